Source: an optimization exercise on an open RTL-to-GDS flow (aim: small area, a short achievable clock period and few clock cycles per item). Production flows keep margins and buffers that such runs may drop.
Where RTL was checked, it was by simulation tests only, not by an equivalence proof against the original.
Order is by start time. A run may have started before the one above it ended, and the first run may already hold edits.
The series may have gaps, and a smaller design here may also do less where the tests do not look.
Only the layout flow was run in run 1; the RTL was not checked for function there.
Power and IR drop assume default switching activity.

==> flow/design.v <==
`timescale 1ns / 1ps
module cnn_top(
    input wire clk,
    input wire rst,
    input wire start,
    output reg  [9:0]  img_addr,
    input  wire [7:0]  img_data,
    output reg  [14:0] w_addr,
    input  wire [7:0]  w_data,
    output wire [10:0] s_raddr,
    input  wire [7:0]  s_rdata,
    output wire [10:0] s_waddr,
    output reg  [7:0]  s_wdata,
    output reg         s_we,
    output reg  [3:0]  result,
    output wire [79:0] scores,
    output reg         done
);
    localparam B1_BASE = 21672;
    localparam W2_BASE = 21704;
    localparam B2_BASE = 22024;
    localparam H_BASE  = 676;
    localparam LK_NONE = 3'd0, LK_CQ0 = 3'd1, LK_CQM = 3'd2, LK_CQ3 = 3'd3,
               LK_FC1 = 3'd4, LK_FC2 = 3'd5;
    localparam S_IDLE = 3'd0, S_CONV = 3'd1, S_FC1 = 3'd2, S_FC2 = 3'd3,
               S_WAIT = 3'd4, S_FIN = 3'd5;
    reg [2:0] st;
    reg [1:0] f;           
    reg [3:0] pr, pc;      
    reg [1:0] q;           
    reg [1:0] kr, kc;      
    reg [9:0] pb;          
    reg [2:0] gap;         
    reg       bphase;      
    reg [4:0] o;           
    reg [9:0] i;           
    reg [14:0] wp;         
    reg [9:0] rp;          
    reg [9:0] wcnt;        
    assign s_raddr = {1'b0, rp};
    assign s_waddr = {1'b0, wcnt};
    reg       i_asel, i_bias, i_cb, i_first;    
    reg [2:0] i_lk;
    reg       m_asel, m_bias, m_cb, m_first;    
    reg [2:0] m_lk;
    reg       d_first, p_first;
    reg [2:0] d_lk, p_lk, a_lk;
    reg       o_cout, o_sc;
    wire [1:0] rowo = q[1] + kr;
    wire [9:0] conv_addr = pb + rowo * 5'd28 + q[0] + kc;
    wire [5:0] conv_w = {f, 3'b000} + f + {kr, 1'b0} + kr + kc;
    wire       tap_last = (kr == 2'd2) && (kc == 2'd2);
    always @(posedge clk) begin
        if (rst) begin
            st <= S_IDLE;
            done <= 1'b0;
            i_asel <= 1'b0; i_bias <= 1'b0; i_cb <= 1'b0; i_first <= 1'b0; i_lk <= LK_NONE;
        end else begin
            i_asel <= 1'b0; i_bias <= 1'b0; i_cb <= 1'b0; i_first <= 1'b0; i_lk <= LK_NONE;
            case (st)
                S_IDLE: begin
                    if (start) begin
                        st <= S_CONV;
                        f <= 2'd0; pr <= 4'd0; pc <= 4'd0; q <= 2'd0; kr <= 2'd0; kc <= 2'd0;
                        pb <= 10'd0; gap <= 3'd0; bphase <= 1'b1;
                    end
                end
                S_CONV: begin
                    if (gap != 3'd0) begin
                        gap <= gap - 3'd1;
                    end else if (bphase) begin
                        w_addr <= 15'd36 + f;
                        i_cb <= 1'b1;
                        bphase <= 1'b0;
                    end else begin
                        img_addr <= conv_addr;
                        w_addr <= {9'd0, conv_w};
                        i_first <= (kr == 2'd0) && (kc == 2'd0);
                        i_lk <= !tap_last ? LK_NONE :
                                (q == 2'd0) ? LK_CQ0 :
                                (q == 2'd3) ? LK_CQ3 : LK_CQM;
                        if (kc == 2'd2) begin
                            kc <= 2'd0;
                            if (kr == 2'd2) begin
                                kr <= 2'd0;
                                q <= q + 2'd1;
                                if (q == 2'd3) begin
                                    if (pc == 4'd12) begin
                                        pc <= 4'd0;
                                        if (pr == 4'd12) begin
                                            pr <= 4'd0;
                                            pb <= 10'd0;
                                            f <= f + 2'd1;
                                            gap <= 3'd4;
                                            bphase <= 1'b1;
                                            if (f == 2'd3) begin
                                                st <= S_FC1;
                                                o <= 5'd0; i <= 10'd0;
                                                wp <= 15'd40;
                                                gap <= 3'd0;
                                            end
                                        end else begin
                                            pr <= pr + 4'd1;
                                            pb <= pb + 10'd32;
                                        end
                                    end else begin
                                        pc <= pc + 4'd1;
                                        pb <= pb + 10'd2;
                                    end
                                end
                            end else begin
                                kr <= kr + 2'd1;
                            end
                        end else begin
                            kc <= kc + 2'd1;
                        end
                    end
                end
                S_FC1, S_FC2: begin
                    if (bphase) begin
                        w_addr <= (st == S_FC1 ? 15'd21672 : 15'd22024) + o;
                        i_bias <= 1'b1;
                        i_first <= 1'b1;
                        bphase <= 1'b0;
                        i <= 10'd0;
                        rp <= (st == S_FC1) ? 10'h3ff : H_BASE - 10'd1;
                    end else begin
                        w_addr <= wp;
                        wp <= wp + 15'd1;
                        rp <= rp + 10'd1;
                        i <= i + 10'd1;
                        i_asel <= 1'b1;
                        if (st == S_FC1 ? (i == 10'd675) : (i == 10'd31)) begin
                            i_lk <= (st == S_FC1) ? LK_FC1 : LK_FC2;
                            bphase <= 1'b1;
                            o <= o + 5'd1;
                            if (st == S_FC1 && o == 5'd31) begin
                                st <= S_FC2;
                                o <= 5'd0;
                                wp <= W2_BASE;
                            end else if (st == S_FC2 && o == 5'd9) begin
                                st <= S_WAIT;
                            end
                        end
                    end
                end
                S_WAIT: begin
                    if (o_sc && k == 4'd9) begin
                        done <= 1'b1;
                        st <= S_FIN;
                    end
                end
                S_FIN: begin
                    if (!start) begin
                        done <= 1'b0;
                        st <= S_IDLE;
                    end
                end
                default: st <= S_IDLE;
            endcase
        end
    end
    reg [7:0] a_r;
    reg signed [7:0] w_r;
    reg signed [16:0] p;
    reg signed [25:0] acc;
    reg signed [19:0] mx;
    reg signed [7:0] bc;
    reg [79:0] sc;
    reg [7:0] bestv;
    reg [3:0] k;
    assign scores = sc;
    always @(posedge clk) begin
        if (rst) begin
            m_asel <= 1'b0; m_bias <= 1'b0; m_cb <= 1'b0; m_first <= 1'b0; m_lk <= LK_NONE;
            d_first <= 1'b0; d_lk <= LK_NONE;
            p_first <= 1'b0; p_lk <= LK_NONE;
            a_lk <= LK_NONE;
            o_cout <= 1'b0; o_sc <= 1'b0;
            s_we <= 1'b0;
        end else begin
            m_asel <= i_asel; m_bias <= i_bias; m_cb <= i_cb; m_first <= i_first; m_lk <= i_lk;
            d_first <= m_first; d_lk <= m_lk;
            p_first <= d_first; p_lk <= d_lk;
            a_lk <= p_lk;
            o_cout <= (a_lk == LK_CQ3);
            o_sc <= (a_lk == LK_FC2);
            s_we <= (a_lk == LK_FC1) || o_cout;
        end
    end
    wire [7:0] fc_clip = acc[25] ? 8'd0 : (|acc[24:15]) ? 8'd255 : acc[14:7];
    wire signed [12:0] cv_t = $signed(mx[19:8]) + bc;
    wire [7:0] cv_clip = cv_t[12] ? 8'd0 : (|cv_t[11:8]) ? 8'd255 : cv_t[7:0];
    always @(posedge clk) begin
        a_r <= m_bias ? 8'd128 : m_asel ? s_rdata : img_data;
        w_r <= w_data;
        if (m_cb) bc <= w_data;
        p <= $signed({1'b0, a_r}) * w_r;
        acc <= (p_first ? 26'sd0 : acc) + p;
        if (a_lk == LK_CQ0) mx <= acc[19:0];
        else if ((a_lk == LK_CQM || a_lk == LK_CQ3) && $signed(acc[19:0]) > mx) mx <= acc[19:0];
        if (a_lk == LK_FC2) sc <= {fc_clip, sc[79:8]};
        if (a_lk == LK_FC1) s_wdata <= fc_clip;
        else if (o_cout) s_wdata <= cv_clip;
        if (st == S_IDLE) k <= 4'd0;
        else if (o_sc) begin
            if (k == 4'd0 || sc[79:72] > bestv) begin
                bestv <= sc[79:72];
                result <= k;
            end
            k <= k + 4'd1;
        end
        if (st == S_IDLE) wcnt <= 10'd0;
        else if (s_we) wcnt <= wcnt + 10'd1;
    end
endmodule
==> flow/run.sh <==
#!/bin/bash
# synth_recipe.tcl (not shown) runs the flow's synth.tcl, then flattens the netlist and writes it again
# the make line also repeats each setting of config.mk as NAME=value (left out here)
make -C /OpenROAD-flow-scripts/flow DESIGN_CONFIG=/design/flow/config.mk WORK_HOME=/design/flow/orfs CLKGATE_MAP_FILE= SYNTH_SCRIPT=/design/flow/synth_recipe.tcl finish
==> flow/config.mk <==
export PLATFORM = sky130hd
export DESIGN_NAME = cnn_top
export DESIGN_NICKNAME = cnn_top
export VERILOG_FILES = /design/flow/design.v
export SDC_FILE = /design/flow/constraint.sdc
export NUM_CORES = 4
export LEC_CHECK = 0
export CAP_MARGIN = 20
export CORE_MARGIN = 2
export CORE_UTILIZATION = 40
export SLEW_MARGIN = 20
==> flow/constraint.sdc <==
create_clock -name core_clock -period 9.0 [get_ports {clk}]
set_input_delay 1.8000 -clock core_clock [delete_from_list [all_inputs] [get_ports {clk}]]
set_output_delay 1.8000 -clock core_clock [all_outputs]
set_load 0.01 [all_outputs]
==> summary.txt, run 1 <==
- The run finished with no timing, DRC or antenna violations.
- The slowest stage of the critical path is the sky130_fd_sc_hd__fa_1 cell.
- The area of the die is 44500 sq um.
- The floorplan row count is 75.
- The deepest level of the CTS H-tree is 2.
- The net count of the finished layout is 1921.
- At the later pin of the worst-skew pair, clock insertion delay measures 550 ps.
- Yosys instantiated no cell more often than sky130_fd_sc_hd__edfxtp_1.
- The count of endpoints failing setup in the final report is 0.
- The number of slew-limit violations in the final report is 0.
- The worst path meets setup with 4290 ps of slack.
- The class of the tightest hold or removal check is reg -> reg.
- The most used flip-flop cell after synthesis is sky130_fd_sc_hd__edfxtp_1.
- The number of global-route vias before repair came to 11400.
- The total power draw is 5760 uW.
- The async set-or-reset flop fraction in the synthesized netlist is 0%.
- Hold repair after CTS inserted 0 buffers.
- The starting utilization of the core area is 40.7%.
- The required time at the endpoint of the critical path is 9480 ps.
- The detail route stage leaves a number of antenna-violating nets equal to 0.
- The number of vias per cell is 5.01.
- The area growth from synthesis to layout is 20.7%.
- The post-placement worst setup slack is 4290 ps.
- Buffers inserted during clock tree synthesis total 39.
- The number of buffers added on ports is 165.
- The pre-antenna-repair detailed-routing pass consisted of 4 iterations.
- Summed over all layers, the routed wires come to 36000 um.
- The routed wire length per instance is 15.8 um.
- At the end of routability-driven placement, the weighted congestion stood at 0.816.
- By area the synthesized netlist is led by sky130_fd_sc_hd__edfxtp_1 39%, sky130_fd_sc_hd__dfxtp_1 12%, sky130_fd_sc_hd__ha_1 11%.
- The TritonCTS sink count is 328.
- Dividing total power by cell area gives a power density of 278 nW/um^2.
- Adding up every negative setup slack in the final design gives 0 ps.
- Setup repair after global routing left no endpoint under its margin.
- The number of distinct standard cells referenced by the synthesized netlist is 65.
- The startpoint identified for the worst register-to-register timing path is w_r[7].
- The source of the worst hold timing path is acc[0].
- The share of synthesized area in the top cell type comes to 39.1%.
- The total overflow left after global routing is 0.
- The remaining design rule violation count is 0.
- The number of gates resized after CTS is 0.
- The root buffer cell is sky130_fd_sc_hd__clkbuf_16.
- The first global-routing pass estimated 58600 um of wire.
- The data arrival time of the critical path is 5190 ps.
- The count of state elements after synthesis is 328.
- The hold violation count in the final report is 0.
- The achievable frequency is 212 MHz.
- The pin count of the biggest net entering global routing is 81.
- The layout cell share with drive strength beyond 1 is 5.77%.
- After legalization and detailed placement, the total HPWL measured 26500 um.
- The boundary pin count is 168.
- The slew at the pin closest to its max-slew limit is 999 ps.
- The relative max-transition margin is 33.4%.
- In this run the static leakage power is 0.00828 uW.
- The synthesized design contains 223 enable-type register cells.
- The total core area is 42100 sq um.
- The most area-hungry cell type in the Yosys netlist is sky130_fd_sc_hd__edfxtp_1.
- The largest driver fanout on the critical path is 6.
- The floorplan step set the die width to 211 um.
- The critical path starts at w_r[7].
- The final worst hold slack is 411 ps.
- The worst setup path is captured at a flop.
- Counting stages on the worst path, the most repeated cell is sky130_fd_sc_hd__fa_1.
- By count the netlist is led by 223 x sky130_fd_sc_hd__edfxtp_1, 146 x sky130_fd_sc_hd__ha_1, 139 x sky130_fd_sc_hd__inv_1, 137 x sky130_fd_sc_hd__nor2_1, 105 x sky130_fd_sc_hd__dfxtp_1.
- The startpoint class of the critical path is a flop.
- After clock tree synthesis, the clock-pin slew on the worst setup and hold paths is 60 ps.
- The share of the cycle needed by the critical path after routing is 52.3%.
- For this block, the initial DRC count from the detailed router was 436.
- The number of setup buffers added after CTS is 0.
- The TritonCTS clock tree is done.
- The global routing usage summed across all routing layers is 16.4%.
- The count of mapped cells out of synthesis is 1518.
- For this run, the slowest stage of the critical path takes 550 ps.
- Measured along the y axis, the die boundary spans 211 um.
- The initial antenna violation count is 4.
- The warning count from the yosys run is 1.
- The kind of cell adding the most delay to the critical path is adder cells.
- Across the routed clock network, the largest skew measured is 21.8 ps.
- The worst vdd rail ir drop is 0.156 mV.
- The signal on the critical path passes through inv_1 > nor2_1 > fa_1 > fa_1 > fa_1 > inv_1 > fa_1 > inv_1 > ha_1 > or3_1 > a41oi_1 > nor2b_1 > o21a_1 > o41ai_1 > xnor2_1.
- The per-instance average area after synthesis is 11.3 sq um.
- The clock period minus worst slack is 4710 ps.
- The netlist area before placement is 17100 sq um.
- The total vias in the final route is 11400.
- Counting both buffers and inverters, the worst setup path holds a total of 3.
- The tool flagged a number of max-cap violations equal to 0.
- The critical path is of the reg -> reg type.
- The share of the Yosys chip area taken by registers is 51.3%.
- The number of buffers on the longest clock path is 3.
## area by class of cell
cell class                      count  area (sq um)
Fill cell                        3769         21400
Sequential cell                   328          8800
Multi-Input combinational cell   1019          7730
Timing Repair Buffer              177          1740
Clock buffer                       42           997
Tap cell                          539           674
Inverter                          139           522
Clock inverter                     28           241
Antenna cell                        1          2.50
## logic make-up (layout without fill, tap and decap cells)
group / after synthesis / after routing / share of synthesized area (%)
compound gates: 228 / 228 / 8.68
xor+xnor: 99 / 99 / 5.06
fa+ha+maj: 190 / 190 / 15.8
buf+inv: 172 / 386 / 3.82
flops: 328 / 328 / 51.3
mux: 15 / 15 / 1.03
other cells: 1 / 3 / 0.0219
simple gates: 485 / 485 / 14.3
## power by group
part | switching [uW] | internal (uW) | total, uW
Sequential | 190 | 1900 | 2090
Combinational | 1160 | 969 | 2130
Clock | 637 | 894 | 1530
Total | 1990 | 3770 | 5760
## cells in the final DEF, fill, tap and decap left out, drive strengths merged, types with 4 or more instances in the layout
| master | count |
|---|---|
| o21ai | 48 |
| clkbuf | 42 |
| o22ai | 5 |
| nor3 | 27 |
| clkinv | 19 |
| a21o | 22 |
| clkdlybuf4s50 | 164 |
| nand2b | 27 |
| nand2 | 79 |
| dfxtp | 105 |
| or2 | 4 |
| mux2i | 12 |
| a21oi | 74 |
| o21a | 10 |
| ha | 146 |
| inv | 142 |
| buf | 13 |
| nor4 | 5 |
| nand4 | 15 |
| o21bai | 9 |
| xnor2 | 52 |
| edfxtp | 223 |
| and3 | 19 |
| o211ai | 6 |
| and2 | 52 |
| or3 | 7 |
| a211o | 5 |
| nor3b | 4 |
| nand3 | 40 |
| a211oi | 12 |
| xor2 | 47 |
| a31oi | 7 |
| o311ai | 9 |
| nor2 | 137 |
| nor2b | 59 |
| fa | 44 |
## sequential cells by signal, indices dropped and copies added (netlist names), 10 cells and up
| name | flops |
|---|---|
| mx | 20 |
| i | 10 |
| wp | 15 |
| pb | 10 |
| acc | 26 |
| rp | 10 |
| sc | 80 |
| img_addr | 10 |
| p | 17 |
| wcnt | 10 |
| w_addr | 15 |
## worst paths after layout
check / endpoint / depth (start not counted) / slack (ps)
worst min register to register: mx[0] / 0 / 410
worst max register to register: p[15] / 15 / 4290
worst max-delay path: p[15] / 15 / 4290
worst min-delay path: mx[0] / 0 / 410
## routing by layer
layer	up-vias	global-route usage, %	wire (um)
met2	243	27.3	16800
met4	0	5.03	818
met5	-	0	0
met1	5418	21.2	16500
met3	51	3.87	1850
li1	5671	-	-
## per-stage QoR
step / utilization [%] / std cells / instance area [sq um]
after floorplan: - / 1519 / 17100
final: 49.1 / 2273 / 20700
after global placement: 46.2 / 2202 / 19500
after detailed placement: 46.2 / 2202 / 19500
after global routing: 49.1 / 2272 / 20700
after CTS: 49.1 / 2272 / 20700
==> inputs of run 2 (changes only) <==
--- a/flow/design.v
+++ b/flow/design.v
@@ -33,7 +33,6 @@
     reg [2:0] gap;         
     reg       bphase;      
     reg [4:0] o;           
-    reg [9:0] i;           
     reg [14:0] wp;         
     reg [9:0] rp;          
     reg [9:0] wcnt;        
@@ -43,8 +42,8 @@
     reg [2:0] i_lk;
     reg       m_asel, m_bias, m_cb, m_first;    
     reg [2:0] m_lk;
-    reg       d_first, p_first;
-    reg [2:0] d_lk, p_lk, a_lk;
+    reg       d_first, p1_first, p_first;
+    reg [2:0] d_lk, p1_lk, p_lk, a_lk;
     reg       o_cout, o_sc;
     wire [1:0] rowo = q[1] + kr;
     wire [9:0] conv_addr = pb + rowo * 5'd28 + q[0] + kc;
@@ -56,6 +55,8 @@
             done <= 1'b0;
             i_asel <= 1'b0; i_bias <= 1'b0; i_cb <= 1'b0; i_first <= 1'b0; i_lk <= LK_NONE;
         end else begin
+            img_addr <= conv_addr;
+            w_addr <= {9'd0, conv_w};
             i_asel <= 1'b0; i_bias <= 1'b0; i_cb <= 1'b0; i_first <= 1'b0; i_lk <= LK_NONE;
             case (st)
                 S_IDLE: begin
@@ -73,8 +74,6 @@
                         i_cb <= 1'b1;
                         bphase <= 1'b0;
                     end else begin
-                        img_addr <= conv_addr;
-                        w_addr <= {9'd0, conv_w};
                         i_first <= (kr == 2'd0) && (kc == 2'd0);
                         i_lk <= !tap_last ? LK_NONE :
                                 (q == 2'd0) ? LK_CQ0 :
@@ -91,11 +90,11 @@
                                             pr <= 4'd0;
                                             pb <= 10'd0;
                                             f <= f + 2'd1;
-                                            gap <= 3'd4;
+                                            gap <= 3'd5;
                                             bphase <= 1'b1;
                                             if (f == 2'd3) begin
                                                 st <= S_FC1;
-                                                o <= 5'd0; i <= 10'd0;
+                                                o <= 5'd0;
                                                 wp <= 15'd40;
                                                 gap <= 3'd0;
                                             end
@@ -122,15 +121,13 @@
                         i_bias <= 1'b1;
                         i_first <= 1'b1;
                         bphase <= 1'b0;
-                        i <= 10'd0;
                         rp <= (st == S_FC1) ? 10'h3ff : H_BASE - 10'd1;
                     end else begin
                         w_addr <= wp;
                         wp <= wp + 15'd1;
                         rp <= rp + 10'd1;
-                        i <= i + 10'd1;
                         i_asel <= 1'b1;
-                        if (st == S_FC1 ? (i == 10'd675) : (i == 10'd31)) begin
+                        if (rp == 10'd674 || rp == 10'd706) begin
                             i_lk <= (st == S_FC1) ? LK_FC1 : LK_FC2;
                             bphase <= 1'b1;
                             o <= o + 5'd1;
@@ -162,9 +159,11 @@
     end
     reg [7:0] a_r;
     reg signed [7:0] w_r;
+    reg [11:0] pl;
+    reg signed [11:0] ph;
     reg signed [16:0] p;
     reg signed [25:0] acc;
-    reg signed [19:0] mx;
+    reg signed [11:0] mx;
     reg signed [7:0] bc;
     reg [79:0] sc;
     reg [7:0] bestv;
@@ -174,6 +173,7 @@
         if (rst) begin
             m_asel <= 1'b0; m_bias <= 1'b0; m_cb <= 1'b0; m_first <= 1'b0; m_lk <= LK_NONE;
             d_first <= 1'b0; d_lk <= LK_NONE;
+            p1_first <= 1'b0; p1_lk <= LK_NONE;
             p_first <= 1'b0; p_lk <= LK_NONE;
             a_lk <= LK_NONE;
             o_cout <= 1'b0; o_sc <= 1'b0;
@@ -181,7 +181,8 @@
         end else begin
             m_asel <= i_asel; m_bias <= i_bias; m_cb <= i_cb; m_first <= i_first; m_lk <= i_lk;
             d_first <= m_first; d_lk <= m_lk;
-            p_first <= d_first; p_lk <= d_lk;
+            p1_first <= d_first; p1_lk <= d_lk;
+            p_first <= p1_first; p_lk <= p1_lk;
             a_lk <= p_lk;
             o_cout <= (a_lk == LK_CQ3);
             o_sc <= (a_lk == LK_FC2);
@@ -189,19 +190,20 @@
         end
     end
     wire [7:0] fc_clip = acc[25] ? 8'd0 : (|acc[24:15]) ? 8'd255 : acc[14:7];
-    wire signed [12:0] cv_t = $signed(mx[19:8]) + bc;
+    wire signed [12:0] cv_t = mx + bc;
     wire [7:0] cv_clip = cv_t[12] ? 8'd0 : (|cv_t[11:8]) ? 8'd255 : cv_t[7:0];
     always @(posedge clk) begin
         a_r <= m_bias ? 8'd128 : m_asel ? s_rdata : img_data;
         w_r <= w_data;
         if (m_cb) bc <= w_data;
-        p <= $signed({1'b0, a_r}) * w_r;
+        pl <= a_r * w_r[3:0];
+        ph <= $signed({1'b0, a_r}) * $signed(w_r[7:4]);
+        p <= $signed({ph, 4'b0000}) + $signed({5'b00000, pl});
         acc <= (p_first ? 26'sd0 : acc) + p;
-        if (a_lk == LK_CQ0) mx <= acc[19:0];
-        else if ((a_lk == LK_CQM || a_lk == LK_CQ3) && $signed(acc[19:0]) > mx) mx <= acc[19:0];
+        if (a_lk == LK_CQ0) mx <= acc[19:8];
+        else if ((a_lk == LK_CQM || a_lk == LK_CQ3) && $signed(acc[19:8]) > mx) mx <= acc[19:8];
         if (a_lk == LK_FC2) sc <= {fc_clip, sc[79:8]};
-        if (a_lk == LK_FC1) s_wdata <= fc_clip;
-        else if (o_cout) s_wdata <= cv_clip;
+        s_wdata <= (a_lk == LK_FC1) ? fc_clip : cv_clip;
         if (st == S_IDLE) k <= 4'd0;
         else if (o_sc) begin
             if (k == 4'd0 || sc[79:72] > bestv) begin
--- a/flow/config.mk
+++ b/flow/config.mk
@@ -7,5 +7,5 @@
 export LEC_CHECK = 0
 export CAP_MARGIN = 20
 export CORE_MARGIN = 2
-export CORE_UTILIZATION = 40
+export CORE_UTILIZATION = 60
 export SLEW_MARGIN = 20
==> summary.txt, run 2 <==
- The pin count of the biggest net entering global routing is 82 (+1.2%).
- The total core area is 27700 sq um (-34%).
- The most used flip-flop cell after synthesis is sky130_fd_sc_hd__edfxtp_1.
- The count of routing violations after the opening detailed-route iteration came to 621 (+42%).
- The total length of routed wires is 33200 um (-7.6%).
- The number of gates resized after CTS is 0 (unchanged).
- The worst setup path is of the reg -> reg kind.
- The required time at the endpoint of the critical path is 9400 ps (-80 ps).
- The achievable frequency came to 257 MHz (+21%).
- The width of the chip came to 171 um (-19%).
- Leaving out fill and tap cells, the most frequent cells in the layout are 197 x sky130_fd_sc_hd__edfxtp_1, 165 x sky130_fd_sc_hd__clkdlybuf4s50_1, 146 x sky130_fd_sc_hd__nor2_1.
- The global route total overflow is 0 (unchanged).
- The layout cell share with drive strength beyond 1 is 5.67% (-0.096 points).
- The number of buffers added by the clock tree synthesis step came to 38 (-2.6%).
- The power per cell area came to 284 nW/um^2 (+2.0%).
- The number of vias per cell is 5.46 (+8.9%).
- The number of global-route vias before repair is 11300 (-0.81%).
- The number of buffer and inverter instances along the worst setup path is 1 (-2).
- The wire length of the first global-routing pass is 54200 um (-7.5%).
- The count of mapped cells out of synthesis is 1514 (-0.26%).
- The number of buffers on the longest clock path is 3 (unchanged).
- The area of the die is 29400 sq um (-34%).
- The number of stages on the worst setup path was 15 (unchanged).
- The number of max-capacitance violations reported is 0 (unchanged).
- The delay of the slowest critical-path stage is 520 ps (-30 ps).
- The final worst hold slack is 325 ps (-85.5 ps).
- The depth of the worst hold-timing path is 0 (unchanged).
- The number of enable-type register cells in the synthesized netlist was 197 (-12%).
- The async set-or-reset flop fraction in the synthesized netlist is 0% (unchanged).
- The floorplan row count was 61 (-19%).
- The die height is 171 um (-19%).
- The post-detailed-route count of antenna-violating nets came to 0 (unchanged).
- The number of buffers added on ports is 165 (unchanged).
- The TritonCTS sink count is 338 (+3.0%).
- The count of state elements after synthesis is 338 (+3.0%).
- The number of distinct standard cells referenced by the synthesized netlist is 70 (+7.7%).
- The remaining design rule violation count is 0 (unchanged).
- The register name with the most flops is sc.
- The largest individual stage delay along the critical path comes from the cell sky130_fd_sc_hd__fa_1.
- The number of slew-limit violations in the final report came to 0 (unchanged).
- The sequential-to-total area share from yosys stat came to 52.0% (+0.63 points).
- The number of cells on the worst reg-to-reg path is 15 (unchanged).
- The half-perimeter wire length after placement was 23900 um (-9.7%).
- The warning count from the yosys run was 1 (unchanged).
- The register clock-pin slew on the reported worst setup and hold paths is 60 ps (about the same).
- Sorting the synthesized cells by how often they occur yields 197 x sky130_fd_sc_hd__edfxtp_1, 146 x sky130_fd_sc_hd__nor2_1, 142 x sky130_fd_sc_hd__ha_1, 141 x sky130_fd_sc_hd__dfxtp_1, 127 x sky130_fd_sc_hd__inv_1.
- The per-instance average area after synthesis came to 11.1 sq um (-1.6%).
- The clock period minus worst slack is 3900 ps (-811 ps).
- The number of search-and-repair iterations in the first detailed-routing pass came to 5 (+1).
- The total power draw came to 5750 uW (-0.15%).
- Leaving out fill and tap cells, the most frequent cell in the layout is sky130_fd_sc_hd__edfxtp_1.
- The sum of negative setup slack is 0 ps (unchanged).
- The startpoint class of the critical path is a flop.
- The total vias in the final route came to 11500 (+0.90%).
- By instance count, the leading cell after synthesis is sky130_fd_sc_hd__edfxtp_1.
- On the critical path the largest part of the delay comes from adder cells.
- CTS placed an instance of sky130_fd_sc_hd__clkbuf_16 at the clock tree root.
- The routed wire length per instance was 15.8 um (-0.20%).
- The most area-hungry cell type in the Yosys netlist is sky130_fd_sc_hd__edfxtp_1.
- The static leakage power was 0.00824 uW (-0.49%).
- The relative max-transition margin is 32.3% (-1.1 points).
- The fill cell instance count of the final layout is 2027 (-46%).
- The netlist area before placement was 16800 sq um (-1.9%).
- The post-cts hold buffer count is 0 (unchanged).
- The count of endpoints failing setup in the final report is 0 (unchanged).
- The buffer count from post-CTS setup fixing is 0 (unchanged).
- The share of the cycle needed by the critical path after routing is 43.3% (-9.0 points).
- The largest driver fanout on the critical path was 8 (+2).
- The slew at the pin closest to its max-slew limit came to 1020 ps (+16.5 ps).
- The path class of the tightest hold or removal check is reg -> reg.
- The global routing usage summed across all routing layers is 22.8% (+6.4 points).
- The flow ran to the end and the layout has no timing, DRC or antenna violations.
- Traced cell by cell, the critical path runs through nand2b_1 > fa_1 > fa_1 > fa_1 > inv_1 > ha_1 > fa_1 > a21oi_1 > nor2_1 > nor2_1 > o21bai_1 > a21oi_1 > o21bai_1 > a21oi_1 > xnor2_1.
- The endpoint kind of the worst setup timing path is a flop.
- The antenna diode count was 0 (-1).
- The initial antenna violation count is 0 (-4).
- The worst vdd rail ir drop is 0.165 mV (+5.7%).
- The number of flip-flops in the largest register is 80 (unchanged).
- The hold violation count in the final report is 0 (unchanged).
- The final net count is 1900 (-1.1%).
- The weighted congestion reported at the end of routability-driven placement is 0.863 (+5.8%).
- TritonCTS built the clock tree.
- The data arrival time of the critical path was 4290 ps (-900 ps).
- The insertion delay to the later sink of the worst-skew pair is 510 ps (-40 ps).
- The boundary pin count is 168 (unchanged).
- The area growth from synthesis to layout is 20.5%.
- The starting utilization of the core area is 60.7% (+20 points).
- The deepest level of the CTS H-tree is 2 (unchanged).
- Ranked by total cell area, the synthesized netlist is headed by sky130_fd_sc_hd__edfxtp_1 35%, sky130_fd_sc_hd__dfxtp_1 17%, sky130_fd_sc_hd__ha_1 11%.
- Setup repair after global routing left no endpoint under its margin.
- The worst clock skew is 12.9 ps (-8.86 ps).
- The share of Yosys cell area claimed by the top area cell type is 35.2% (-3.9 points).
- The most prevalent standard cell on the critical path is sky130_fd_sc_hd__fa_1.
run 2: cell types whose count changed in the layout (fill, tap and decap cells not counted), sizes merged, moves of 9 or more:
cell / change
nand2b: -14
clkinv: -11
inv: -14
a21oi: +9
edfxtp: -26
clkbuf: +14
dfxtp: +36
o22ai: +9
xnor2: +12
fa: -11
nor2: +9
nand2: +12
run 2: cell type report:
class                   instances  area [sq um]  area share, %
clock inverters                13           171          0.846
multi-input cells            1018          7500           37.0
repair buffers                175          1730           8.52
clock buffers                  56          1180           5.84
inverters                     127           477           2.35
flip-flops and latches        338          8740           43.1
well taps                     378           473           2.33
run 2: power by group:
part / leakage [uW] / total, uW / internal (uW) / switching, uW
sequential: 0.00298 / 2130 / 1950 / 176
clock: 0.000672 / 1630 / 1030 / 598
combinational: 0.00459 / 1990 / 891 / 1100
total: 0.00824 / 5750 / 3870 / 1880
run 2: routing by layer:
| layer | GRT usage (%) | up-vias | share of wire (%) |
|---|---|---|---|
| met4 | 5.23 | 0 | 1.4 |
| li1 | - | 5639 | - |
| met2 | 38.6 | 340 | 47 |
| met1 | 31.3 | 5468 | 46 |
| met3 | 3.08 | 38 | 5.4 |
| met5 | 0 | - | 0 |
run 2: cells by family (layout without fill, tap and decap cells):
group	Yosys count	count (layout)	share of synthesized area [%]
simple gates	479	479	14.2
xor+xnor	108	108	5.62
fa+ha+maj	175	175	14.5
buf+inv	159	371	3.64
other cells	1	2	0.0223
compound gates	239	239	9.14
flops	338	338	52.0
mux	15	15	0.893
run 2: path summary, 6_finish.rpt:
check	from	to	slack (ps)
worst max-delay path	a_r[0]	ph[11]	5100
worst max register to register	a_r[0]	ph[11]	5100
worst min-delay path	pl[3]	p[3]	330
worst min register to register	pl[3]	p[3]	330
run 2: per-stage QoR:
stage / utilization, % / std cells / worst slack (ps) / area (sq um)
global route: 73.2 / 2105 / 4860 / 20300
floorplan: - / 1515 / 4810 / 16800
detailed placement: 68.2 / 2036 / 4850 / 18900
CTS: 73.1 / 2105 / 5060 / 20300
global placement: 68.2 / 2036 / 4940 / 18900
finish: 73.2 / 2105 / 5100 / 20300
Testbench counts for the RTL of run 2, summed over its fixed seeds: cycles 741,720, images 16.
==> inputs of run 3 (changes only) <==
==> flow/design.v (replaced) <==
module mul8us_cs(input wire [7:0] a, input wire [7:0] w, output wire [15:0] vs, output wire [15:0] vc);
    wire [7:0] pp0, pp1, pp2, pp3, pp4, pp5, pp6, nx;
    assign pp0 = a & {8{w[0]}};
    assign pp1 = a & {8{w[1]}};
    assign pp2 = a & {8{w[2]}};
    assign pp3 = a & {8{w[3]}};
    assign pp4 = a & {8{w[4]}};
    assign pp5 = a & {8{w[5]}};
    assign pp6 = a & {8{w[6]}};
    assign nx = ~(a & {8{w[7]}});
    wire s0 = pp0[6] ^ pp1[5];
    wire c0 = pp0[6] & pp1[5];
    wire s1 = pp0[7] ^ pp1[6] ^ pp2[5];
    wire c1 = (pp0[7] & pp1[6]) | (pp0[7] & pp2[5]) | (pp1[6] & pp2[5]);
    wire s2 = pp3[4] ^ pp4[3] ^ pp5[2];
    wire c2 = (pp3[4] & pp4[3]) | (pp3[4] & pp5[2]) | (pp4[3] & pp5[2]);
    wire s3 = pp1[7] ^ pp2[6] ^ pp3[5];
    wire c3 = (pp1[7] & pp2[6]) | (pp1[7] & pp3[5]) | (pp2[6] & pp3[5]);
    wire s4 = pp4[4] ^ pp5[3];
    wire c4 = pp4[4] & pp5[3];
    wire s5 = pp2[7] ^ pp3[6] ^ pp4[5];
    wire c5 = (pp2[7] & pp3[6]) | (pp2[7] & pp4[5]) | (pp3[6] & pp4[5]);
    wire s6 = pp0[4] ^ pp1[3];
    wire c6 = pp0[4] & pp1[3];
    wire s7 = pp0[5] ^ pp1[4] ^ pp2[3];
    wire c7 = (pp0[5] & pp1[4]) | (pp0[5] & pp2[3]) | (pp1[4] & pp2[3]);
    wire s8 = pp3[2] ^ pp4[1];
    wire c8 = pp3[2] & pp4[1];
    wire s9 = s0 ^ pp2[4] ^ pp3[3];
    wire c9 = (s0 & pp2[4]) | (s0 & pp3[3]) | (pp2[4] & pp3[3]);
    wire s10 = pp4[2] ^ pp5[1] ^ pp6[0];
    wire c10 = (pp4[2] & pp5[1]) | (pp4[2] & pp6[0]) | (pp5[1] & pp6[0]);
    wire s11 = c0 ^ s1 ^ s2;
    wire c11 = (c0 & s1) | (c0 & s2) | (s1 & s2);
    wire s12 = pp6[1] ^ nx[0] ^ 1'b1;
    wire c12 = (pp6[1] & nx[0]) | (pp6[1] & 1'b1) | (nx[0] & 1'b1);
    wire s13 = c1 ^ c2 ^ s3;
    wire c13 = (c1 & c2) | (c1 & s3) | (c2 & s3);
    wire s14 = s4 ^ pp6[2] ^ nx[1];
    wire c14 = (s4 & pp6[2]) | (s4 & nx[1]) | (pp6[2] & nx[1]);
    wire s15 = c3 ^ c4 ^ s5;
    wire c15 = (c3 & c4) | (c3 & s5) | (c4 & s5);
    wire s16 = pp5[4] ^ pp6[3] ^ nx[2];
    wire c16 = (pp5[4] & pp6[3]) | (pp5[4] & nx[2]) | (pp6[3] & nx[2]);
    wire s17 = c5 ^ pp3[7] ^ pp4[6];
    wire c17 = (c5 & pp3[7]) | (c5 & pp4[6]) | (pp3[7] & pp4[6]);
    wire s18 = pp5[5] ^ pp6[4] ^ nx[3];
    wire c18 = (pp5[5] & pp6[4]) | (pp5[5] & nx[3]) | (pp6[4] & nx[3]);
    wire s19 = pp4[7] ^ pp5[6] ^ pp6[5];
    wire c19 = (pp4[7] & pp5[6]) | (pp4[7] & pp6[5]) | (pp5[6] & pp6[5]);
    wire s20 = pp0[3] ^ pp1[2];
    wire c20 = pp0[3] & pp1[2];
    wire s21 = s6 ^ pp2[2] ^ pp3[1];
    wire c21 = (s6 & pp2[2]) | (s6 & pp3[1]) | (pp2[2] & pp3[1]);
    wire s22 = c6 ^ s7 ^ s8;
    wire c22 = (c6 & s7) | (c6 & s8) | (s7 & s8);
    wire s23 = c7 ^ c8 ^ s9;
    wire c23 = (c7 & c8) | (c7 & s9) | (c8 & s9);
    wire s24 = c9 ^ c10 ^ s11;
    wire c24 = (c9 & c10) | (c9 & s11) | (c10 & s11);
    wire s25 = c11 ^ c12 ^ s13;
    wire c25 = (c11 & c12) | (c11 & s13) | (c12 & s13);
    wire s26 = c13 ^ c14 ^ s15;
    wire c26 = (c13 & c14) | (c13 & s15) | (c14 & s15);
    wire s27 = c15 ^ c16 ^ s17;
    wire c27 = (c15 & c16) | (c15 & s17) | (c16 & s17);
    wire s28 = c17 ^ c18 ^ s19;
    wire c28 = (c17 & c18) | (c17 & s19) | (c18 & s19);
    wire s29 = c19 ^ pp5[7] ^ pp6[6];
    wire c29 = (c19 & pp5[7]) | (c19 & pp6[6]) | (pp5[7] & pp6[6]);
    wire s30 = pp0[2] ^ pp1[1];
    wire c30 = pp0[2] & pp1[1];
    wire s31 = s20 ^ pp2[1] ^ pp3[0];
    wire c31 = (s20 & pp2[1]) | (s20 & pp3[0]) | (pp2[1] & pp3[0]);
    wire s32 = c20 ^ s21 ^ pp4[0];
    wire c32 = (c20 & s21) | (c20 & pp4[0]) | (s21 & pp4[0]);
    wire s33 = c21 ^ s22 ^ pp5[0];
    wire c33 = (c21 & s22) | (c21 & pp5[0]) | (s22 & pp5[0]);
    wire s34 = c22 ^ s23 ^ s10;
    wire c34 = (c22 & s23) | (c22 & s10) | (s23 & s10);
    wire s35 = c23 ^ s24 ^ s12;
    wire c35 = (c23 & s24) | (c23 & s12) | (s24 & s12);
    wire s36 = c24 ^ s25 ^ s14;
    wire c36 = (c24 & s25) | (c24 & s14) | (s25 & s14);
    wire s37 = c25 ^ s26 ^ s16;
    wire c37 = (c25 & s26) | (c25 & s16) | (s26 & s16);
    wire s38 = c26 ^ s27 ^ s18;
    wire c38 = (c26 & s27) | (c26 & s18) | (s27 & s18);
    wire s39 = c27 ^ s28 ^ nx[4];
    wire c39 = (c27 & s28) | (c27 & nx[4]) | (s28 & nx[4]);
    wire s40 = c28 ^ s29 ^ nx[5];
    wire c40 = (c28 & s29) | (c28 & nx[5]) | (s29 & nx[5]);
    wire s41 = c29 ^ pp6[7] ^ nx[6];
    wire c41 = (c29 & pp6[7]) | (c29 & nx[6]) | (pp6[7] & nx[6]);
    assign vs = {1'b0, c41, c40, c39, c38, c37, c36, c35, c34, c33, c32, c31, c30, s30, pp0[1], pp0[0]};
    assign vc = {1'b0, nx[7], s41, s40, s39, s38, s37, s36, s35, s34, s33, s32, s31, pp2[0], pp1[0], 1'b0};
endmodule
`timescale 1ns / 1ps
module cnn_top(
    input wire clk,
    input wire rst,
    input wire start,
    output reg  [9:0]  img_addr,
    input  wire [7:0]  img_data,
    output reg  [14:0] w_addr,
    input  wire [7:0]  w_data,
    output reg  [10:0] s_raddr,
    input  wire [7:0]  s_rdata,
    output reg  [10:0] s_waddr,
    output reg  [7:0]  s_wdata,
    output reg         s_we,
    output reg  [3:0]  result,
    output wire [79:0] scores,
    output reg         done
);
    localparam W2_BASE = 15'd21704;
    localparam PB2_0   = 11'd1614;     
    localparam LK_NONE = 3'd0, LK_CQ0 = 3'd1, LK_CQM = 3'd2, LK_CQ3 = 3'd3,
               LK_FC1 = 3'd4, LK_FC2 = 3'd5;
    localparam S_IDLE = 3'd0, S_COPY = 3'd1, S_CONV = 3'd2, S_FC1 = 3'd3,
               S_FC2 = 3'd4, S_WAIT = 3'd5, S_FIN = 3'd6;
    reg [2:0] st;
    reg [1:0] f;           
    reg [3:0] pr, pc;      
    reg [1:0] q;           
    reg [1:0] kr, kc;      
    reg [9:0] pb;          
    reg [10:0] pb2;        
    reg [2:0] gap;         
    reg       bphase;      
    reg [4:0] o;           
    reg [14:0] wp;         
    reg       i_cp, i_asel, i_bias, i_cb, i_first, i_lw;    
    reg [2:0] i_lk;
    reg       m_cp, m_asel, m_bias, m_cb, m_first, m_lw;    
    reg [2:0] m_lk;
    reg       d_first, d_lw, c_first, c_lw, a_lw;
    reg [2:0] d_lk, c_lk, a_lk;
    reg       o_cout, o_lw, o_sc, o_cout2;
    wire [1:0] rowo = q[1] + kr;
    wire [6:0] toff = rowo * 5'd28 + q[0] + kc;
    wire [9:0] conv_addr  = pb + toff;
    wire [10:0] conv_addr2 = pb2 + toff;
    wire [5:0] conv_w = {f, 3'b000} + f + {kr, 1'b0} + kr + kc;
    wire       tap_last = (kr == 2'd2) && (kc == 2'd2);
    wire       win_last = (pr == 4'd6) && (pc == 4'd6);
    always @(posedge clk) begin
        img_addr <= conv_addr;
        w_addr <= {9'd0, conv_w};
        s_raddr <= conv_addr2;
        if (rst) begin
            st <= S_IDLE;
            done <= 1'b0;
            i_cp <= 1'b0; i_asel <= 1'b0; i_bias <= 1'b0; i_cb <= 1'b0; i_first <= 1'b0;
            i_lw <= 1'b0; i_lk <= LK_NONE;
        end else begin
            i_cp <= 1'b0; i_asel <= 1'b0; i_bias <= 1'b0; i_cb <= 1'b0; i_first <= 1'b0;
            i_lw <= 1'b0; i_lk <= LK_NONE;
            case (st)
                S_IDLE: begin
                    pb <= 10'd336;
                    if (start) st <= S_COPY;
                end
                S_COPY: begin
                    img_addr <= pb;
                    i_cp <= 1'b1;
                    pb <= pb + 10'd1;
                    w_addr <= 15'd36;
                    i_cb <= (pb == 10'd336);
                    if (pb == 10'd783) begin
                        st <= S_CONV;
                        f <= 2'd0; pr <= 4'd0; pc <= 4'd0; q <= 2'd0; kr <= 2'd0; kc <= 2'd0;
                        pb <= 10'd0; pb2 <= PB2_0; gap <= 3'd0; bphase <= 1'b0;
                    end
                end
                S_CONV: begin
                    if (gap != 3'd0) begin
                        gap <= gap - 3'd1;
                    end else if (bphase) begin
                        w_addr <= 15'd36 + f;
                        i_cb <= 1'b1;
                        bphase <= 1'b0;
                    end else begin
                        i_first <= (kr == 2'd0) && (kc == 2'd0);
                        i_lw <= win_last;
                        i_lk <= !tap_last ? LK_NONE :
                                (q == 2'd0) ? LK_CQ0 :
                                (q == 2'd3) ? LK_CQ3 : LK_CQM;
                        if (kc == 2'd2) begin
                            kc <= 2'd0;
                            if (kr == 2'd2) begin
                                kr <= 2'd0;
                                q <= q + 2'd1;
                                if (q == 2'd3) begin
                                    pb2 <= pb2 + ((pc == 4'd5) ? 11'd32 : 11'd2);
                                    if (win_last) begin
                                        pr <= 4'd0; pc <= 4'd0;
                                        pb <= 10'd0; pb2 <= PB2_0;
                                        f <= f + 2'd1;
                                        gap <= 3'd4;
                                        bphase <= 1'b1;
                                        if (f == 2'd3) begin
                                            st <= S_FC1;
                                            o <= 5'd0;
                                            wp <= 15'd40;
                                            gap <= 3'd0;
                                        end
                                    end else if (pc == 4'd12) begin
                                        pc <= 4'd0;
                                        pr <= pr + 4'd1;
                                        pb <= pb + 10'd32;
                                    end else begin
                                        pc <= pc + 4'd1;
                                        pb <= pb + 10'd2;
                                    end
                                end
                            end else begin
                                kr <= kr + 2'd1;
                            end
                        end else begin
                            kc <= kc + 2'd1;
                        end
                    end
                end
                S_FC1, S_FC2: begin
                    if (bphase) begin
                        w_addr <= (st == S_FC1 ? 15'd21672 : 15'd22024) + o;
                        i_bias <= 1'b1;
                        i_first <= 1'b1;
                        bphase <= 1'b0;
                        s_raddr <= (st == S_FC1) ? 11'h7ff : 11'd675;
                    end else begin
                        w_addr <= wp;
                        wp <= wp + 15'd1;
                        s_raddr <= s_raddr + 11'd1;
                        i_asel <= 1'b1;
                        if (s_raddr == 11'd674 || s_raddr == 11'd706) begin
                            i_lk <= (st == S_FC1) ? LK_FC1 : LK_FC2;
                            bphase <= 1'b1;
                            o <= o + 5'd1;
                            if (st == S_FC1 && o == 5'd31) begin
                                st <= S_FC2;
                                o <= 5'd0;
                                wp <= W2_BASE;
                            end else if (st == S_FC2 && o == 5'd9) begin
                                st <= S_WAIT;
                            end
                        end
                    end
                end
                S_WAIT: begin
                    if (o_sc && k == 4'd9) begin
                        done <= 1'b1;
                        st <= S_FIN;
                    end
                end
                S_FIN: begin
                    if (!start) begin
                        done <= 1'b0;
                        st <= S_IDLE;
                    end
                end
                default: st <= S_IDLE;
            endcase
        end
    end
    reg [7:0] a_r, a2_r, w_r;
    reg [15:0] vs, vc, vs2, vc2;
    reg [25:0] acc;
    reg [19:0] acc2;
    reg signed [11:0] mx, mx2;
    reg signed [7:0] bc;
    reg [79:0] sc;
    reg [7:0] bestv;
    reg [3:0] k;
    reg [9:0] wa;          
    assign scores = sc;
    wire [15:0] pvs, pvc, pvs2, pvc2;
    mul8us_cs mul1 (.a(a_r),  .w(w_r), .vs(pvs),  .vc(pvc));
    mul8us_cs mul2 (.a(a2_r), .w(w_r), .vs(pvs2), .vc(pvc2));
    wire [25:0] kinit = (st == S_FC1) ? -26'd22183936 :      
                        (st == S_CONV) ? -26'd294912 :       
                                         -26'd1081344;       
    always @(posedge clk) begin
        if (rst) begin
            m_cp <= 1'b0; m_asel <= 1'b0; m_bias <= 1'b0; m_cb <= 1'b0; m_first <= 1'b0;
            m_lw <= 1'b0; m_lk <= LK_NONE;
            d_first <= 1'b0; d_lw <= 1'b0; d_lk <= LK_NONE;
            c_first <= 1'b0; c_lw <= 1'b0; c_lk <= LK_NONE;
            a_lw <= 1'b0; a_lk <= LK_NONE;
            o_cout <= 1'b0; o_lw <= 1'b0; o_sc <= 1'b0; o_cout2 <= 1'b0;
            s_we <= 1'b0;
        end else begin
            m_cp <= i_cp; m_asel <= i_asel; m_bias <= i_bias; m_cb <= i_cb; m_first <= i_first;
            m_lw <= i_lw; m_lk <= i_lk;
            d_first <= m_first; d_lw <= m_lw; d_lk <= m_lk;
            c_first <= d_first; c_lw <= d_lw; c_lk <= d_lk;
            a_lw <= c_lw; a_lk <= c_lk;
            o_cout <= (a_lk == LK_CQ3);
            o_lw <= a_lw;
            o_sc <= (a_lk == LK_FC2);
            o_cout2 <= o_cout && !o_lw;
            s_we <= m_cp || (a_lk == LK_FC1) || o_cout || o_cout2;
        end
    end
    wire [7:0] fc_clip = acc[25] ? 8'd0 : (|acc[24:15]) ? 8'd255 : acc[14:7];
    wire signed [12:0] cv_t = (o_cout ? mx : mx2) + bc;
    wire [7:0] cv_clip = cv_t[12] ? 8'd0 : (|cv_t[11:8]) ? 8'd255 : cv_t[7:0];
    wire signed [11:0] av  = acc[19:8];
    wire signed [11:0] av2 = acc2[19:8];
    always @(posedge clk) begin
        a_r <= m_bias ? 8'd128 : m_asel ? s_rdata : img_data;
        a2_r <= s_rdata;
        w_r <= w_data;
        if (m_cb) bc <= w_data;
        vs <= pvs; vc <= pvc;
        vs2 <= pvs2; vc2 <= pvc2;
        acc <= (c_first ? kinit : acc) + vs + vc;
        acc2 <= (c_first ? -20'd294912 : acc2) + vs2 + vc2;
        if (a_lk == LK_CQ0) begin
            mx <= av; mx2 <= av2;
        end else if (a_lk == LK_CQM || a_lk == LK_CQ3) begin
            if (av > mx) mx <= av;
            if (av2 > mx2) mx2 <= av2;
        end
        if (a_lk == LK_FC2) sc <= {fc_clip, sc[79:8]};
        s_wdata <= m_cp ? img_data : (a_lk == LK_FC1) ? fc_clip : cv_clip;
        if (m_cp) s_waddr <= {1'b1, wa};
        else if (o_cout2) s_waddr <= {1'b0, wa + 10'd85};
        else s_waddr <= {1'b0, wa};
        if (st == S_IDLE) wa <= 10'd576;
        else if (m_cp || (a_lk == LK_FC1) || o_cout2) wa <= wa + 10'd1;
        else if (o_cout && o_lw) wa <= wa + 10'd85;
        if (st == S_IDLE) k <= 4'd0;
        else if (o_sc) begin
            if (k == 4'd0 || sc[79:72] > bestv) begin
                bestv <= sc[79:72];
                result <= k;
            end
            k <= k + 4'd1;
        end
    end
endmodule
==> summary.txt, run 3 <==
- The sum of negative setup slack came to 0 ps (unchanged).
- The tightest min-delay check is of the reg -> reg type.
- The achievable frequency was 245 MHz (-4.5%).
- The number of buffers added on ports is 167 (+1.2%).
- The number of flip-flops in the largest register is 80 (unchanged).
- The number of buffers added by the clock tree synthesis step is 45 (+18%).
- The netlist area before placement was 21800 sq um (+30%).
- The width of the chip is 195 um (+14%).
- The clock period minus worst slack came to 4080 ps (+182 ps).
- The warning count from the yosys run is 1 (unchanged).
- By area the synthesized netlist is led by sky130_fd_sc_hd__edfxtp_1 25%, sky130_fd_sc_hd__dfxtp_1 22%, sky130_fd_sc_hd__fa_1 9.7%.
- The starting utilization of the core area is 61.2% (+0.48 points).
- The boundary pin count is 168 (unchanged).
- The sequential cell area in the final layout is 10300 sq um (+18%).
- The total vias in the final route is 15100 (+31%).
- The total power draw is 7090 uW (+23%).
- The slew at the pin closest to its max-slew limit is 1150 ps (+135 ps).
- The TritonCTS sink count is 422 (+25%).
- The antenna diode count is 0 (unchanged).
- The area of the die is 37900 sq um (+29%).
- The source of the worst hold timing path is c_lk[1].
- The count of endpoints failing setup in the final report is 0 (unchanged).
- The setup slack after layout is 4920 ps (-182 ps).
- The final net count is 2444 (+29%).
- The weighted congestion reported at the end of routability-driven placement is 0.848 (-1.8%).
- The largest driver fanout on the critical path is 61 (+53).
- The number of search-and-repair iterations in the first detailed-routing pass is 5 (unchanged).
- The sequential-to-total area share from yosys stat was 47.2% (-4.8 points).
- In the layout the commonest cells are 237 x sky130_fd_sc_hd__dfxtp_1, 184 x sky130_fd_sc_hd__edfxtp_1, 168 x sky130_fd_sc_hd__nor2_1.
- The post-route non-filler standard cell count came to 2662 (+26%).
- The worst clock skew came to 21.4 ps (+8.46 ps).
- The async set-or-reset flop fraction in the synthesized netlist is 0% (unchanged).
- The share of Yosys cell area claimed by the top area cell type was 25.3% (-9.8 points).
- The number of max-capacitance violations reported is 0 (unchanged).
- The pin count of the biggest net entering global routing is 62 (-24%).
- The startpoint class of the critical path is a flop.
- The wire length of the first global-routing pass is 79400 um (+47%).
- Setup repair after global routing left no endpoint under its margin.
- The register clock-pin slew on the reported worst setup and hold paths came to 60 ps (about the same).
- The post-detailed-route count of antenna-violating nets is 0 (unchanged).
- In the synthesized netlist the dominant register cell turns out to be sky130_fd_sc_hd__dfxtp_1.
- The most common cell after layout, fill and taps aside is sky130_fd_sc_hd__dfxtp_1.
- The footprint of the multi-input gates is 10800 sq um (+44%).
- The fill cell instance count of the final layout is 2682 (+32%).
- The number of buffers on the longest clock path is 3 (unchanged).
- The root buffer cell chosen for the clock tree is sky130_fd_sc_hd__clkbuf_16.
- The startpoint of the worst-slack reg-to-reg timing path is c_first.
- The die height is 195 um (+14%).
- The number of slew-limit violations in the final report is 0 (unchanged).
- The worst setup path is captured at a flop.
- The relative max-transition margin was 23.1% (-9.2 points).
- The global routing usage summed across all routing layers came to 26.1% (+3.3 points).
- The synthesized-area fraction occupied by ao, oa, aoi and oai cells is 10.0% (+0.87 points).
- The initial antenna violation count is 1 (+1).
- The deepest level of the CTS H-tree is 2 (unchanged).
- The area growth from synthesis to layout is 16.1%.
- The hold violation count in the final report is 0 (unchanged).
- More flip-flops sit in one register than any other, and that register is sc.
- The floorplan row count is 69 (+13%).
- The post-placement worst setup slack is 4990 ps (+142 ps).
- The most area-hungry cell type in the Yosys netlist is sky130_fd_sc_hd__edfxtp_1.
- The run finished with no timing, DRC or antenna violations.
- The setup path with the least slack is of type reg -> reg.
- The share of the cycle needed by the critical path after routing came to 45.3% (+2.0 points).
- The global route total overflow is 0 (unchanged).
- The number of cells on the worst reg-to-reg path was 12 (-3).
- The main combinational cell family by area after synthesis is adder cells.
- The total core area came to 35700 sq um (+29%).
- The adder-cell share of the synthesized area came to 18.2% (+3.7 points).
- The static leakage power is 0.0102 uW (+23%).
- The origin of the worst setup path is c_first.
- The required time at the endpoint of the critical path is 9460 ps (+60 ps).
- The share of cell area taken by muxes after synthesis is 1.10% (+0.20 points).
- The remaining design rule violation count is 0 (unchanged).
- The number of gates resized after CTS is 0 (unchanged).
- The routed wire length per instance is 18.3 um (+16%).
- The count of routing violations after the opening detailed-route iteration came to 843 (+36%).
- The half-perimeter wire length after placement is 36100 um (+51%).
- The depth of the worst hold-timing path is 1 (+1).
- The insertion delay to the later sink of the worst-skew pair came to 580 ps (+70 ps).
- The number of enable-type register cells in the synthesized netlist is 184 (-6.6%).
- The per-instance average area after synthesis was 10.9 sq um (-1.8%).
- In the synthesized netlist, the cells that appear most often are 238 x sky130_fd_sc_hd__dfxtp_1, 184 x sky130_fd_sc_hd__edfxtp_1, 168 x sky130_fd_sc_hd__nor2_1, 152 x sky130_fd_sc_hd__nand2_1, 147 x sky130_fd_sc_hd__ha_1.
- The simple logic cell fraction of the synthesized area is 15.3% (+1.1 points).
- The power per cell area was 280 nW/um^2 (-1.3%).
- The post-cts hold buffer count came to 0 (unchanged).
- The number of distinct standard cells referenced by the synthesized netlist came to 89 (+27%).
- Yosys instantiated no cell more often than sky130_fd_sc_hd__dfxtp_1.
- The data arrival time of the critical path is 4540 ps (+250 ps).
- The number of vias per cell is 5.67 (+3.9%).
- The TritonCTS clock tree is done.
- The final standard cell utilization of the core was 71.0% (-2.1 points).
- The buffer count from post-CTS setup fixing is 0 (unchanged).
- The xor and xnor fraction of the mapped netlist area is 4.81% (-0.81 points).
- The worst vdd rail ir drop was 0.221 mV (+34%).
- The count of mapped cells out of synthesis is 2000 (+32%).
- The number of global-route vias before repair was 15200 (+34%).
- The total length of routed wires is 48700 um (+47%).
- The count of state elements after synthesis came to 422 (+25%).
- The cell total after placement is 2578 (+27%).
- The layout cell share with drive strength beyond 1 is 5.18% (-0.50 points).
run 3: cell types whose count changed in the layout (fill, tap and decap cells not counted), sizes merged, moves of 9 or more:
cell and change:
dfxtp +97, fa +73, nand2 +61, and2 +46, o21ai +26, nor2 +22
o21a +20, nor2b +15, o211ai +14, edfxtp -13, inv +13, clkbuf +12
nand3 +9, o31ai +9
run 3: routing by layer:
metal  track usage [%]  up-vias  wire length, um
li1                  -     7222                -
met2              42.2      453            22700
met5                 0        -                0
met3              4.75       98             2680
met1              35.8     7312            21900
met4              8.69        0             1500
run 3: final cells by class:
type	instances	area share, %
clock buffer	68	5.19
clock inverter	16	0.440
inverter	139	2.06
multi-input combinational	1383	42.6
sequential	422	40.6
tap	461	2.28
timing repair buffer	173	6.76
run 3: final timing paths:
check                           endpoint  slack (ps)
worst max-delay path            acc2[17]        4920
worst min-delay path             a_lk[1]         430
worst max register to register  acc2[17]        4920
worst min register to register   a_lk[1]         430
run 3: kinds of logic after synthesis:
kind of cell,count (synthesis)
and+or+nand+nor,657
DFF,422
AOI/OAI and AO/OA,331
adders and majority gates,253
buffers and inverters,195
xor gates and xnor gates,119
muxes,23
run 3: power breakdown:
part	leakage [uW]	internal, uW	total [uW]	switching (uW)
combinational	0.00581	1220	2720	1500
clock	0.000710	1010	1780	760
sequential	0.00364	2330	2600	263
total	0.0102	4570	7090	2520
run 3: critical path, stage by stage (launching register included):
cell and delay, ps:
sky130_fd_sc_hd__dfxtp_2 320, sky130_fd_sc_hd__buf_4 480, sky130_fd_sc_hd__nor2b_1 140, sky130_fd_sc_hd__fa_1 450, sky130_fd_sc_hd__ha_1 250, sky130_fd_sc_hd__fa_1 440
sky130_fd_sc_hd__a211oi_1 340, sky130_fd_sc_hd__o21ai_1 180, sky130_fd_sc_hd__a2111oi_1 540, sky130_fd_sc_hd__o21ai_1 240, sky130_fd_sc_hd__a31oi_2 280, sky130_fd_sc_hd__mux2i_1 220
sky130_fd_sc_hd__nor2_1 60
run 3: through the flow:
step | cell area, sq um | hold slack [ps]
after global placement | 23900 | 416
after detailed placement | 23900 | 414
final | 25300 | 433
after global routing | 25300 | 454
after CTS | 25300 | 433
after floorplan | 21800 | 406
Testbench counts for the RTL of run 3, summed over its fixed seeds: cycles 555,272, images 16.
==> inputs of run 4 (changes only) <==
--- a/flow/design.v
+++ b/flow/design.v
@@ -114,51 +114,66 @@
     output reg         done
 );
     localparam W2_BASE = 15'd21704;
-    localparam PB2_0   = 11'd1614;     
-    localparam LK_NONE = 3'd0, LK_CQ0 = 3'd1, LK_CQM = 3'd2, LK_CQ3 = 3'd3,
-               LK_FC1 = 3'd4, LK_FC2 = 3'd5;
-    localparam S_IDLE = 3'd0, S_COPY = 3'd1, S_CONV = 3'd2, S_FC1 = 3'd3,
-               S_FC2 = 3'd4, S_WAIT = 3'd5, S_FIN = 3'd6;
+    localparam LK_NONE = 2'd0, LK_CQ0 = 2'd1, LK_CQM = 2'd2, LK_CQ3 = 2'd3;
+    localparam S_IDLE = 3'd0, S_COPY = 3'd1, S_CONV = 3'd2, S_DRAIN = 3'd3,
+               S_FC1 = 3'd4, S_FC2 = 3'd5, S_WAIT = 3'd6, S_FIN = 3'd7;
     reg [2:0] st;
     reg [1:0] f;           
     reg [3:0] pr, pc;      
     reg [1:0] q;           
     reg [1:0] kr, kc;      
     reg [9:0] pb;          
-    reg [10:0] pb2;        
+    reg [9:0] pb2;         
     reg [2:0] gap;         
     reg       bphase;      
-    reg [4:0] o;           
+    reg [5:0] o;           
     reg [14:0] wp;         
-    reg       i_cp, i_asel, i_bias, i_cb, i_first, i_lw;    
-    reg [2:0] i_lk;
-    reg       m_cp, m_asel, m_bias, m_cb, m_first, m_lw;    
-    reg [2:0] m_lk;
-    reg       d_first, d_lw, c_first, c_lw, a_lw;
-    reg [2:0] d_lk, c_lk, a_lk;
-    reg       o_cout, o_lw, o_sc, o_cout2;
+    reg [9:0] sp;          
+    reg       bub;         
+    reg [5:0] od;          
+    reg       cexp;        
+    reg       r_v, r_b, r1_v, r1_b, sbv, sbb;
+    reg [7:0] sb;
+    reg       i_cp, i_asel, i_bias, i_cb, i_first, i_lw, i_sv, i_close, i_f2;
+    reg [1:0] i_lk;
+    reg [7:0] i_val;
+    reg       m_cp, m_asel, m_bias, m_cb, m_first, m_lw, m_sv, m_close, m_f2;
+    reg [1:0] m_lk;
+    reg [7:0] m_val;
+    reg       d_first, d_lw, d_close, d_f2;
+    reg [1:0] d_lk;
+    reg       c_first, c_lw, c_close, c_f2;
+    reg [1:0] c_lk;
+    reg       a_lw, a_f2;
+    reg [1:0] a_lk;
+    reg       o_cout, o_lw, o_sc;
     wire [1:0] rowo = q[1] + kr;
     wire [6:0] toff = rowo * 5'd28 + q[0] + kc;
     wire [9:0] conv_addr  = pb + toff;
-    wire [10:0] conv_addr2 = pb2 + toff;
+    wire [9:0] conv_addr2 = pb2 + toff;
     wire [5:0] conv_w = {f, 3'b000} + f + {kr, 1'b0} + kr + kc;
     wire       tap_last = (kr == 2'd2) && (kc == 2'd2);
-    wire       win_last = (pr == 4'd6) && (pc == 4'd6);
+    wire       win_last = (pr == 4'd12) && (pc == 4'd12);
+    reg [9:0] ep;          
+    reg [3:0] k;
     always @(posedge clk) begin
         img_addr <= conv_addr;
         w_addr <= {9'd0, conv_w};
-        s_raddr <= conv_addr2;
+        s_raddr <= {1'b1, conv_addr2};
+        i_val <= cexp ? 8'd0 : sb;
         if (rst) begin
             st <= S_IDLE;
             done <= 1'b0;
             i_cp <= 1'b0; i_asel <= 1'b0; i_bias <= 1'b0; i_cb <= 1'b0; i_first <= 1'b0;
-            i_lw <= 1'b0; i_lk <= LK_NONE;
+            i_lw <= 1'b0; i_sv <= 1'b0; i_close <= 1'b0; i_f2 <= 1'b0; i_lk <= LK_NONE;
+            r_v <= 1'b0; r_b <= 1'b0;
         end else begin
             i_cp <= 1'b0; i_asel <= 1'b0; i_bias <= 1'b0; i_cb <= 1'b0; i_first <= 1'b0;
-            i_lw <= 1'b0; i_lk <= LK_NONE;
+            i_lw <= 1'b0; i_sv <= 1'b0; i_close <= 1'b0; i_f2 <= 1'b0; i_lk <= LK_NONE;
+            r_v <= 1'b0; r_b <= 1'b0;
             case (st)
                 S_IDLE: begin
-                    pb <= 10'd336;
+                    pb <= 10'd0;
                     if (start) st <= S_COPY;
                 end
                 S_COPY: begin
@@ -166,11 +181,11 @@
                     i_cp <= 1'b1;
                     pb <= pb + 10'd1;
                     w_addr <= 15'd36;
-                    i_cb <= (pb == 10'd336);
+                    i_cb <= (pb == 10'd0);
                     if (pb == 10'd783) begin
                         st <= S_CONV;
                         f <= 2'd0; pr <= 4'd0; pc <= 4'd0; q <= 2'd0; kr <= 2'd0; kc <= 2'd0;
-                        pb <= 10'd0; pb2 <= PB2_0; gap <= 3'd0; bphase <= 1'b0;
+                        pb <= 10'd0; pb2 <= 10'd210; gap <= 3'd0; bphase <= 1'b0;
                     end
                 end
                 S_CONV: begin
@@ -192,26 +207,24 @@
                                 kr <= 2'd0;
                                 q <= q + 2'd1;
                                 if (q == 2'd3) begin
-                                    pb2 <= pb2 + ((pc == 4'd5) ? 11'd32 : 11'd2);
+                                    pb2 <= pb2 + ((pc == 4'd10 || pc == 4'd11) ? 10'd34 : 10'd4);
                                     if (win_last) begin
                                         pr <= 4'd0; pc <= 4'd0;
-                                        pb <= 10'd0; pb2 <= PB2_0;
+                                        pb <= 10'd0; pb2 <= 10'd210;
                                         f <= f + 2'd1;
                                         gap <= 3'd4;
                                         bphase <= 1'b1;
                                         if (f == 2'd3) begin
-                                            st <= S_FC1;
-                                            o <= 5'd0;
-                                            wp <= 15'd40;
-                                            gap <= 3'd0;
+                                            st <= S_DRAIN;
+                                            gap <= 3'd7;
                                         end
-                                    end else if (pc == 4'd12) begin
-                                        pc <= 4'd0;
+                                    end else if (pc >= 4'd11) begin
+                                        pc <= pc - 4'd11;
                                         pr <= pr + 4'd1;
-                                        pb <= pb + 10'd32;
+                                        pb <= pb + 10'd34;
                                     end else begin
-                                        pc <= pc + 4'd1;
-                                        pb <= pb + 10'd2;
+                                        pc <= pc + 4'd2;
+                                        pb <= pb + 10'd4;
                                     end
                                 end
                             end else begin
@@ -222,29 +235,77 @@
                         end
                     end
                 end
-                S_FC1, S_FC2: begin
+                S_DRAIN: begin
+                    if (gap != 3'd0) gap <= gap - 3'd1;
+                    else begin
+                        st <= S_FC1;
+                        o <= 6'd0; od <= 6'd0; sp <= 10'd0; bub <= 1'b1; cexp <= 1'b0;
+                        wp <= 15'd40;
+                    end
+                end
+                S_FC1: begin
+                    if (bub) begin
+                        r_b <= 1'b1;
+                        bub <= 1'b0;
+                        sp <= 10'd0;
+                        gap <= 3'd5;
+                    end else if (o[5]) begin
+                        if (gap != 3'd0) gap <= gap - 3'd1;
+                        else begin
+                            st <= S_FC2;
+                            o <= 6'd0;
+                            wp <= W2_BASE;
+                            bphase <= 1'b1;
+                        end
+                    end else begin
+                        s_raddr <= {1'b0, sp};
+                        r_v <= 1'b1;
+                        sp <= sp + 10'd1;
+                        if (sp + 10'd1 == ep) begin
+                            bub <= 1'b1;
+                            o <= o + 6'd1;
+                        end
+                    end
+                    if (sbb) begin
+                        od <= od + 6'd1;
+                        i_close <= (od != 6'd0);
+                        if (!od[5]) begin
+                            w_addr <= 15'd21672 + od[4:0];
+                            i_bias <= 1'b1;
+                            i_first <= 1'b1;
+                        end
+                    end else if (sbv) begin
+                        i_sv <= 1'b1;
+                        w_addr <= wp;
+                        if (cexp) begin
+                            wp <= wp + sb + 15'd1;
+                            cexp <= 1'b0;
+                        end else if (sb == 8'd0) begin
+                            cexp <= 1'b1;
+                        end else begin
+                            wp <= wp + 15'd1;
+                        end
+                    end
+                end
+                S_FC2: begin
+                    i_f2 <= 1'b1;
+                    s_raddr <= {6'b111111, sp[4:0]};
                     if (bphase) begin
-                        w_addr <= (st == S_FC1 ? 15'd21672 : 15'd22024) + o;
+                        w_addr <= 15'd22024 + o[3:0];
                         i_bias <= 1'b1;
                         i_first <= 1'b1;
                         bphase <= 1'b0;
-                        s_raddr <= (st == S_FC1) ? 11'h7ff : 11'd675;
+                        sp <= 10'd0;
                     end else begin
                         w_addr <= wp;
                         wp <= wp + 15'd1;
-                        s_raddr <= s_raddr + 11'd1;
+                        sp <= sp + 10'd1;
                         i_asel <= 1'b1;
-                        if (s_raddr == 11'd674 || s_raddr == 11'd706) begin
-                            i_lk <= (st == S_FC1) ? LK_FC1 : LK_FC2;
+                        if (sp[4:0] == 5'd31) begin
+                            i_lk <= LK_CQ3;     
                             bphase <= 1'b1;
-                            o <= o + 5'd1;
-                            if (st == S_FC1 && o == 5'd31) begin
-                                st <= S_FC2;
-                                o <= 5'd0;
-                                wp <= W2_BASE;
-                            end else if (st == S_FC2 && o == 5'd9) begin
-                                st <= S_WAIT;
-                            end
+                            o <= o + 6'd1;
+                            if (o == 6'd9) st <= S_WAIT;
                         end
                     end
                 end
@@ -272,44 +333,60 @@
     reg signed [7:0] bc;
     reg [79:0] sc;
     reg [7:0] bestv;
-    reg [3:0] k;
     reg [9:0] wa;          
+    reg       ropen;       
+    reg [7:0] rl;          
+    reg       mpend;       
+    reg       e1, e2, e3, e4, v2a, v2b;    
+    reg [7:0] ev_r;        
     assign scores = sc;
     wire [15:0] pvs, pvc, pvs2, pvc2;
     mul8us_cs mul1 (.a(a_r),  .w(w_r), .vs(pvs),  .vc(pvc));
     mul8us_cs mul2 (.a(a2_r), .w(w_r), .vs(pvs2), .vc(pvc2));
-    wire [25:0] kinit = (st == S_FC1) ? -26'd22183936 :      
-                        (st == S_CONV) ? -26'd294912 :       
-                                         -26'd1081344;       
+    wire [25:0] kinit = (st == S_CONV) ? -26'd294912 :       
+                        c_f2 ? -26'd1081344 :                
+                        {~{1'b0, ep}, 15'd0};                
     always @(posedge clk) begin
         if (rst) begin
+            r1_v <= 1'b0; r1_b <= 1'b0; sbv <= 1'b0; sbb <= 1'b0;
             m_cp <= 1'b0; m_asel <= 1'b0; m_bias <= 1'b0; m_cb <= 1'b0; m_first <= 1'b0;
-            m_lw <= 1'b0; m_lk <= LK_NONE;
-            d_first <= 1'b0; d_lw <= 1'b0; d_lk <= LK_NONE;
-            c_first <= 1'b0; c_lw <= 1'b0; c_lk <= LK_NONE;
-            a_lw <= 1'b0; a_lk <= LK_NONE;
-            o_cout <= 1'b0; o_lw <= 1'b0; o_sc <= 1'b0; o_cout2 <= 1'b0;
+            m_lw <= 1'b0; m_sv <= 1'b0; m_close <= 1'b0; m_f2 <= 1'b0; m_lk <= LK_NONE;
+            d_first <= 1'b0; d_lw <= 1'b0; d_close <= 1'b0; d_f2 <= 1'b0; d_lk <= LK_NONE;
+            c_first <= 1'b0; c_lw <= 1'b0; c_close <= 1'b0; c_f2 <= 1'b0; c_lk <= LK_NONE;
+            a_lw <= 1'b0; a_f2 <= 1'b0; a_lk <= LK_NONE;
+            o_cout <= 1'b0; o_lw <= 1'b0; o_sc <= 1'b0;
+            e1 <= 1'b0; e2 <= 1'b0; e3 <= 1'b0; e4 <= 1'b0; v2a <= 1'b0; v2b <= 1'b0;
             s_we <= 1'b0;
         end else begin
+            r1_v <= r_v; r1_b <= r_b; sbv <= r1_v; sbb <= r1_b;
             m_cp <= i_cp; m_asel <= i_asel; m_bias <= i_bias; m_cb <= i_cb; m_first <= i_first;
-            m_lw <= i_lw; m_lk <= i_lk;
-            d_first <= m_first; d_lw <= m_lw; d_lk <= m_lk;
-            c_first <= d_first; c_lw <= d_lw; c_lk <= d_lk;
-            a_lw <= c_lw; a_lk <= c_lk;
-            o_cout <= (a_lk == LK_CQ3);
+            m_lw <= i_lw; m_sv <= i_sv; m_close <= i_close; m_f2 <= i_f2; m_lk <= i_lk;
+            d_first <= m_first; d_lw <= m_lw; d_close <= m_close; d_f2 <= m_f2; d_lk <= m_lk;
+            c_first <= d_first; c_lw <= d_lw; c_close <= d_close; c_f2 <= d_f2; c_lk <= d_lk;
+            a_lw <= c_lw; a_f2 <= c_f2; a_lk <= c_lk;
+            o_cout <= (a_lk == LK_CQ3) && !a_f2;
             o_lw <= a_lw;
-            o_sc <= (a_lk == LK_FC2);
-            o_cout2 <= o_cout && !o_lw;
-            s_we <= m_cp || (a_lk == LK_FC1) || o_cout || o_cout2;
+            o_sc <= (a_lk == LK_CQ3) && a_f2;
+            e1 <= o_cout;
+            e2 <= e1;
+            v2a <= o_cout && !o_lw;
+            v2b <= v2a;
+            e3 <= v2b;
+            e4 <= e3;
+            s_we <= m_cp || c_close || e1 || e3 || ((e2 || e4) && mpend);
         end
     end
     wire [7:0] fc_clip = acc[25] ? 8'd0 : (|acc[24:15]) ? 8'd255 : acc[14:7];
-    wire signed [12:0] cv_t = (o_cout ? mx : mx2) + bc;
-    wire [7:0] cv_clip = cv_t[12] ? 8'd0 : (|cv_t[11:8]) ? 8'd255 : cv_t[7:0];
+    wire signed [12:0] cv_t = (e1 ? mx2 : mx) + bc;
+    wire [7:0] ev = cv_t[12] ? 8'd0 : (|cv_t[11:8]) ? 8'd255 : cv_t[7:0];
     wire signed [11:0] av  = acc[19:8];
     wire signed [11:0] av2 = acc2[19:8];
+    wire       run_ext = ropen && (rl != 8'd255);
+    wire       evz = (ev_r == 8'd0);
     always @(posedge clk) begin
-        a_r <= m_bias ? 8'd128 : m_asel ? s_rdata : img_data;
+        sb <= s_rdata;
+        m_val <= i_val;
+        a_r <= m_bias ? 8'd128 : m_sv ? m_val : m_asel ? s_rdata : img_data;
         a2_r <= s_rdata;
         w_r <= w_data;
         if (m_cb) bc <= w_data;
@@ -323,14 +400,46 @@
             if (av > mx) mx <= av;
             if (av2 > mx2) mx2 <= av2;
         end
-        if (a_lk == LK_FC2) sc <= {fc_clip, sc[79:8]};
-        s_wdata <= m_cp ? img_data : (a_lk == LK_FC1) ? fc_clip : cv_clip;
-        if (m_cp) s_waddr <= {1'b1, wa};
-        else if (o_cout2) s_waddr <= {1'b0, wa + 10'd85};
-        else s_waddr <= {1'b0, wa};
-        if (st == S_IDLE) wa <= 10'd576;
-        else if (m_cp || (a_lk == LK_FC1) || o_cout2) wa <= wa + 10'd1;
-        else if (o_cout && o_lw) wa <= wa + 10'd85;
+        if (a_lk == LK_CQ3 && a_f2) sc <= {fc_clip, sc[79:8]};
+        if (m_cp) begin
+            s_waddr <= {1'b1, wa};
+            s_wdata <= img_data;
+        end else if (c_close) begin
+            s_waddr <= {1'b1, wa};
+            s_wdata <= fc_clip;
+        end else if (e1 || e3) begin
+            if (evz && run_ext) begin
+                s_waddr <= {1'b0, ep - 10'd1};
+                s_wdata <= rl + 8'd1;
+            end else begin
+                s_waddr <= {1'b0, ep};
+                s_wdata <= ev_r;
+            end
+        end else begin
+            s_waddr <= {1'b0, ep};
+            s_wdata <= 8'd0;
+        end
+        if (st == S_IDLE) wa <= 10'd208;
+        else if (m_cp || c_close) wa <= wa + 10'd1;
+        if (o_cout || e1) ev_r <= ev;
+        if (st == S_IDLE) begin
+            ep <= 10'd0; ropen <= 1'b0; mpend <= 1'b0;
+        end else if (e1 || e3) begin
+            if (!evz) begin
+                ep <= ep + 10'd1;
+                ropen <= 1'b0;
+            end else if (run_ext) begin
+                rl <= rl + 8'd1;
+            end else begin
+                ep <= ep + 10'd1;
+                mpend <= 1'b1;
+            end
+        end else if ((e2 || e4) && mpend) begin
+            ep <= ep + 10'd1;
+            mpend <= 1'b0;
+            ropen <= 1'b1;
+            rl <= 8'd0;
+        end
         if (st == S_IDLE) k <= 4'd0;
         else if (o_sc) begin
             if (k == 4'd0 || sc[79:72] > bestv) begin
==> summary.txt, run 4 <==
- The flow ran to the end and the layout has no timing, DRC or antenna violations.
- The per-instance average area after synthesis is 10.1 sq um (-7.0%).
- The delay of the slowest critical-path stage is 670 ps (+130 ps).
- The wire length of the first global-routing pass is 105000 um (+33%).
- The share of Yosys cell area claimed by the top area cell type is 24.3% (-1.0 points).
- The share of the cycle needed by the critical path after routing is 43.7% (-1.6 points).
- After synthesis, the cell types taking the most area are sky130_fd_sc_hd__edfxtp_1 24%, sky130_fd_sc_hd__dfxtp_1 21%, sky130_fd_sc_hd__fa_1 8.0%.
- The portion of total power attributed to sequential cells is 36.6% (about the same).
- The required time at the endpoint of the critical path is 9490 ps (+30 ps).
- The global route total overflow was 0 (unchanged).
- The power per cell area is 265 nW/um^2 (-5.2%).
- The number of flip-flops in the largest register came to 80 (unchanged).
- The TritonCTS sink count is 501 (+19%).
- The number of search-and-repair iterations in the first detailed-routing pass is 6 (+1).
- The total vias in the final route came to 20200 (+34%).
- The weighted congestion reported at the end of routability-driven placement is 0.884 (+4.3%).
- The slew at the pin closest to its max-slew limit is 1080 ps (-69.8 ps).
- The startpoint class of the critical path is a flop.
- The most frequently used cell type in the post-synthesis netlist is sky130_fd_sc_hd__dfxtp_1.
- The clock period minus worst slack was 3930 ps (-145 ps).
- The worst vdd rail ir drop was 0.209 mV (-5.8%).
- The final net count came to 3071 (+26%).
- The post-detailed-placement cell area is 29000 sq um (+21%).
- The register clock-pin slew on the reported worst setup and hold paths was 60 ps (about the same).
- TritonCTS built the clock tree.
- The number of slew-limit violations in the final report is 0 (unchanged).
- The depth of the worst hold-timing path is 0 (-1).
- The number of buffer and inverter instances along the worst setup path is 2 (+1).
- The netlist area before placement is 26900 sq um (+23%).
- The number of distinct standard cells referenced by the synthesized netlist came to 84 (-5.6%).
- The number of gates resized after CTS was 0 (unchanged).
- The endpoint kind of the worst setup timing path is a flop.
- The async set-or-reset flop fraction in the synthesized netlist was 0% (unchanged).
- The number of cells on the worst reg-to-reg path is 12 (unchanged).
- The number of stages on the worst setup path is 12 (unchanged).
- The sum of negative setup slack is 0 ps (unchanged).
- The antenna diode count is 0 (unchanged).
- The pin count of the biggest net entering global routing came to 82 (+32%).
- The worst clock skew is 24.2 ps (+2.86 ps).
- The routed wire length per instance is 19.2 um (+5.2%).
- The total length of routed wires was 65600 um (+35%).
- The kind of cell adding the most delay to the critical path is compound AO/OA/AOI/OAI gates.
- The switching part of the total power is 35.0% (-0.56 points).
- The data arrival time of the critical path is 4420 ps (-120 ps).
- On the critical path, the stage with the largest delay is an instance of sky130_fd_sc_hd__o31ai_1.
- The library cell used most frequently in the layout, excluding fill and tap cells, is sky130_fd_sc_hd__dfxtp_1.
- The most used flip-flop cell after synthesis is sky130_fd_sc_hd__dfxtp_1.
- The floorplan row count is 77 (+12%).
- The buffer count from post-CTS setup fixing is 0 (unchanged).
- From synthesis to final layout, the design area changed by 14.3%.
- The relative max-transition margin was 27.9% (+4.8 points).
- The sequential-to-total area share from yosys stat is 45.3% (-1.8 points).
- The global routing usage summed across all routing layers is 28.2% (+2.1 points).
- Sorting the synthesized cells by how often they occur yields 283 x sky130_fd_sc_hd__dfxtp_1, 224 x sky130_fd_sc_hd__nor2_1, 218 x sky130_fd_sc_hd__edfxtp_1, 193 x sky130_fd_sc_hd__nand2_1, 192 x sky130_fd_sc_hd__inv_1.
- The count of state elements after synthesis came to 501 (+19%).
- The count of endpoints failing setup in the final report is 0 (unchanged).
- The register name with the most flops is sc.
- The startpoint-to-endpoint class of the critical path is reg -> reg.
- Leaving out fill and tap cells, the most frequent cells in the layout are 282 x sky130_fd_sc_hd__dfxtp_1, 222 x sky130_fd_sc_hd__nor2_1, 218 x sky130_fd_sc_hd__edfxtp_1.
- The number of enable-type register cells in the synthesized netlist is 218 (+18%).
- The combinational share of power is 36.7% (-1.6 points).
- The count of mapped cells out of synthesis is 2655 (+33%).
- The die height is 216 um (+11%).
- The class of the tightest hold or removal check is reg -> reg.
- The most area-hungry cell type in the Yosys netlist is sky130_fd_sc_hd__edfxtp_1.
- The post-detailed-route count of antenna-violating nets is 0 (unchanged).
- Setup repair after global routing left no endpoint under its margin.
- The insertion delay to the later sink of the worst-skew pair is 610 ps (+30 ps).
- The internal power summed over all cells is 5310 uW (+16%).
- The design area is 30800 sq um (+22%).
- The static leakage power is 0.0122 uW (+20%).
- The number of buffers on the longest clock path is 3 (unchanged).
- The warning count from the yosys run came to 1 (unchanged).
- The boundary pin count is 168 (unchanged).
- The hold violation count in the final report is 0 (unchanged).
- Traced cell by cell, the critical path runs through buf_4 > nor2b_1 > fa_1 > ha_1 > inv_1 > fa_1 > nor2b_1 > o31ai_1 > a31o_2 > o31ai_1 > nand4_1 > xnor2_1.
- The switching power summed over all nets is 2860 uW (+13%).
- The number of vias per cell came to 5.91 (+4.3%).
- The count of routing violations after the opening detailed-route iteration is 1654 (+96%).
- The layout cell share with drive strength beyond 1 is 5.29% (+0.11 points).
- The area of the die is 46600 sq um (+23%).
- The number of global-route vias before repair came to 19900 (+31%).
- The tree is rooted in a sky130_fd_sc_hd__clkbuf_16.
- The number of buffers added by the clock tree synthesis step came to 52 (+16%).
- The number of buffers added on ports is 167 (unchanged).
- The achievable frequency came to 254 MHz (+3.7%).
- The proportion of power drawn by the clock network came to 26.7% (+1.7 points).
- The number of max-capacitance violations reported was 0 (unchanged).
- The deepest level of the CTS H-tree is 2 (unchanged).
- The initial antenna violation count is 0 (-1).
- The half-perimeter wire length after placement is 47900 um (+33%).
- The starting utilization of the core area came to 60.9% (-0.27 points).
- The total core area is 44200 sq um (+24%).
- The largest driver fanout on the critical path is 57 (-6.6%).
- The width of the chip is 216 um (+11%).
- The remaining design rule violation count is 0 (unchanged).
- The post-cts hold buffer count was 0 (unchanged).
## run 4: final timing paths
path                            startpoint        to  slack (ps)
worst max-delay path               c_first   acc[23]        5070
worst min-delay path              i_val[0]  m_val[0]         320
worst max register to register     c_first   acc[23]        5070
worst min register to register    i_val[0]  m_val[0]         320
## run 4: routing by layer
layer	vias up	global-route usage (%)	wire length, um
met2	686	48.5	32900
li1	9490	-	-
met4	0	10.7	1990
met5	-	0	0
met1	9857	36.6	27200
met3	132	3.68	3570
## run 4: power by group through the flow
stage               Sequential (uW)  Combinational (uW)  Clock, uW
floorplan                      2930                2240          0
global placement               3030                2840          0
detailed placement             3030                2940          0
CTS                            2990                2980       2220
global route                   3020                3360       2300
finish                         2990                3000       2180
## run 4: final cells by class
cell class / count / area, sq um
multi-input cells: 1846 / 13600
fillers: 3358 / 13400
flip-flops and latches: 501 / 12200
repair buffers: 182 / 1780
clock buffers: 72 / 1530
inverters: 192 / 721
clock inverters: 26 / 213
well taps: 592 / 741
## run 4: cell families (layout without fill, tap and decap cells)
family	count (synthesis)	count (layout)	share of synthesized area [%]
xor+xnor	137	137	4.52
buf+inv	308	472	4.37
fa+ha+maj	269	269	15.5
mux	27	27	1.05
flops	501	501	45.3
compound gates	528	528	12.5
simple gates	885	885	16.7
## run 4: metrics by stage
stage / hold slack (ps) / setup slack (ps) / total power (uW) / utilization [%] / std cells
detailed placement: 312 / 5210 / 5970 / 65.6 / 3313
CTS: 327 / 5170 / 8190 / 69.6 / 3411
global placement: 310 / 5150 / 5870 / 65.6 / 3313
global route: 328 / 4820 / 8680 / 69.6 / 3411
finish: 325 / 5070 / 8170 / 69.6 / 3411
floorplan: 310 / 4980 / 5170 / - / 2655
Testbench counts for the RTL of run 4, summed over its fixed seeds: cycles 437,240, images 16.
==> inputs of run 5 (changes only) <==
--- a/flow/design.v
+++ b/flow/design.v
@@ -130,7 +130,6 @@
     reg [14:0] wp;         
     reg [9:0] sp;          
     reg       bub;         
-    reg [5:0] od;          
     reg       cexp;        
     reg       r_v, r_b, r1_v, r1_b, sbv, sbb;
     reg [7:0] sb;
@@ -239,7 +238,7 @@
                     if (gap != 3'd0) gap <= gap - 3'd1;
                     else begin
                         st <= S_FC1;
-                        o <= 6'd0; od <= 6'd0; sp <= 10'd0; bub <= 1'b1; cexp <= 1'b0;
+                        o <= 6'd0; sp <= 10'd0; bub <= 1'b1; cexp <= 1'b0;
                         wp <= 15'd40;
                     end
                 end
@@ -267,10 +266,9 @@
                         end
                     end
                     if (sbb) begin
-                        od <= od + 6'd1;
-                        i_close <= (od != 6'd0);
-                        if (!od[5]) begin
-                            w_addr <= 15'd21672 + od[4:0];
+                        i_close <= (o != 6'd0);
+                        if (!o[5]) begin
+                            w_addr <= 15'd21672 + o[4:0];
                             i_bias <= 1'b1;
                             i_first <= 1'b1;
                         end
@@ -327,8 +325,12 @@
     end
     reg [7:0] a_r, a2_r, w_r;
     reg [15:0] vs, vc, vs2, vc2;
-    reg [25:0] acc;
-    reg [19:0] acc2;
+    reg [15:0] acl, acl2;
+    reg [9:0] ach;
+    reg [3:0] ach2;
+    reg [1:0] cy, cy2;
+    wire [25:0] acc = {ach + cy, acl};
+    wire [19:0] acc2 = {ach2 + cy2, acl2};
     reg signed [11:0] mx, mx2;
     reg signed [7:0] bc;
     reg [79:0] sc;
@@ -377,7 +379,7 @@
         end
     end
     wire [7:0] fc_clip = acc[25] ? 8'd0 : (|acc[24:15]) ? 8'd255 : acc[14:7];
-    wire signed [12:0] cv_t = (e1 ? mx2 : mx) + bc;
+    wire signed [12:0] cv_t = (e2 ? mx2 : mx) + bc;
     wire [7:0] ev = cv_t[12] ? 8'd0 : (|cv_t[11:8]) ? 8'd255 : cv_t[7:0];
     wire signed [11:0] av  = acc[19:8];
     wire signed [11:0] av2 = acc2[19:8];
@@ -392,8 +394,10 @@
         if (m_cb) bc <= w_data;
         vs <= pvs; vc <= pvc;
         vs2 <= pvs2; vc2 <= pvc2;
-        acc <= (c_first ? kinit : acc) + vs + vc;
-        acc2 <= (c_first ? -20'd294912 : acc2) + vs2 + vc2;
+        {cy, acl} <= (c_first ? {2'b00, kinit[15:0]} : {2'b00, acl}) + vs + vc;
+        ach <= c_first ? kinit[25:16] : ach + cy;
+        {cy2, acl2} <= (c_first ? 18'h08000 : {2'b00, acl2}) + vs2 + vc2;
+        ach2 <= c_first ? 4'hb : ach2 + cy2;      
         if (a_lk == LK_CQ0) begin
             mx <= av; mx2 <= av2;
         end else if (a_lk == LK_CQM || a_lk == LK_CQ3) begin
@@ -421,7 +425,7 @@
         end
         if (st == S_IDLE) wa <= 10'd208;
         else if (m_cp || c_close) wa <= wa + 10'd1;
-        if (o_cout || e1) ev_r <= ev;
+        ev_r <= ev;       
         if (st == S_IDLE) begin
             ep <= 10'd0; ropen <= 1'b0; mpend <= 1'b0;
         end else if (e1 || e3) begin
--- a/flow/config.mk
+++ b/flow/config.mk
@@ -8,4 +8,7 @@
 export CAP_MARGIN = 20
 export CORE_MARGIN = 2
 export CORE_UTILIZATION = 60
+export CTS_CLUSTER_DIAMETER = 70
+export CTS_CLUSTER_SIZE = 25
+export SETUP_SLACK_MARGIN = 5
 export SLEW_MARGIN = 20
==> summary.txt, run 5 <==
- The run finished with no timing, DRC or antenna violations.
- The post-route non-filler standard cell count is 3238 (-5.1%).
- The total length of routed wires is 60800 um (-7.3%).
- The power per cell area was 264 nW/um^2 (-0.56%).
- The design area came to 29300 sq um (-4.8%).
- The pin count of the biggest net entering global routing is 81 (-1.2%).
- The number of flip-flops in the largest register is 80 (unchanged).
- The number of vias per cell came to 5.72 (-3.2%).
- The floorplan row count is 76 (-1.3%).
- Walking the worst path, the cells encountered are buf_4 > nor2b_1 > fa_1 > ha_1 > a211o_1 > a2111o_1 > a21boi_0 > a21oi_1 > a21o_1 > a21oi_1 > xnor2_1.
- The total vias in the final route is 18500 (-8.1%).
- The total power draw came to 7740 uW (-5.3%).
- The worst vdd rail ir drop is 0.224 mV (+7.3%).
- The number of buffers on the longest clock path is 3 (unchanged).
- The share of cell area taken by muxes after synthesis is 1.07% (+0.027 points).
- The number of buffers added by the clock tree synthesis step came to 35 (-33%).
- The boundary pin count was 168 (unchanged).
- The combinational share of power is 38.3% (+1.6 points).
- The xor and xnor fraction of the mapped netlist area came to 4.94% (+0.42 points).
- The share of Yosys cell area claimed by the top area cell type is 23.7% (-0.65 points).
- The remaining design rule violation count is 0 (unchanged).
- The post-detailed-placement cell area is 28000 sq um (-3.5%).
- The global route total overflow was 0 (unchanged).
- The area of the die came to 44800 sq um (-3.8%).
- The synthesized-area fraction occupied by ao, oa, aoi and oai cells is 11.4% (-1.1 points).
- The deepest level of the CTS H-tree came to 2 (unchanged).
- Setup repair after global routing left no endpoint under its margin.
- The share of the cycle needed by the critical path after routing is 40.8% (-2.9 points).
- The startpoint class of the critical path is a flop.
- The sequential-to-total area share from yosys stat came to 46.3% (+0.97 points).
- The post-detailed-route count of antenna-violating nets is 0 (unchanged).
- Counting flops per register, the top entry is sc.
- The insertion delay to the later sink of the worst-skew pair is 570 ps (-40 ps).
- The number of slew-limit violations in the final report is 0 (unchanged).
- The simple logic cell fraction of the synthesized area was 15.7% (-1.0 points).
- The initial antenna violation count is 0 (unchanged).
- The TritonCTS clock tree is done.
- The achievable frequency is 272 MHz (+7.1%).
- The internal power summed over all cells is 4960 uW (-6.5%).
- The async set-or-reset flop fraction in the synthesized netlist is 0% (unchanged).
- The most frequently used cell type in the post-synthesis netlist is sky130_fd_sc_hd__dfxtp_1.
- The sum of negative setup slack is 0 ps (unchanged).
- The root buffer cell chosen for the clock tree is sky130_fd_sc_hd__clkbuf_16.
- The switching power summed over all nets is 2770 uW (-2.9%).
- The post-cts hold buffer count is 0 (unchanged).
- The number of max-capacitance violations reported is 0 (unchanged).
- From synthesis to final layout, the design area changed by 13.2%.
- The number of gates resized after CTS is 0 (unchanged).
- The number of buffers added on ports was 167 (unchanged).
- The delay of the slowest critical-path stage was 500 ps (-170 ps).
- The portion of total power attributed to sequential cells is 38.8% (+2.2 points).
- The netlist area before placement is 25900 sq um (-3.9%).
- The slowest stage of the critical path is the sky130_fd_sc_hd__fa_1 cell.
- The switching part of the total power is 35.9% (+0.87 points).
- The width of the chip is 212 um (-1.9%).
- The count of mapped cells out of synthesis was 2513 (-5.3%).
- The static leakage power is 0.0117 uW (-4.1%).
- The largest driver fanout on the critical path is 42 (-26%).
- The final net count is 2926 (-4.7%).
- The most prevalent standard cell on the critical path is sky130_fd_sc_hd__a21oi_1.
- The half-perimeter wire length after placement is 44800 um (-6.4%).
- The number of enable-type register cells in the synthesized netlist is 204 (-6.4%).
- The hold violation count in the final report came to 0 (unchanged).
- The worst clock skew came to 23.3 ps (-0.924 ps).
- The count of routing violations after the opening detailed-route iteration is 1484 (-10%).
- The wire length of the first global-routing pass was 96000 um (-8.8%).
- The register clock-pin slew on the reported worst setup and hold paths is 90 ps (+30 ps).
- The setup slack after layout came to 5330 ps (+262 ps).
- The count of endpoints failing setup in the final report is 0 (unchanged).
- The proportion of power drawn by the clock network was 23.0% (-3.7 points).
- The weighted congestion reported at the end of routability-driven placement came to 0.875 (-1.0%).
- The layout cell share with drive strength beyond 1 is 4.34% (-0.95 points).
- The number of search-and-repair iterations in the first detailed-routing pass came to 5 (-1).
- The number of distinct standard cells referenced by the synthesized netlist came to 79 (-6.0%).
- In the layout the commonest cells are 293 x sky130_fd_sc_hd__dfxtp_1, 204 x sky130_fd_sc_hd__nor2_1, 204 x sky130_fd_sc_hd__edfxtp_1.
- STA classifies the critical path endpoint as a flop.
- The cell total after placement came to 3175 (-4.2%).
- The buffer count from post-CTS setup fixing was 0 (unchanged).
- The main combinational cell family by area after synthesis is adder cells.
- The warning count from the yosys run is 1 (unchanged).
- The global routing usage summed across all routing layers is 27.3% (-0.94 points).
- By area the synthesized netlist is led by sky130_fd_sc_hd__edfxtp_1 24%, sky130_fd_sc_hd__dfxtp_1 23%, sky130_fd_sc_hd__fa_1 8.3%.
- In this run the worst hold path is classified as reg -> reg.
- The adder-cell share of the synthesized area is 16.3% (+0.77 points).
- The per-instance average area after synthesis came to 10.3 sq um (+1.6%).
- The routed wire length per instance is 18.8 um (-2.4%).
- The clock period minus worst slack is 3670 ps (-262 ps).
- The die height was 212 um (-1.9%).
- The post-placement worst setup slack came to 5380 ps (+162 ps).
- Counting instances in the post-synthesis netlist gives the leading cell types as 293 x sky130_fd_sc_hd__dfxtp_1, 205 x sky130_fd_sc_hd__nor2_1, 204 x sky130_fd_sc_hd__edfxtp_1, 189 x sky130_fd_sc_hd__nand2_1, 185 x sky130_fd_sc_hd__inv_1.
- The relative max-transition margin is 30.3% (+2.3 points).
- The number of global-route vias before repair is 17900 (-9.9%).
- The count of state elements after synthesis came to 497 (-0.80%).
- The slew at the pin closest to its max-slew limit is 1050 ps (-34.8 ps).
- The most common cell after layout, fill and taps aside is sky130_fd_sc_hd__dfxtp_1.
- The starting utilization of the core area is 60.4% (-0.53 points).
- For this run, the leading register cell type out of synthesis is sky130_fd_sc_hd__dfxtp_1.
- The total core area was 42900 sq um (-3.0%).
- The biggest area contributor in the post-synthesis netlist is sky130_fd_sc_hd__edfxtp_1.
- The data arrival time of the critical path came to 4160 ps (-260 ps).
- The startpoint-to-endpoint class of the critical path is reg -> reg.
- The required time at the endpoint of the critical path is 9490 ps (about the same).
- The TritonCTS sink count is 497 (-0.80%).
==> run 5: cell count changes after synthesis, moves of 9 or more <==
cell,change
sky130_fd_sc_hd__a211oi_1,-11
sky130_fd_sc_hd__dfxtp_1,+10
sky130_fd_sc_hd__a211o_1,-9
sky130_fd_sc_hd__nor2_1,-19
sky130_fd_sc_hd__xnor2_1,-12
sky130_fd_sc_hd__a31oi_1,-14
sky130_fd_sc_hd__o31ai_1,-9
sky130_fd_sc_hd__edfxtp_1,-14
sky130_fd_sc_hd__xor2_1,+17
==> run 5: final cells by class <==
class                           instances  area (sq um)
Antenna cell                            1          2.50
Clock buffer                           38           930
Clock inverter                         24           352
Fill cell                            3351         13600
Inverter                              186           698
Multi-Input combinational cell       1723         12800
Sequential cell                       497         12000
Tap cell                              585           732
Timing Repair Buffer                  184          1790
==> run 5: path summary, 6_finish.rpt <==
| path | startpoint | end | slack, ps | depth (start not counted) |
|---|---|---|---|---|
| min | i_val[4] | m_val[4] | 330 | 0 |
| max | c_first | acl[14] | 5330 | 11 |
| max reg2reg | c_first | acl[14] | 5330 | 11 |
| min reg2reg | i_val[4] | m_val[4] | 330 | 0 |
==> run 5: stage by stage <==
step | utilization [%] | hold slack (ps)
after floorplan | - | 310
after global routing | 68.4 | 337
after global placement | 65.3 | 310
after CTS | 68.3 | 333
final | 68.4 | 332
after detailed placement | 65.3 | 312
==> run 5: critical path: cells and delay by family, from the launching register on <==
kind	cells	cell delay, ps
flip-flops	1	320
XOR/XNOR	1	130
adder cells (fa/ha/maj)	2	840
AND/OR/NAND/NOR	1	140
AO/OA/AOI/OAI	6	1700
buffers and inverters	1	420
==> run 5: logic make-up after synthesis <==
logic type	count (synthesis)
buffers and inverters	293
AND/OR/NAND/NOR	811
adder cells (fa/ha/maj)	272
XOR/XNOR	143
AO/OA/AOI/OAI	471
multiplexers	26
flip-flops	497
==> run 5: metal layers <==
| metal | vias up | track usage [%] | wire length, um | part of all wire (%) |
|---|---|---|---|---|
| met1 | 8971 | 35.8 | 25700 | 42 |
| met5 | - | 0 | 0 | 0 |
| met2 | 584 | 46.3 | 29600 | 49 |
| met3 | 129 | 3.12 | 3160 | 5.2 |
| met4 | 0 | 11.1 | 2370 | 3.9 |
| li1 | 8845 | - | - | - |
==> run 5: power groups by stage <==
stage / clock (uW) / combinational, uW / sequential, uW
after floorplan: 0 / 2230 / 2940
after global placement: 0 / 2830 / 3050
final: 1780 / 2960 / 3000
after detailed placement: 0 / 2930 / 3040
after global routing: 1900 / 3350 / 3030
after CTS: 1820 / 2960 / 3000
Testbench counts for the RTL of run 5, summed over its fixed seeds: cycles 437,240, images 16.

-- re-timing with driven ports --
How much do the figures lean on ideal ports? The routed layouts below were timed once more, with nothing changed but the port constraints.
Step 1 sets driving cells, clkbuf_16 on the clock port and buf_2 on the other inputs (assumed; they add their load-dependent delay and slew).
Step 2 also shifts input and output timing later by t, the mid clock arrival at the registers, as if the neighbouring blocks saw the same clock.
Slacks: ideal ports / drivers / drivers and shift; pairs: ideal ports / drivers.
| run | t, ns | slack for setup (ns) | clock arrival spread, ns | slew at the worst register clock pin (ns) | pins driven straight from the clock port |
|---|---|---|---|---|---|
| run 1 | 0.592 | 4.293 / 4.293 / 4.293 | 0.022 / 0.022 | 0.06 / 0.06 | 1 |
| run 2 | 0.555 | 5.103 / 5.103 / 4.982 | 0.015 / 0.014 | 0.06 / 0.06 | 1 |
| run 3 | 0.621 | 4.921 / 4.921 / 4.921 | 0.022 / 0.022 | 0.06 / 0.06 | 1 |
| run 4 | 0.661 | 5.066 / 5.066 / 5.066 | 0.028 / 0.028 | 0.07 / 0.07 | 1 |
| run 5 | 0.618 | 5.327 / 5.327 / 5.327 | 0.028 / 0.028 | 0.10 / 0.10 | 1 |
After both steps setup and hold are still met in every run listed. The setup slack of run 2, which loses most, moves by 0.000 ns with the drivers and by -0.121 ns with both steps.
